What follows belongs to an exercise in optimizing a design on an open flow for small area and few clock cycles; a production flow would make more cautious choices.
Where RTL was checked, it was by simulation tests only, not by an equivalence proof against the original.
Runs are listed by start time; runs that overlapped did not see each other's results, and the first one shown may already differ from the original design.
Some runs may be left out. An edit can pass the tests and still lose a function that they never use.
For runs 4, 7, 10 and 13, only the layout was checked, not whether the RTL still works.

### run.sh
#!/bin/bash
# synth_recipe.tcl (not shown) runs the flow's synth.tcl, then flattens the netlist and writes it again
# the make line also repeats each setting of config.mk as NAME=value (left out here)
make -C /OpenROAD-flow-scripts/flow DESIGN_CONFIG=/design/flow/config.mk WORK_HOME=/design/flow/orfs CLKGATE_MAP_FILE= SYNTH_SCRIPT=/design/flow/synth_recipe.tcl finish
### config.mk
export PLATFORM = sky130hd
export DESIGN_NAME = LCD_CTRL
export DESIGN_NICKNAME = LCD_CTRL
export VERILOG_FILES = /design/flow/design.v
export SDC_FILE = /design/flow/constraint.sdc
export NUM_CORES = 4
export LEC_CHECK = 0
export CAP_MARGIN = 20
export CORE_MARGIN = 2
export CORE_UTILIZATION = 30
export PLACE_DENSITY = 0.35
export SLEW_MARGIN = 20
### constraint.sdc
create_clock -name core_clock -period 10.0 [get_ports {clk}]
set_input_delay 2.0000 -clock core_clock [delete_from_list [all_inputs] [get_ports {clk}]]
set_output_delay 2.0000 -clock core_clock [all_outputs]
set_load 0.01 [all_outputs]
### design.v
module LCD_CTRL(clk, reset, IROM_Q, cmd, cmd_valid, IROM_EN, IROM_A, IRB_RW, IRB_D, IRB_A, busy, done);
input            clk;
input            reset;
input      [7:0] IROM_Q;
input      [3:0] cmd;
input            cmd_valid;
output reg       IROM_EN;
output     [5:0] IROM_A;
output reg       IRB_RW;
output     [7:0] IRB_D;
output     [5:0] IRB_A;
output reg       busy;
output reg       done;
reg        [2:0] state, nx_state;
reg        [6:0] cnt;
reg              cnt_re, cnt_en;
reg        [3:0] ctrl1, ctrl2, ctrl3, ctrl4;
reg        [7:0] position [3:0];
reg        [8:0] buffer [63:0];
wire       [9:0] average;
integer          i;
assign           IROM_A = cnt[5:0];
assign           IRB_A  = cnt[5:0];
parameter  [2:0] ST_IN = 3'b000,
		         ST_RE = 3'b001,
		         ST_OP = 3'b010,
	             ST_WR = 3'b011,
		         ST_DO = 3'b100;
always@ (posedge clk or posedge reset) begin
	if (reset)
            state <= ST_IN;
	else
	    state <= nx_state;
end
always@ (*) begin
	nx_state  = state;
	case(state)
 	    ST_IN  : nx_state = ST_RE;
	    ST_RE  : nx_state = cnt[6]              ? ST_OP : ST_RE;
	    ST_OP  : nx_state = (cmd_valid & ~|cmd) ? ST_WR : ST_OP;
	    ST_WR  : nx_state = cnt[6]              ? ST_DO : ST_WR;
	    ST_DO  : begin end    
	endcase
end
always@ (*) begin
	busy      = 1'b1;
	done      = 1'b0;
	IROM_EN   = 1'b1;
	IRB_RW    = 1'b1;
	cnt_re    = 1'b0;
	cnt_en    = 1'b0;
	case(state)
		ST_IN : begin
			busy      = 1'b1;
			done      = 1'b0;
			IROM_EN   = 1'b1;
			IRB_RW    = 1'b1;
			cnt_re    = 1'b0;
			cnt_en    = 1'b0;
		end
		ST_RE : begin
			busy      = 1'b1;
			done      = 1'b0;
			IROM_EN   = 1'b0;
			IRB_RW    = 1'b1;
			cnt_re    = cnt[6];
			cnt_en    = 1'b1;
		end
		ST_OP : begin
			busy      = 1'b0;
			done      = 1'b0;
			IROM_EN   = 1'b1;
			IRB_RW    = 1'b1;
			cnt_re    = 1'b0;
			cnt_en    = 1'b0;
		end
		ST_WR : begin
			busy      = 1'b1;
			done      = 1'b0;
			IROM_EN   = 1'b1;
			IRB_RW    = 1'b0;
			cnt_re    = cnt[6];
			cnt_en    = 1'b1;
		end
		ST_DO : begin
			busy      = 1'b0;
			done      = 1'b1;
			IROM_EN   = 1'b1;
			IRB_RW    = 1'b1;
			cnt_re    = 1'b0;
			cnt_en    = 1'b0;
		end
	endcase
end
always@ (posedge clk or posedge reset) begin
	if (reset)
        cnt     <= 7'b0;
	else begin
	    if (cnt_re)
		    cnt <= 7'b0;
	    else if (cnt_en) 
		    cnt <= cnt + 7'b1;
	end
end
assign    IRB_D  = (state == ST_WR) ? buffer[cnt[5:0]] : 8'b00000000;
parameter [3:0] CTRL_SU   = 4'b1110,
                CTRL_SD   = 4'b0001,
                CTRL_SL   = 4'b0010,
                CTRL_SR   = 4'b0011,
                CTRL_AV   = 4'b0100,
                CTRL_DOWN = 4'b0101,
                CTRL_UP   = 4'b0110,
                CTRL_RIGHT= 4'b0111,
                CTRL_LEFT = 4'b1000,
                CTRL_RE   = 4'b1001,
                CTRL_EN   = 4'b1010,
                CTRL_DE   = 4'b1011,
                CTRL_TH   = 4'b1100,
                CTRL_INTH = 4'b1101;
always@ (*) begin
	ctrl1 = 4'b0000;
	ctrl2 = 4'b0000;
	ctrl3 = 4'b0000;
	ctrl4 = 4'b0000;
	if (state == ST_OP && cmd_valid) begin
		case (cmd) 
		4'b0001 : begin
			ctrl1 = CTRL_SU;
			ctrl2 = CTRL_SU;
			ctrl3 = CTRL_SU;
			ctrl4 = CTRL_SU;
		end
		4'b0010 : begin
			ctrl1 = CTRL_SD;
			ctrl2 = CTRL_SD;
			ctrl3 = CTRL_SD;
			ctrl4 = CTRL_SD;
		end
		4'b0011 : begin
			ctrl1 = CTRL_SL;
			ctrl2 = CTRL_SL;
			ctrl3 = CTRL_SL;
			ctrl4 = CTRL_SL;
		end
		4'b0100 : begin
			ctrl1 = CTRL_SR;
			ctrl2 = CTRL_SR;
			ctrl3 = CTRL_SR;
			ctrl4 = CTRL_SR;
		end
		4'b0101 : begin
			ctrl1 = CTRL_AV;
			ctrl2 = CTRL_AV;
			ctrl3 = CTRL_AV;
			ctrl4 = CTRL_AV;
		end
		4'b0110 : begin
		    ctrl1 = CTRL_DOWN;
			ctrl2 = CTRL_DOWN;
		    ctrl3 = CTRL_UP;
			ctrl4 = CTRL_UP;
		end
		4'b0111 : begin
		    ctrl1 = CTRL_RIGHT;
			ctrl2 = CTRL_LEFT;
		    ctrl3 = CTRL_RIGHT;
			ctrl4 = CTRL_LEFT;
		end
		4'b1000 : begin
			ctrl1 = CTRL_RE;
			ctrl2 = CTRL_RE;
			ctrl3 = CTRL_RE;
			ctrl4 = CTRL_RE;
		end
		4'b1001 : begin
			ctrl1 = CTRL_EN;
			ctrl2 = CTRL_EN;
			ctrl3 = CTRL_EN;
			ctrl4 = CTRL_EN;
		end
		4'b1010: begin
			ctrl1 = CTRL_DE;
			ctrl2 = CTRL_DE;
			ctrl3 = CTRL_DE;
			ctrl4 = CTRL_DE;
		end
		4'b1011: begin
			ctrl1 = CTRL_TH;
			ctrl2 = CTRL_TH;
			ctrl3 = CTRL_TH;
			ctrl4 = CTRL_TH;
		end
		4'b1100: begin
			ctrl1 = CTRL_INTH;
			ctrl2 = CTRL_INTH;
			ctrl3 = CTRL_INTH;
			ctrl4 = CTRL_INTH;
		end
		endcase
	end
end
always@ (posedge clk) begin 						
    if (reset) begin
        position[0] <= 27;
        position[1] <= 28;
        position[2] <= 35;
        position[3] <= 36;
    end
    else begin
        case (ctrl1)
            CTRL_SU   :  position[0] <= (position[0] >= 8) ? position[0] - 8 : position[0];
            CTRL_SD   :  position[0] <= (position[3] <= 55) ? position[0] + 8 : position[0];
            CTRL_SL   :  position[0] <= ((position[0] != 0) & (position[0] != 8) & (position[0] != 16) & (position[0] != 24) & (position[0] != 32) & (position[0] != 40) & (position[0] != 48) & (position[0] != 56)) ? position[0] - 1 : position[0];
            CTRL_SR   :  position[0] <= ((position[1] != 7) & (position[1] != 15) & (position[1] != 23) & (position[1] != 31) & (position[1] != 39) & (position[1] != 47) & (position[1] != 55)) ? position[0] + 1 : position[0];
            CTRL_RE   :  position[0] <= 27;
        endcase 
        case (ctrl2)
            CTRL_SU   :  position[1] <= (position[0] >= 8) ? position[1] - 8 : position[1];
            CTRL_SD   :  position[1] <= (position[3] <= 55) ? position[1] + 8 : position[1];
            CTRL_SL   :  position[1] <= ((position[0] != 0) & (position[0] != 8) & (position[0] != 16) & (position[0] != 24) & (position[0] != 32) & (position[0] != 40) & (position[0] != 48) & (position[0] != 56)) ? position[1] - 1 : position[1];
            CTRL_SR   :  position[1] <= ((position[1] != 7) & (position[1] != 15) & (position[1] != 23) & (position[1] != 31) & (position[1] != 39) & (position[1] != 47) & (position[1] != 55)) ? position[1] + 1 : position[1];
            CTRL_RE   :  position[1] <= 28;
        endcase 
        case (ctrl3)
            CTRL_SU   :  position[2] <= (position[0] >= 8) ? position[2] - 8 : position[2];
            CTRL_SD   :  position[2] <= (position[3] <= 55) ? position[2] + 8 : position[2];
            CTRL_SL   :  position[2] <= ((position[0] != 0) & (position[0] != 8) & (position[0] != 16) & (position[0] != 24) & (position[0] != 32) & (position[0] != 40) & (position[0] != 48) & (position[0] != 56)) ? position[2] - 1 : position[2];
            CTRL_SR   :  position[2] <= ((position[1] != 7) & (position[1] != 15) & (position[1] != 23) & (position[1] != 31) & (position[1] != 39) & (position[1] != 47) & (position[1] != 55)) ? position[2] + 1 : position[2];
            CTRL_RE   :  position[2] <= 35;
        endcase 
        case (ctrl4)
            CTRL_SU   :  position[3] <= (position[0] >= 8) ? position[3] - 8 : position[3];
            CTRL_SD   :  position[3] <= (position[3] <= 55) ? position[3] + 8 : position[3];
            CTRL_SL   :  position[3] <= ((position[0] != 0) & (position[0] != 8) & (position[0] != 16) & (position[0] != 24) & (position[0] != 32) & (position[0] != 40) & (position[0] != 48) & (position[0] != 56)) ? position[3] - 1 : position[3];
            CTRL_SR   :  position[3] <= ((position[1] != 7) & (position[1] != 15) & (position[1] != 23) & (position[1] != 31) & (position[1] != 39) & (position[1] != 47) & (position[1] != 55)) ? position[3] + 1 : position[3];
            CTRL_RE   :  position[3] <= 36;
        endcase 
    end
end
assign average = (buffer[position[0]] + buffer[position[1]] + buffer[position[2]] + buffer[position[3]]) >> 2;
always@ (posedge clk) begin 						
    if (reset) begin
        for (i = 0; i <= 63; i = i + 1)
            buffer[i] <= 9'b0;
    end
    else begin
        if (state == ST_RE && cnt != 7'b0)  begin
            buffer[cnt[5:0] - 6'd1] <= {1'b0, IROM_Q};
        end
        else if (state == ST_OP) begin
            case (ctrl1)
                CTRL_DOWN :  buffer[position[0]] <= buffer[position[2]];
                CTRL_RIGHT:  buffer[position[0]] <= buffer[position[1]];
                CTRL_AV   :  buffer[position[0]] <= average[8:0];
                CTRL_EN   :  buffer[position[0]] <= (buffer[position[0]] + 64 > 255) ? 255 : buffer[position[0]] + 64; 
                CTRL_DE   :  buffer[position[0]] <= (buffer[position[0]] - 64 > 255)   ? 9'b0: buffer[position[0]] - 64;
                CTRL_TH   :  buffer[position[0]] <= (buffer[position[0]] > 128)      ? 255 : 0;
                CTRL_INTH :  buffer[position[0]] <= (buffer[position[0]] < 128)      ? 255 : 0;
            endcase 
            case (ctrl2)
                CTRL_DOWN :  buffer[position[1]] <= buffer[position[3]];
                CTRL_LEFT :  buffer[position[1]] <= buffer[position[0]];
                CTRL_AV   :  buffer[position[1]] <= average[8:0];
                CTRL_EN   :  buffer[position[1]] <= (buffer[position[1]] + 64 > 255) ? 255 : buffer[position[1]] + 64; 
                CTRL_DE   :  buffer[position[1]] <= (buffer[position[1]] - 64 > 255)   ? 9'b0: buffer[position[1]] - 64;
                CTRL_TH   :  buffer[position[1]] <= (buffer[position[1]] > 128)      ? 255 : 0;
                CTRL_INTH :  buffer[position[1]] <= (buffer[position[1]] < 128)      ? 255 : 0;
            endcase 
            case (ctrl3)
                CTRL_UP   :  buffer[position[2]] <= buffer[position[0]];
                CTRL_RIGHT:  buffer[position[2]] <= buffer[position[3]];
                CTRL_AV   :  buffer[position[2]] <= average[8:0];
                CTRL_EN   :  buffer[position[2]] <= (buffer[position[2]] + 64 > 255) ? 255 : buffer[position[2]] + 64; 
                CTRL_DE   :  buffer[position[2]] <= (buffer[position[2]] - 64 > 255)   ? 9'b0: buffer[position[2]] - 64;
                CTRL_TH   :  buffer[position[2]] <= (buffer[position[2]] > 128)      ? 255 : 0;
                CTRL_INTH :  buffer[position[2]] <= (buffer[position[2]] < 128)      ? 255 : 0;
            endcase 
            case (ctrl4)
                CTRL_UP   :  buffer[position[3]] <= buffer[position[1]];
                CTRL_LEFT :  buffer[position[3]] <= buffer[position[2]];
                CTRL_AV   :  buffer[position[3]] <= average[8:0];
                CTRL_EN   :  buffer[position[3]] <= (buffer[position[3]] + 64 > 255) ? 255 : buffer[position[3]] + 64; 
                CTRL_DE   :  buffer[position[3]] <= (buffer[position[3]] - 64 > 255)   ? 9'b0: buffer[position[3]] - 64;
                CTRL_TH   :  buffer[position[3]] <= (buffer[position[3]] > 128)      ? 255 : 0;
                CTRL_INTH :  buffer[position[3]] <= (buffer[position[3]] < 128)      ? 255 : 0;
            endcase 
        end
    end
end
endmodule
==> out/metrics.csv, run 1 <==
metric;value;unit
status;finished clean;
ys_ff_latch;640;
cts_tree;built;
rsz0062_at_grt;false;
std_cell_rows;176;
worstHoldStart;position[1][7];
yosysWarnings;2;
clk_pin_slew_worst_paths;0.06;ns
max-slew-margin-rel;9.61;%
period_minus_slack;9.47;ns
totalWireLength;635000;um
grt_max_degree;67;
worst_pin_slew;1.35;ns
critical_path.max_fanout;31;
synth-edff-count;576;
place.gp.congestion;1.12;
grt_pass1_wl;798000;um
place_hpwl;472000;um
maxSlewViolCount;0;
worstSetupEndpointType;flop;
wl_per_cell;62.8;um
final_antenna_net_count;0;
fin_skew;0.0660;ns
synth_area;0.0696;mm^2
finalCritPeriodShare;94.7;%
synth_top_area_share;24.9;%
grt_antenna_before_repair;145;
setup_viol_count_final;0;
synth_top_area_cell;edfxtp_1;
io-pin-count;39;
gr-total-overflow;0;
nNetsFinal;6931;
fillers;23238;
die_area;0.236;mm^2
synth_fp_nets;7076;
htreeDepth;3;
ys_types;126;
firstDrtPassIters;13;
ctsResizeCount;0;
clock-root-buffer;clkbuf_16;
core_area;0.230;mm^2
cap_violations;0;
drive_gt1_share;24.7;%
initial_core_util;30.2;%
start_kind;flop;
track_usage;51.8;%
syn-instance-count;6979;
layout-area-overhead-vs-synth;13.2;%
netlist_top_cells_count;nand2_1, nor2_1, mux4_2, edfxtp_1, clkbuf_1;
seq_area_frac_synth;26.8;%
fmax;0.106;GHz
drt-initial-drc-count;17662;
grt_pass1_vias;71497;
numCtsBuffers;90;
synthMostInstantiatedCell;nand2_1;
vias_per_cell;8.18;
ctsLongestPathBuffers;3;
ys.flop_type;edfxtp_1;
post-cts-setup-buffers;0;
ys_top_cells_by_area;edfxtp_1, mux4_2, mux2i_1;
setup_tns;0;ns
cts.sinks;640;
min_path_type;reg2reg;
cp.arrival;10.09;ns
finalNonFillerCells;10108;
routed-via-count;82648;
syn_area_per_cell;9.97;um^2
die_h;486;um
crit_required;10.62;ns
ctsHoldBuffers;0;
numPortBuffers;38;
fp.dieW;486;um
critPathKind;reg2reg;
drc;0;
numPlacedInstances;9767;
hold_viol;0;
insertion_delay;0.81;ns
async_reset_ff_share;1.56;%
## sequential cells by signal, summed over array words and instances (netlist names), named ones only
register,flops
state,3
buffer,576
position,30
cnt,7
## critical path, cell delays in order, from the launching register on
cell,delay (ns)
dfxtp_4,0.79
buf_4,0.65
mux4_2,0.59
mux2i_1,0.55
nor3_1,0.22
a211oi_1,0.73
buf_4,0.25
o21bai_1,0.21
buf_4,0.25
fa_1,0.44
fa_1,0.49
inv_1,0.04
ha_1,0.37
nor2_1,0.09
a211oi_1,0.43
o31a_1,0.20
o21a_1,0.12
nor2_1,0.05
xnor2_1,0.20
a221oi_1,0.41
a211o_1,0.93
and2_4,0.47
buf_12,0.29
a221oi_1,0.13
nor2_1,0.19
## path summary, 6_finish.rpt
check | cells past startpoint | slack, ns | to
worst max-delay path | 24 | 0.53 | buffer[1][7]
max in group asynchronous | 3 | 8.00 | cnt[1]
worst min register to register | 2 | 0.53 | position[1][7]
min in group asynchronous | 3 | 1.57 | state[0]
worst min-delay path | 2 | 0.53 | position[1][7]
worst max register to register | 24 | 0.53 | buffer[1][7]
## routing by layer
metal	part of all wire [%]	track usage, %
met5	0.17	1.37
met4	7.2	31.8
met3	18	33.7
met2	37	63.9
met1	38	65.2
## placed cells by master, fill, tap and decap left out, drive strengths merged, types with 67 or more instances in the layout
cell     Yosys  routed
a211oi      68      68
nor2b       88      88
mux2i      360     360
clkbuf     367     101
o21ai      269     269
a32oi      103     103
edfxtp     576     576
diode        0     171
buf        355     448
a2111oi     67      67
a222oi     140     140
nor2       720     720
o22ai       97      97
a221oi     444     444
a21oi      214     214
nand3      144     144
mux4       603     603
nand2b      68      68
inv        113     117
nand2      747     747
a31oi      162     162
nor3       213     213
a22oi      192     192
## area by class of cell
type / instances / area [um^2] / share of cell area (%)
clock buffer: 101 / 2340 / 2.98
clock inverter: 68 / 732 / 0.929
inverter: 122 / 458 / 0.581
multi-input combinational: 5495 / 47700 / 60.6
timing repair buffer: 485 / 4590 / 5.82
sequential: 640 / 18700 / 23.7
tap: 3026 / 3790 / 4.81
antenna: 171 / 428 / 0.543
## per-stage QoR
stage / util, % / instance area (um^2) / setup slack [ns] / hold WS [ns]
after floorplan: - / 69600 / 3.73 / 0.492
after global placement: 32.6 / 75100 / 0.364 / 0.519
after detailed placement: 32.7 / 75200 / 0.966 / 0.525
after CTS: 34.0 / 78300 / 0.972 / 0.535
after global routing: 34.0 / 78400 / 0.657 / 0.561
final: 34.2 / 78800 / 0.527 / 0.532
## kinds of logic (layout without fill, tap and decap cells)
kind of cell,after synthesis,count (layout),synth area share (%)
AND/OR/NAND/NOR,2266,2266,15.1
AO/OA/AOI/OAI,2099,2099,24.5
multiplexers,1004,1004,25.4
buffers and inverters,844,776,5.97
flip-flops,640,640,26.8
adder cells (fa/ha/maj),82,82,1.74
XOR/XNOR,44,44,0.554
other,0,171,0
Testbench counts, summed over its fixed seeds: cycles 13,809.
Power of run 1 is not shown: the default activity estimate is doubtful for this run.
==> inputs of run 2 (changes only) <==
==> design.v (replaced) <==
module LCD_CTRL(clk, reset, IROM_Q, cmd, cmd_valid, IROM_EN, IROM_A, IRB_RW, IRB_D, IRB_A, busy, done);
input            clk;
input            reset;
input      [7:0] IROM_Q;
input      [3:0] cmd;
input            cmd_valid;
output           IROM_EN;
output     [5:0] IROM_A;
output           IRB_RW;
output     [7:0] IRB_D;
output     [5:0] IRB_A;
output           busy;
output           done;
reg  [2:0] wr;           
reg  [2:0] wc;           
reg  [5:0] lo, hi;       
reg        started;      
reg        side;         
reg        ld_v;         
reg        ld_lo;        
reg  [5:0] ld_a;
reg        wr_req;       
wire [7:0] pix   [0:63];
reg [63:0] dirty;
wire       all_req  = started & (lo == 6'd0) & (hi == 6'd63);
wire       load_end = all_req & ~ld_v;
wire [5:0] p        = {wr, wc};
wire [5:0] p9       = p + 6'd9;
wire       want_lo  = started & (p < lo);
wire       want_hi  = ~started | (p9 > hi);
wire       go_lo    = started & (lo != 6'd0) & (want_lo | (~want_hi & ((hi == 6'd63) | side)));
wire       issue    = ~all_req;
wire [5:0] req_a    = ~started ? 6'd27 : (go_lo ? lo - 6'd1 : hi + 6'd1);
wire [5:0] s_lo     = lo + {5'd0, ld_v &  ld_lo};
wire [5:0] s_hi     = hi - {5'd0, ld_v & ~ld_lo};
wire       ready    = started & (p >= s_lo) & (p9 <= s_hi);
assign IROM_EN = ~issue;
assign IROM_A  = req_a;
always @(posedge clk or posedge reset) begin
    if (reset) begin
        lo      <= 6'd0;
        hi      <= 6'd0;
        started <= 1'b0;
        side    <= 1'b0;
        ld_v    <= 1'b0;
        ld_lo   <= 1'b0;
        ld_a    <= 6'd0;
    end else begin
        ld_v <= issue;
        if (issue) begin
            ld_a    <= req_a;
            ld_lo   <= go_lo;
            started <= 1'b1;
            side    <= ~side;
            if (~started) begin
                lo <= 6'd27;
                hi <= 6'd27;
            end else if (go_lo)
                lo <= lo - 6'd1;
            else
                hi <= hi + 6'd1;
        end
    end
end
assign busy = ~done & (wr_req | ~ready);
wire take    = cmd_valid & ~busy;
wire is_data = (cmd == 4'd5) | (cmd == 4'd6) | (cmd == 4'd7) |
               (cmd == 4'd9) | (cmd == 4'd10) | (cmd == 4'd11) | (cmd == 4'd12);
wire cmd_we  = take & is_data;
always @(posedge clk or posedge reset) begin
    if (reset) begin
        wr     <= 3'd3;
        wc     <= 3'd3;
        wr_req <= 1'b0;
    end else if (take) begin
        case (cmd)
            4'd0: wr_req <= 1'b1;
            4'd1: if (wr != 3'd0) wr <= wr - 3'd1;
            4'd2: if (wr != 3'd6) wr <= wr + 3'd1;
            4'd3: if (wc != 3'd0) wc <= wc - 3'd1;
            4'd4: if (wc != 3'd6) wc <= wc + 3'd1;
            4'd8: begin wr <= 3'd3; wc <= 3'd3; end
            default: ;
        endcase
    end
end
wire       flushing = wr_req & load_end;
reg  [5:0] fa;           
integer    k;
always @(*) begin
    fa = 6'd0;
    for (k = 63; k >= 0; k = k - 1)
        if (dirty[k]) fa = k[5:0];
end
wire       any_dirty = |dirty;
wire       flush_we  = flushing & any_dirty;
assign done = flushing & ~any_dirty;
wire [1:0] rh0 = wr[2:1] + {1'b0, wr[0]};
wire [1:0] rh1 = wr[2:1];
wire [1:0] ch0 = wc[2:1] + {1'b0, wc[0]};
wire [1:0] ch1 = wc[2:1];
wire [5:0] wa [0:3];     
assign wa[0] = {rh0, 1'b0, ch0, 1'b0};
assign wa[1] = {rh0, 1'b0, ch1, 1'b1};
assign wa[2] = {rh1, 1'b1, ch0, 1'b0};
assign wa[3] = {rh1, 1'b1, ch1, 1'b1};
wire [5:0] ra [0:3];     
wire [7:0] bv [0:3];     
genvar b;
generate
    for (b = 0; b < 4; b = b + 1) begin : g_rd
        assign ra[b] = flushing ? {fa[5:4], b[1], fa[2:1], b[0]} : wa[b];
        assign bv[b] = pix[ra[b]];
    end
endgenerate
wire [9:0] sum = bv[0] + bv[1] + bv[2] + bv[3];
wire [7:0] avg = sum[9:2];
reg  [7:0] nv [0:3];     
integer    j;
always @(*) begin
    for (j = 0; j < 4; j = j + 1) begin
        case (cmd)
            4'd5:    nv[j] = avg;
            4'd6:    nv[j] = bv[j ^ 2];
            4'd7:    nv[j] = bv[j ^ 1];
            4'd9:    nv[j] = (bv[j][7:6] == 2'b11) ? 8'd255 : {bv[j][7:6] + 2'd1, bv[j][5:0]};
            4'd10:   nv[j] = (bv[j][7:6] == 2'b00) ? 8'd0   : {bv[j][7:6] - 2'd1, bv[j][5:0]};
            4'd11:   nv[j] = (bv[j] > 8'd128) ? 8'd255 : 8'd0;
            default: nv[j] = (bv[j] < 8'd128) ? 8'd255 : 8'd0;
        endcase
    end
end
genvar a;
generate
    for (a = 0; a < 64; a = a + 1) begin : g_pix
        wire [1:0] bk   = {a[3], a[0]};
        wire       c_hit = cmd_we & (wa[bk] == a);
        wire       l_hit = ld_v & (ld_a == a);
        reg  [7:0] q;
        always @(posedge clk) begin
            if (c_hit)
                q <= nv[bk];
            else if (l_hit)
                q <= IROM_Q;
        end
        assign pix[a] = q;
        always @(posedge clk or posedge reset) begin
            if (reset)
                dirty[a] <= 1'b0;
            else if (c_hit)
                dirty[a] <= 1'b1;
            else if (flush_we & (fa == a))
                dirty[a] <= 1'b0;
        end
    end
endgenerate
wire [1:0] fb = {fa[3], fa[0]};
assign IRB_RW = ~(ld_v | flush_we);
assign IRB_A  = ld_v ? ld_a : fa;
assign IRB_D  = ld_v ? IROM_Q : bv[fb];
endmodule
==> out/metrics.csv, run 2 <==
metric;value;unit;change
status;finished clean;;
layout-area-overhead-vs-synth;15.7;%;
stdcell_area;0.0413;mm^2;-48%
min_path_type;reg2reg;;
reg2reg_depth;27;;+13%
firstDrtPassIters;8;;-5
period_minus_slack;9.49;ns;+0.0178 ns
clk_pin_slew_worst_paths;0.06;ns;about the same
setup_viol_count_final;0;;unchanged
crit_required;10.36;ns;-0.26 ns
max_stage_delay;0.97;ns;+0.04 ns
nNetsFinal;3960;;-43%
ctsResizeCount;0;;unchanged
ys_ff_latch;605;;-5.5%
cp.buffers_inverters;5;;unchanged
ctsHoldBuffers;0;;unchanged
drive_gt1_share;14.8;%;-9.9 points
grt_antenna_before_repair;7;;-95%
async_reset_ff_share;15.4;%;+14 points
timing.rr.start;lo[1];;
place.gp.congestion;1.03;;-7.6%
routed-via-count;32591;;-61%
initial_core_util;30.3;%;+0.051 points
numCtsBuffers;80;;-11%
numPortBuffers;38;;unchanged
wl_per_cell;34.2;um;-45%
syn-instance-count;3804;;-45%
cts_tree;built;;
largest_register_ffs;512;;-11%
dpl_cell_area;0.0388;mm^2;-48%
drt-initial-drc-count;3764;;-79%
track_usage;30.4;%;-21 points
ctsLongestPathBuffers;3;;unchanged
top_register;g_pix.q;;
fp.dieW;349;um;-28%
ys_types;108;;-14%
worst_pin_slew;1.24;ns;-0.115 ns
core_area;0.118;mm^2;-49%
synth_area;0.0357;mm^2;-49%
critPathKind;reg2reg;;
fin_skew;0.0142;ns;-0.0518 ns
fmax;0.105;GHz;-0.19%
synth_top_area_share;43.0;%;+18 points
drc;0;;unchanged
hold_depth;1;;-1
antenna_cells;0;;-100%
whs;0.529;ns;-0.00367 ns
ys.flop_type;edfxtp_1;;
insertion_delay;0.66;ns;-0.15 ns
grt_pass1_vias;31589;;-56%
place_hpwl;136000;um;-71%
worstHoldStart;side;;
die_h;349;um;-28%
path_common_cell;a21oi_1;;
clock-root-buffer;clkbuf_16;;
grt_max_degree;61;;-9.0%
cp_slowest_cell;a2111oi_0;;
yosysWarnings;2;;unchanged
critical_path.max_fanout;18;;-42%
totalWireLength;188000;um;-70%
path_delay_family;compound AO/OA/AOI/OAI gates;;
final_common_cell;nor2_1;;
top_regs;g_pix.q: 512 flops, dirty: 64 flops;;
synth_top_area_cell;edfxtp_1;;
gr-total-overflow;0;;unchanged
seq_area_frac_synth;49.6;%;+23 points
start_kind;flop;;
syn_area_per_cell;9.39;um^2;-5.8%
grt_pass1_wl;260000;um;-67%
hold_viol;0;;unchanged
netlist_top_cells_count;nor2_1, edfxtp_1, a21oi_1, nand2_1, o21ai_0;;
cp.arrival;9.85;ns;-0.24 ns
max-slew-margin-rel;17.4;%;+7.8 points
synthMostInstantiatedCell;nor2_1;;
synth-edff-count;512;;-11%
whs_endpoint;side;;
synth_fp_nets;3879;;-45%
final_antenna_net_count;0;;unchanged
finalCritPeriodShare;94.9;%;+0.18 points
io-pin-count;39;;unchanged
reg2reg_slack;0.51;ns;-0.02 ns
cts.sinks;605;;-5.5%
rsz0062_at_grt;false;;
post-cts-setup-buffers;0;;unchanged
std_cell_rows;126;;-28%
r2r-end;g_pix[54].q[7];;
htreeDepth;3;;unchanged
worstSetupEndpointType;flop;;
maxSlewViolCount;0;;unchanged
vias_per_cell;5.95;;-27%
ys_top_cells_by_area;edfxtp_1, nor2_1, dfrtp_1;;
cap_violations;0;;unchanged
final_cell_mix;nor2_1, edfxtp_1, a21oi_1;;
setup_tns;0;ns;unchanged
die_area;0.122;mm^2;-48%
run 2: cell count changes after synthesis, sizes merged, moves of 72 or more:
cell    previous run  this run
mux4             603         2
a221oi           444        25
nand2            747       409
mux2i            360        67
buf              355        74
a21oi            214       467
a22oi            192        16
nor3             213        57
clkbuf           367       212
a222oi           140        12
a32oi            103        14
dfrtp             10        89
nor2b             88        16
run 2: layout make-up:
| type | count | area (um^2) |
|---|---|---|
| well taps | 1536 | 1920 |
| inverters | 71 | 269 |
| repair buffers | 285 | 2240 |
| clock inverters | 43 | 387 |
| fillers | 11975 | 76700 |
| flip-flops and latches | 605 | 17700 |
| clock buffers | 99 | 2080 |
| multi-input cells | 2842 | 16700 |
run 2: per-layer routing:
| metal | part of all wire (%) | global-route usage, % |
|---|---|---|
| met5 | 0.016 | 0 |
| met4 | 4.2 | 11.9 |
| met3 | 7.7 | 5.71 |
| met2 | 46 | 48.3 |
| met1 | 43 | 40.6 |
run 2: through the flow:
| stage | setup WS [ns] | util, % | std cells |
|---|---|---|---|
| after floorplan | 2.58 | - | 3804 |
| after global placement | 0.202 | 32.9 | 5335 |
| after detailed placement | 0.783 | 32.9 | 5338 |
| after CTS | 0.700 | 35.0 | 5480 |
| after global routing | 0.133 | 35.0 | 5481 |
| final | 0.509 | 35.0 | 5481 |
run 2: kinds of logic after synthesis:
| kind of cell | count (synthesis) | share of synthesized area, % |
|---|---|---|
| AOI/OAI and AO/OA | 1125 | 20.0 |
| xor gates and xnor gates | 30 | 0.735 |
| adders and majority gates | 60 | 2.48 |
| buffers and inverters | 357 | 4.21 |
| DFF | 605 | 49.6 |
| muxes | 141 | 4.29 |
| other | 1 | 0.0105 |
| and+or+nand+nor | 1485 | 18.7 |
run 2: worst max path at each step:
stage          startpoint              to  slack, ns  cells past startpoint
2_1_floorplan       lo[1]  g_pix[20].q[7]       2.58                     33
3_3_place_gp        lo[1]  g_pix[54].q[7]       0.20                     27
6_report            lo[1]  g_pix[54].q[7]       0.51                     27
3_5_place_dp        lo[1]  g_pix[54].q[7]       0.78                     27
5_1_grt             lo[1]  g_pix[37].q[7]       0.13                     26
4_1_cts             lo[1]        IRB_D[5]       0.70                     17
run 2: worst register-to-register path: stages (launching register included):
cell and delay (ns):
dfrtp_1 0.43, inv_1 0.11, ha_1 0.24, nor4b_4 0.31
and4_2 0.78, o2111ai_2 0.66, nand2_1 0.42, buf_4 0.30
nor2_1 0.26, a22oi_1 0.40, o2111ai_1 0.17, a2111oi_0 0.97
buf_4 0.28, inv_1 0.12, fa_1 0.53, fa_1 0.43
ha_1 0.36, a21o_1 0.21, a21oi_1 0.22, o21bai_1 0.11
a21oi_1 0.23, nor2b_1 0.07, o21ai_0 0.17, a21oi_1 0.25
a221o_1 0.37, a2111oi_4 0.35, buf_4 0.31, a21oi_1 0.12
Testbench counts for the RTL of run 2, summed over its fixed seeds: cycles 7,011.
Power of run 2 is not shown: the default activity estimate is doubtful for this run.
==> inputs of run 3 (changes only) <==
--- a/design.v
+++ b/design.v
@@ -14,53 +14,89 @@
 reg  [2:0] wr;           
 reg  [2:0] wc;           
-reg  [5:0] lo, hi;       
-reg        started;      
-reg        side;         
+reg  [2:0] r0, r1;       
+reg  [2:0] c0, c1;
+reg        sact;         
+reg  [1:0] sdir;         
+reg  [2:0] sk;           
 reg        ld_v;         
-reg        ld_lo;        
 reg  [5:0] ld_a;
 reg        wr_req;       
+reg [63:0] dirty;
 wire [7:0] pix   [0:63];
-reg [63:0] dirty;
-wire       all_req  = started & (lo == 6'd0) & (hi == 6'd63);
-wire       load_end = all_req & ~ld_v;
-wire [5:0] p        = {wr, wc};
-wire [5:0] p9       = p + 6'd9;
-wire       want_lo  = started & (p < lo);
-wire       want_hi  = ~started | (p9 > hi);
-wire       go_lo    = started & (lo != 6'd0) & (want_lo | (~want_hi & ((hi == 6'd63) | side)));
-wire       issue    = ~all_req;
-wire [5:0] req_a    = ~started ? 6'd27 : (go_lo ? lo - 6'd1 : hi + 6'd1);
-wire [5:0] s_lo     = lo + {5'd0, ld_v &  ld_lo};
-wire [5:0] s_hi     = hi - {5'd0, ld_v & ~ld_lo};
-wire       ready    = started & (p >= s_lo) & (p9 <= s_hi);
+wire       rows_e = (r1 < r0);               
+wire       av_u   = (r0 != 3'd0);
+wire       av_d   = (r1 != 3'd7);
+wire       av_l   = (c0 != 3'd0) & ~rows_e;
+wire       av_r   = (c1 != 3'd7) & ~rows_e;
+wire       full   = ~av_u & ~av_d & ~av_l & ~av_r;
+wire [2:0] wr1    = wr + 3'd1;
+wire [2:0] wc1    = wc + 3'd1;
+wire       in_r   = ~rows_e & (wr >= r0) & (wr1 <= r1);
+wire       in_c   = (wc >= c0) & (wc1 <= c1);
+reg  [1:0] nd;
+always @(*) begin
+    if (av_d & ~(wr1 <= r1))      nd = 2'd1;
+    else if (av_u & (wr < r0))    nd = 2'd0;
+    else if (av_l & (wc < c0))    nd = 2'd2;
+    else if (av_r & ~(wc1 <= c1)) nd = 2'd3;
+    else if (av_u & (~av_d | (wr - r0) <= (r1 - wr1)) & (~av_l | (wr - r0) <= (wc - c0)) & (~av_r | (wr - r0) <= (c1 - wc1)))
+                                  nd = 2'd0;
+    else if (av_d & (~av_l | (r1 - wr1) <= (wc - c0)) & (~av_r | (r1 - wr1) <= (c1 - wc1)))
+                                  nd = 2'd1;
+    else if (av_l & (~av_r | (wc - c0) <= (c1 - wc1)))
+                                  nd = 2'd2;
+    else                          nd = 2'd3;
+end
+wire       issue  = sact | ~full;
+wire [1:0] d      = sact ? sdir : nd;
+wire [2:0] k      = sact ? sk : 3'd0;
+wire [2:0] slast  = d[1] ? (r1 - r0) : (c1 - c0);
+wire       last   = (k == slast);
+reg  [2:0] qr, qc;       
+always @(*) begin
+    case (d)
+        2'd0:    begin qr = r0 - 3'd1; qc = c0 + k;    end
+        2'd1:    begin qr = r1 + 3'd1; qc = c0 + k;    end
+        2'd2:    begin qr = r0 + k;    qc = c0 - 3'd1; end
+        default: begin qr = r0 + k;    qc = c1 + 3'd1; end
+    endcase
+end
 assign IROM_EN = ~issue;
-assign IROM_A  = req_a;
+assign IROM_A  = {qr, qc};
 always @(posedge clk or posedge reset) begin
     if (reset) begin
-        lo      <= 6'd0;
-        hi      <= 6'd0;
-        started <= 1'b0;
-        side    <= 1'b0;
-        ld_v    <= 1'b0;
-        ld_lo   <= 1'b0;
-        ld_a    <= 6'd0;
+        r0   <= 3'd3;
+        r1   <= 3'd2;
+        c0   <= 3'd3;
+        c1   <= 3'd4;
+        sact <= 1'b0;
+        sdir <= 2'd0;
+        sk   <= 3'd0;
+        ld_v <= 1'b0;
+        ld_a <= 6'd0;
     end else begin
         ld_v <= issue;
+        ld_a <= {qr, qc};
         if (issue) begin
-            ld_a    <= req_a;
-            ld_lo   <= go_lo;
-            started <= 1'b1;
-            side    <= ~side;
-            if (~started) begin
-                lo <= 6'd27;
-                hi <= 6'd27;
-            end else if (go_lo)
-                lo <= lo - 6'd1;
-            else
-                hi <= hi + 6'd1;
+            sact <= ~last;
+            sdir <= d;
+            sk   <= k + 3'd1;
+            if (last) begin
+                case (d)
+                    2'd0:    r0 <= r0 - 3'd1;
+                    2'd1:    r1 <= r1 + 3'd1;
+                    2'd2:    c0 <= c0 - 3'd1;
+                    default: c1 <= c1 + 3'd1;
+                endcase
+            end
         end
     end
 end
+wire       ld_in  = ((ld_a[5:3] == wr) | (ld_a[5:3] == wr1)) & ((ld_a[2:0] == wc) | (ld_a[2:0] == wc1));
+wire       ready  = in_r & in_c & ~(ld_v & ld_in);
+wire       load_end = full & ~sact & ~ld_v;
+wire       flushing  = wr_req & load_end;
+wire       any_dirty = |dirty;
+assign done = flushing & ~any_dirty;
 assign busy = ~done & (wr_req | ~ready);
 wire take    = cmd_valid & ~busy;
@@ -85,15 +121,12 @@
     end
 end
-wire       flushing = wr_req & load_end;
 reg  [5:0] fa;           
-integer    k;
+integer    n;
 always @(*) begin
     fa = 6'd0;
-    for (k = 63; k >= 0; k = k - 1)
-        if (dirty[k]) fa = k[5:0];
+    for (n = 63; n >= 0; n = n - 1)
+        if (dirty[n]) fa = n[5:0];
 end
-wire       any_dirty = |dirty;
-wire       flush_we  = flushing & any_dirty;
-assign done = flushing & ~any_dirty;
+wire       flush_we = flushing & any_dirty;
 wire [1:0] rh0 = wr[2:1] + {1'b0, wr[0]};
 wire [1:0] rh1 = wr[2:1];
@@ -134,23 +167,14 @@
 generate
     for (a = 0; a < 64; a = a + 1) begin : g_pix
-        wire [1:0] bk   = {a[3], a[0]};
+        wire [1:0] bk    = {a[3], a[0]};
         wire       c_hit = cmd_we & (wa[bk] == a);
         wire       l_hit = ld_v & (ld_a == a);
+        wire       h_hit = ~(c_hit | l_hit);
         reg  [7:0] q;
-        always @(posedge clk) begin
-            if (c_hit)
-                q <= nv[bk];
-            else if (l_hit)
-                q <= IROM_Q;
-        end
+        always @(posedge clk)
+            q <= ({8{c_hit}} & nv[bk]) | ({8{l_hit}} & IROM_Q) | ({8{h_hit}} & q);
         assign pix[a] = q;
-        always @(posedge clk or posedge reset) begin
-            if (reset)
-                dirty[a] <= 1'b0;
-            else if (c_hit)
-                dirty[a] <= 1'b1;
-            else if (flush_we & (fa == a))
-                dirty[a] <= 1'b0;
-        end
+        always @(posedge clk)
+            dirty[a] <= ~reset & (c_hit | (dirty[a] & ~(flush_we & (fa == a))));
     end
 endgenerate
--- a/config.mk
+++ b/config.mk
@@ -8,5 +8,5 @@
 export CAP_MARGIN = 20
 export CORE_MARGIN = 2
-export CORE_UTILIZATION = 30
-export PLACE_DENSITY = 0.35
+export CORE_UTILIZATION = 50
+export PLACE_DENSITY = 0.6
 export SLEW_MARGIN = 20
==> out/metrics.csv, run 3 <==
metric;value;unit;change
worst_pin_slew;1.21;ns;-0.0297 ns
track_usage;42.9;%;+13 points
grt_max_degree;66;;+8.2%
syn-instance-count;3834;;+0.79%
synth_top_area_share;36.0;%;-7.0 points
fmax;0.107;GHz;+1.6%
seq_area_frac_synth;38.6;%;-11 points
ys_types;104;;-3.7%
top_regs;g_pix.q: 512 flops, dirty: 64 flops, ld_a: 6 flops;;
syn_area_per_cell;8.35;um^2;-11%
firstDrtPassIters;10;;+2
vias_per_cell;7.29;;+23%
start_kind;flop;;
largest_register_ffs;512;;unchanged
drc;0;;unchanged
clk_pin_slew_worst_paths;0.06;ns;about the same
place_hpwl;102000;um;-25%
fp.dieW;257;um;-26%
yosysWarnings;2;;unchanged
final_cell_mix;dfxtp_1, o21ai_0, a22oi_1;;
clock-root-buffer;clkbuf_16;;
crit_required;8.00;ns;-2.36 ns
critPathKind;reg2out;;
numCtsBuffers;68;;-15%
netlist_top_cells_count;dfxtp_1, o21ai_0, a22oi_1, nand2_1, a21oi_1;;
met2_usage;62.4;%;+14 points
routed-via-count;34256;;+5.1%
met3_usage;11.2;%;+5.5 points
period_minus_slack;9.34;ns;-0.154 ns
initial_core_util;50.7;%;+20 points
std_cell_rows;92;;-27%
ctsLongestPathBuffers;3;;unchanged
synth_area;0.0320;mm^2;-10%
min_path_type;reg2reg;;
gr-total-overflow;0;;unchanged
ys_ff_latch;608;;+0.50%
cp_slowest_cell;dfstp_2;;
synth_top_area_cell;dfxtp_1;;
nNetsFinal;3901;;-1.5%
crit_chain;ha_1 -> xor2_1 -> buf_4 -> clkinv_1 -> ha_1 -> xor2_1 -> ha_1 -> o21a_1 -> o21ai_0 -> nand2_1 -> a211o_1 -> o221ai_1 -> nand2_1 -> a32o_1 -> a311o_1 -> o21ai_1 -> mux2i_1 -> nor2_1 -> a21oi_1 -> clkdlybuf4s50_1;;
maxSlewViolCount;0;;unchanged
numPortBuffers;38;;unchanged
htreeDepth;3;;unchanged
io-pin-count;39;;unchanged
grt_pass1_vias;31953;;+1.2%
drive_gt1_share;8.54;%;-6.2 points
status;finished clean;;
final_antenna_net_count;0;;unchanged
grt_pass1_wl;214000;um;-18%
die_h;257;um;-26%
max-slew-margin-rel;19.6;%;+2.2 points
cap_violations;0;;unchanged
place_ws;1.06;ns;+0.280 ns
ctsResizeCount;0;;unchanged
layout-area-overhead-vs-synth;10.7;%;
setup_viol_count_final;0;;unchanged
setup_tns;0;ns;unchanged
synthMostInstantiatedCell;dfxtp_1;;
place.gp.congestion;1.04;;+0.46%
ys_top_cells_by_area;dfxtp_1, a22oi_1, o21ai_0;;
fin_skew;0.0305;ns;+0.0164 ns
critical_path.max_fanout;13;;-5
core_area;0.0632;mm^2;-46%
cts_tree;built;;
cts.sinks;608;;+0.50%
top_register;g_pix.q;;
path_common_cell;ha_1;;
post-cts-setup-buffers;0;;unchanged
grtUsageMet1;56.8;%;+16 points
busiest_layer;met2;;
ctsHoldBuffers;0;;unchanged
ys.flop_type;dfxtp_1;;
cp.arrival;7.34;ns;-2.51 ns
wl_per_cell;31.4;um;-8.3%
worstSetupEndpointType;primary output;;
synth_fp_nets;3931;;+1.3%
async_reset_ff_share;5.26;%;-10 points
synth-edff-count;0;;-100%
max_stage_delay;0.81;ns;-0.16 ns
die_area;0.0661;mm^2;-46%
setup_ws;0.663;ns;+0.154 ns
hold_viol;0;;unchanged
finalCritPeriodShare;93.4;%;-1.5 points
rsz0062_at_grt;false;;
grt_antenna_before_repair;2;;-5
final_common_cell;dfxtp_1;;
drt-initial-drc-count;5549;;+47%
totalWireLength;147000;um;-21%
insertion_delay;0.63;ns;-0.03 ns
==> run 3: cell count changes after synthesis, moves of 87 or more <==
| cell | delta |
|---|---|
| a22oi_1 | +515 |
| a21oi_1 | -199 |
| nor2_1 | -460 |
| dfxtp_1 | +576 |
| a31oi_1 | -87 |
| o21ai_0 | +321 |
| edfxtp_1 | -512 |
==> run 3: layout make-up <==
type                       instances  area (um^2)
antenna                            2         5.00
clock buffer                      99         1960
clock inverter                    19          228
fill                            5808        27800
inverter                          86          323
multi-input combinational       2895        18400
sequential                       608        12300
tap                              846         1060
timing repair buffer             145         1160
==> run 3: cell families (layout without fill, tap and decap cells) <==
logic type,count (synthesis),count (layout),share of synthesized area (%)
other,0,2,0
buffers and inverters,331,349,4.44
multiplexers,104,104,3.35
AND/OR/NAND/NOR,943,943,13.8
XOR/XNOR,37,37,1.01
flip-flops,608,608,38.6
AO/OA/AOI/OAI,1729,1729,35.0
adder cells (fa/ha/maj),82,82,3.77
==> run 3: per-layer routing <==
metal / up-vias / share of wire, %
met1: 16423 / 38
met3: 640 / 13
li1: 14471 / -
met5: - / 0.0095
met4: 2 / 7.2
met2: 2720 / 42
==> run 3: final timing paths <==
kind | start | depth (start not counted) | slack, ns | to
setup / recovery | wc[1] | 20 | 0.66 | IROM_A[4]
hold / removal | g_pix[54].q[3] | 2 | 0.48 | g_pix[54].q[3]
setup reg to reg | r0[1] | 22 | 0.83 | g_pix[46].q[6]
hold reg to reg | g_pix[54].q[3] | 2 | 0.48 | g_pix[54].q[3]
max in group asynchronous | reset | 4 | 7.67 | wc[0]
min in group asynchronous | reset | 4 | 1.96 | r1[2]
==> run 3: worst max-delay path, delay by kind of cell (launching register included) <==
kind	cells	cell delay, ns
AOI/OAI and AO/OA	8	2.18
xor gates and xnor gates	2	0.55
adders and majority gates	3	1.22
buffers and inverters	3	1.43
DFF	1	0.81
muxes	1	0.27
and+or+nand+nor	3	0.24
==> run 3: stage by stage <==
stage | hold slack [ns] | util, % | std cells | instance area [um^2]
finish | 0.476 | 56.1 | 4700 | 35400
global route | 0.495 | 56.1 | 4698 | 35400
CTS | 0.479 | 56.1 | 4698 | 35400
detailed placement | 0.463 | 52.6 | 4580 | 33200
global placement | 0.456 | 52.6 | 4580 | 33200
floorplan | 0.439 | - | 3834 | 32000
Testbench counts for the RTL of run 3, summed over its fixed seeds: cycles 6,753.
Power of run 3 is left out: the tool's default activity adds up to more than one toggle a clock period on the data nets, which glitch-free logic cannot reach.
==> inputs of run 4 (changes only) <==
--- a/design.v
+++ b/design.v
@@ -18,5 +18,5 @@
 reg        sact;         
 reg  [1:0] sdir;         
-reg  [2:0] sk;           
+reg  [2:0] ilo, ihi;     
 reg        ld_v;         
 reg  [5:0] ld_a;
@@ -50,18 +50,24 @@
 wire       issue  = sact | ~full;
 wire [1:0] d      = sact ? sdir : nd;
-wire [2:0] k      = sact ? sk : 3'd0;
-wire [2:0] slast  = d[1] ? (r1 - r0) : (c1 - c0);
-wire       last   = (k == slast);
+wire [2:0] lb     = d[1] ? r0 : c0;      
+wire [2:0] hb     = d[1] ? r1 : c1;
+wire [2:0] wp     = d[1] ? wr : wc;      
+wire [2:0] st     = (wp < lb) ? lb : ((wp > hb) ? hb : wp);
+wire       up_hi  = (ihi != hb);
+wire [2:0] k      = ~sact ? st : (up_hi ? ihi + 3'd1 : ilo - 3'd1);
+wire [2:0] nlo    = (~sact | ~up_hi) ? k : ilo;
+wire [2:0] nhi    = (~sact |  up_hi) ? k : ihi;
+wire       last   = (nlo == lb) & (nhi == hb);
 reg  [2:0] qr, qc;       
 always @(*) begin
     case (d)
-        2'd0:    begin qr = r0 - 3'd1; qc = c0 + k;    end
-        2'd1:    begin qr = r1 + 3'd1; qc = c0 + k;    end
-        2'd2:    begin qr = r0 + k;    qc = c0 - 3'd1; end
-        default: begin qr = r0 + k;    qc = c1 + 3'd1; end
+        2'd0:    begin qr = r0 - 3'd1; qc = k;         end
+        2'd1:    begin qr = r1 + 3'd1; qc = k;         end
+        2'd2:    begin qr = k;         qc = c0 - 3'd1; end
+        default: begin qr = k;         qc = c1 + 3'd1; end
     endcase
 end
-assign IROM_EN = ~issue;
-assign IROM_A  = {qr, qc};
+assign IROM_EN = ~(issue | reset);
+assign IROM_A  = reset ? 6'd27 : {qr, qc};
 always @(posedge clk or posedge reset) begin
     if (reset) begin
@@ -70,9 +76,10 @@
         c0   <= 3'd3;
         c1   <= 3'd4;
-        sact <= 1'b0;
-        sdir <= 2'd0;
-        sk   <= 3'd0;
-        ld_v <= 1'b0;
-        ld_a <= 6'd0;
+        sact <= 1'b1;
+        sdir <= 2'd1;
+        ilo  <= 3'd3;
+        ihi  <= 3'd3;
+        ld_v <= 1'b1;
+        ld_a <= 6'd27;
     end else begin
         ld_v <= issue;
@@ -81,5 +88,6 @@
             sact <= ~last;
             sdir <= d;
-            sk   <= k + 3'd1;
+            ilo  <= nlo;
+            ihi  <= nhi;
             if (last) begin
                 case (d)
@@ -93,6 +101,17 @@
     end
 end
+reg  [2:0] er0, er1, ec0, ec1;
+always @(*) begin
+    er0 = r0; er1 = r1; ec0 = c0; ec1 = c1;
+    case (sdir)
+        2'd0:    begin er0 = r0 - 3'd1; ec0 = ilo; ec1 = ihi; end
+        2'd1:    begin er1 = r1 + 3'd1; ec0 = ilo; ec1 = ihi; end
+        2'd2:    begin ec0 = c0 - 3'd1; er0 = ilo; er1 = ihi; end
+        default: begin ec1 = c1 + 3'd1; er0 = ilo; er1 = ihi; end
+    endcase
+end
+wire       in_s   = sact & (wr >= er0) & (wr1 <= er1) & (wc >= ec0) & (wc1 <= ec1);
 wire       ld_in  = ((ld_a[5:3] == wr) | (ld_a[5:3] == wr1)) & ((ld_a[2:0] == wc) | (ld_a[2:0] == wc1));
-wire       ready  = in_r & in_c & ~(ld_v & ld_in);
+wire       ready  = ((in_r & in_c) | in_s) & ~(ld_v & ld_in);
 wire       load_end = full & ~sact & ~ld_v;
 wire       flushing  = wr_req & load_end;
--- a/config.mk
+++ b/config.mk
@@ -9,4 +9,5 @@
 export CORE_MARGIN = 2
 export CORE_UTILIZATION = 50
+export CTS_BUF_LIST = sky130_fd_sc_hd__clkbuf_4
 export PLACE_DENSITY = 0.6
 export SLEW_MARGIN = 20
==> out/metrics.csv, run 4 <==
metric;value;unit;change
fin_skew;0.102;ns;+0.0714 ns
drt-initial-drc-count;5783;;+4.2%
top_regs;g_pix.q: 512 flops, dirty: 64 flops, ld_a: 6 flops;;
std_cell_rows;94;;+2.2%
ctsLongestPathBuffers;3;;unchanged
synthMostInstantiatedCell;dfxtp_1;;
worst_pin_slew;1.25;ns;+0.0449 ns
cap_violations;0;;unchanged
yosysWarnings;2;;unchanged
grt_max_degree;86;;+30%
ys_ff_latch;611;;+0.49%
synth_area;0.0334;mm^2;+4.2%
drc;0;;unchanged
critical_path.max_fanout;7;;-6
nNetsFinal;4219;;+8.2%
track_usage;44.0;%;+1.1 points
gr-total-overflow;0;;unchanged
firstDrtPassIters;7;;-3
wl_per_cell;30.9;um;-1.5%
numCtsBuffers;164;;+140%
final_cell_mix;dfxtp_1, o21ai_0, a22oi_1;;
period_minus_slack;9.71;ns;+0.372 ns
hold_viol;0;;unchanged
worstSetupEndpointType;primary output;;
finalCritPeriodShare;97.1;%;+3.7 points
ys_types;99;;-4.8%
top_register;g_pix.q;;
cts.sinks;611;;+0.49%
synth_top_area_share;34.6;%;-1.5 points
drive_gt1_share;13.2;%;+4.6 points
insertion_delay;1.09;ns;+0.46 ns
max-slew-margin-rel;16.6;%;-3.0 points
grtUsageMet1;58.4;%;+1.6 points
synth_fp_nets;4115;;+4.7%
maxSlewViolCount;0;;unchanged
syn_area_per_cell;8.33;um^2;-0.27%
largest_register_ffs;512;;unchanged
cts_tree;built;;
start_kind;flop;;
finalNonFillerCells;5102;;+8.6%
ys.flop_type;dfxtp_1;;
die_area;0.0688;mm^2;+4.1%
busiest_layer;met2;;
core_area;0.0659;mm^2;+4.2%
final_antenna_net_count;0;;unchanged
fmax;0.103;GHz;-3.8%
grt_pass1_vias;34724;;+8.7%
critPathKind;reg2out;;
routed-via-count;36934;;+7.8%
htreeDepth;4;;+1
syn-instance-count;4006;;+4.5%
min_path_type;reg2reg;;
layout-area-overhead-vs-synth;11.6;%;
netlist_top_cells_count;dfxtp_1, o21ai_0, a22oi_1, nand2_1, nor2_1;;
fp.dieW;262;um;+2.0%
totalWireLength;158000;um;+6.9%
clock-root-buffer;clkbuf_4;;
die_h;262;um;+2.0%
place_hpwl;108000;um;+6.1%
vias_per_cell;7.24;;-0.68%
clk_pin_slew_worst_paths;0.08;ns;+0.02 ns
initial_core_util;50.6;%;about the same
synth_top_area_cell;dfxtp_1;;
ys_top_cells_by_area;dfxtp_1, a22oi_1, o21ai_0;;
rsz0062_at_grt;false;;
whs;0.477;ns;+0.000787 ns
met2_usage;62.3;%;-0.13 points
setup_viol_count_final;0;;unchanged
crit_required;8.00;ns;about the same
grt_pass1_wl;230000;um;+7.6%
setup_tns;0;ns;unchanged
async_reset_ff_share;5.73;%;+0.47 points
met3_usage;13.7;%;+2.5 points
seq_area_frac_synth;37.3;%;-1.3 points
cp.arrival;7.71;ns;+0.37 ns
ctsHoldBuffers;0;;unchanged
grt_antenna_before_repair;4;;+2
place.gp.congestion;1.09;;+4.8%
status;finished clean;;
numPortBuffers;38;;unchanged
io-pin-count;39;;unchanged
final_common_cell;dfxtp_1;;
synth-edff-count;0;;unchanged
numPlacedInstances;4805;;+4.9%
run 4: cell types whose count changed in the layout (fill, tap and decap cells not counted), sizes merged, moves of 19 or more:
cell,previous run,this run
nor3,35,57
a22oi,533,514
clkbuf,99,240
clkinv,10,42
buf,116,149
a31oi,19,45
o21ai,622,679
a211oi,40,18
nand3,146,95
a21o,51,31
nor2,209,234
run 4: worst paths after layout:
check | startpoint | slack, ns | cells past startpoint | to
max reg2reg | r1[1] | 0.77 | 25 | g_pix[5].q[7]
min reg2reg | g_pix[51].q[3] | 0.48 | 2 | g_pix[51].q[3]
min in group asynchronous | reset | 1.47 | 4 | ilo[2]
max | wr[0] | 0.29 | 24 | IROM_A[3]
min | g_pix[51].q[3] | 0.48 | 2 | g_pix[51].q[3]
max in group asynchronous | reset | 8.04 | 4 | wc[1]
run 4: per-stage QoR:
stage                     setup slack, ns  util, %  instance area [um^2]
final                               0.291     56.5                 37200
after global routing               0.0337     56.5                 37200
after CTS                          0.0439     56.4                 37200
after detailed placement             1.10     53.1                 35000
after global placement               1.21     53.1                 35000
after floorplan                      1.58        -                 33400
run 4: routing by layer:
layer  part of all wire (%)  routed length (um)
met2                     41               64100
met1                     39               60800
met3                     14               21900
met4                    6.9               10800
met5                 0.0070                  11
run 4: area by class of cell:
cell class | count | area [um^2]
diodes | 3 | 7.51
clock buffers | 240 | 1800
clock inverters | 51 | 339
fillers | 6218 | 28600
inverters | 95 | 360
multi-input cells | 3060 | 19800
flip-flops and latches | 611 | 12400
well taps | 864 | 1080
repair buffers | 178 | 1410
run 4: kinds of logic after synthesis:
group,share of synthesized area (%)
fa+ha+maj,3.98
mux,4.20
xor+xnor,1.10
buf+inv,4.03
compound gates,35.3
flops,37.3
simple gates,14.1
run 4: what timing repair did:
| item | 4_1_cts | 5_1_grt |
|---|---|---|
| setup buffers | 0 | 2 |
| hold endpoints to repair | 0 | 0 |
| setup endpoints to repair | 2 | 5 |
| gates resized for setup | 7 | 7 |
run 4: critical path, stage by stage, from the launching register on:
cell	delay, ns
dfstp_2	0.62
clkinvlp_4	0.19
ha_1	0.37
fa_1	0.56
inv_1	0.08
ha_1	0.28
nor2b_1	0.13
o21ai_0	0.18
a211oi_1	0.14
a311o_1	0.36
a211oi_1	0.29
buf_4	0.21
nor3_1	0.07
a21oi_2	0.27
ha_1	0.32
a21o_1	0.18
a21oi_2	0.23
a31oi_2	0.12
nand2_1	0.10
o21ai_0	0.14
mux4_2	0.56
o21ai_1	0.26
a21oi_1	0.18
or2_2	0.30
clkdlybuf4s50_1	0.48
Power of run 4 is not shown: the default activity estimate is doubtful for this run.
==> inputs of run 5 (changes only) <==
--- a/design.v
+++ b/design.v
@@ -18,5 +18,5 @@
 reg        sact;         
 reg  [1:0] sdir;         
-reg  [2:0] ilo, ihi;     
+reg  [2:0] sk;           
 reg        ld_v;         
 reg  [5:0] ld_a;
@@ -50,20 +50,14 @@
 wire       issue  = sact | ~full;
 wire [1:0] d      = sact ? sdir : nd;
-wire [2:0] lb     = d[1] ? r0 : c0;      
-wire [2:0] hb     = d[1] ? r1 : c1;
-wire [2:0] wp     = d[1] ? wr : wc;      
-wire [2:0] st     = (wp < lb) ? lb : ((wp > hb) ? hb : wp);
-wire       up_hi  = (ihi != hb);
-wire [2:0] k      = ~sact ? st : (up_hi ? ihi + 3'd1 : ilo - 3'd1);
-wire [2:0] nlo    = (~sact | ~up_hi) ? k : ilo;
-wire [2:0] nhi    = (~sact |  up_hi) ? k : ihi;
-wire       last   = (nlo == lb) & (nhi == hb);
+wire [2:0] k      = sact ? sk : 3'd0;
+wire [2:0] slast  = d[1] ? (r1 - r0) : (c1 - c0);
+wire       last   = (k == slast);
 reg  [2:0] qr, qc;       
 always @(*) begin
     case (d)
-        2'd0:    begin qr = r0 - 3'd1; qc = k;         end
-        2'd1:    begin qr = r1 + 3'd1; qc = k;         end
-        2'd2:    begin qr = k;         qc = c0 - 3'd1; end
-        default: begin qr = k;         qc = c1 + 3'd1; end
+        2'd0:    begin qr = r0 - 3'd1; qc = c0 + k;    end
+        2'd1:    begin qr = r1 + 3'd1; qc = c0 + k;    end
+        2'd2:    begin qr = r0 + k;    qc = c0 - 3'd1; end
+        default: begin qr = r0 + k;    qc = c1 + 3'd1; end
     endcase
 end
@@ -78,6 +72,5 @@
         sact <= 1'b1;
         sdir <= 2'd1;
-        ilo  <= 3'd3;
-        ihi  <= 3'd3;
+        sk   <= 3'd1;
         ld_v <= 1'b1;
         ld_a <= 6'd27;
@@ -88,6 +81,5 @@
             sact <= ~last;
             sdir <= d;
-            ilo  <= nlo;
-            ihi  <= nhi;
+            sk   <= k + 3'd1;
             if (last) begin
                 case (d)
@@ -101,26 +93,29 @@
     end
 end
-reg  [2:0] er0, er1, ec0, ec1;
-always @(*) begin
-    er0 = r0; er1 = r1; ec0 = c0; ec1 = c1;
-    case (sdir)
-        2'd0:    begin er0 = r0 - 3'd1; ec0 = ilo; ec1 = ihi; end
-        2'd1:    begin er1 = r1 + 3'd1; ec0 = ilo; ec1 = ihi; end
-        2'd2:    begin ec0 = c0 - 3'd1; er0 = ilo; er1 = ihi; end
-        default: begin ec1 = c1 + 3'd1; er0 = ilo; er1 = ihi; end
-    endcase
-end
-wire       in_s   = sact & (wr >= er0) & (wr1 <= er1) & (wc >= ec0) & (wc1 <= ec1);
 wire       ld_in  = ((ld_a[5:3] == wr) | (ld_a[5:3] == wr1)) & ((ld_a[2:0] == wc) | (ld_a[2:0] == wc1));
-wire       ready  = ((in_r & in_c) | in_s) & ~(ld_v & ld_in);
+wire       ready  = in_r & in_c & ~(ld_v & ld_in);
 wire       load_end = full & ~sact & ~ld_v;
 wire       flushing  = wr_req & load_end;
 wire       any_dirty = |dirty;
 assign done = flushing & ~any_dirty;
-assign busy = ~done & (wr_req | ~ready);
-wire take    = cmd_valid & ~busy;
-wire is_data = (cmd == 4'd5) | (cmd == 4'd6) | (cmd == 4'd7) |
-               (cmd == 4'd9) | (cmd == 4'd10) | (cmd == 4'd11) | (cmd == 4'd12);
-wire cmd_we  = take & is_data;
+reg        pv;           
+reg  [3:0] pc;
+assign busy = ~done & (wr_req | pv);
+wire       take    = cmd_valid & ~busy;
+wire [3:0] ec      = pv ? pc : cmd;      
+wire       is_data = (ec == 4'd5) | (ec == 4'd6) | (ec == 4'd7) |
+                     (ec == 4'd9) | (ec == 4'd10) | (ec == 4'd11) | (ec == 4'd12);
+wire       exec    = (pv | take) & (~is_data | ready);
+wire       cmd_we  = exec & is_data;
+always @(posedge clk or posedge reset) begin
+    if (reset) begin
+        pv <= 1'b0;
+        pc <= 4'd0;
+    end else begin
+        pv <= (pv | take) & ~exec;
+        if (take)
+            pc <= cmd;
+    end
+end
 always @(posedge clk or posedge reset) begin
     if (reset) begin
@@ -128,6 +123,6 @@
         wc     <= 3'd3;
         wr_req <= 1'b0;
-    end else if (take) begin
-        case (cmd)
+    end else if (exec) begin
+        case (ec)
             4'd0: wr_req <= 1'b1;
             4'd1: if (wr != 3'd0) wr <= wr - 3'd1;
@@ -172,5 +167,5 @@
 always @(*) begin
     for (j = 0; j < 4; j = j + 1) begin
-        case (cmd)
+        case (ec)
             4'd5:    nv[j] = avg;
             4'd6:    nv[j] = bv[j ^ 2];
@@ -183,9 +178,11 @@
     end
 end
+wire [1:0] fb = {fa[3], fa[0]};
 genvar a;
 generate
     for (a = 0; a < 64; a = a + 1) begin : g_pix
         wire [1:0] bk    = {a[3], a[0]};
-        wire       c_hit = cmd_we & (wa[bk] == a);
+        wire       sel   = (ra[bk] == a);
+        wire       c_hit = cmd_we & sel;
         wire       l_hit = ld_v & (ld_a == a);
         wire       h_hit = ~(c_hit | l_hit);
@@ -195,9 +192,8 @@
         assign pix[a] = q;
         always @(posedge clk)
-            dirty[a] <= ~reset & (c_hit | (dirty[a] & ~(flush_we & (fa == a))));
+            dirty[a] <= ~reset & (c_hit | (dirty[a] & ~(flush_we & sel & (fb == bk))));
     end
 endgenerate
-wire [1:0] fb = {fa[3], fa[0]};
-assign IRB_RW = ~(ld_v | flush_we);
+assign IRB_RW = ~((ld_v & ~reset) | flush_we);
 assign IRB_A  = ld_v ? ld_a : fa;
 assign IRB_D  = ld_v ? IROM_Q : bv[fb];
--- a/config.mk
+++ b/config.mk
@@ -8,6 +8,7 @@
 export CAP_MARGIN = 20
 export CORE_MARGIN = 2
-export CORE_UTILIZATION = 50
-export CTS_BUF_LIST = sky130_fd_sc_hd__clkbuf_4
-export PLACE_DENSITY = 0.6
+export CORE_UTILIZATION = 45
+export CTS_CLUSTER_DIAMETER = 80
+export CTS_CLUSTER_SIZE = 15
+export PLACE_DENSITY = 0.55
 export SLEW_MARGIN = 20
==> out/metrics.csv, run 5 <==
metric;value;unit;change
ys_ff_latch;613;;+0.33%
synth_area;0.0321;mm^2;-3.9%
crit_cells;29;;+21%
cts.sinks;613;;+0.33%
synth_fp_nets;3782;;-8.1%
synth_top_area_share;36.0;%;+1.4 points
max-slew-margin-rel;16.6;%;-0.020 points
syn_area_per_cell;8.70;um^2;+4.5%
crit_required;10.51;ns;+2.51 ns
insertion_delay;0.67;ns;-0.42 ns
synth-edff-count;0;;unchanged
max_stage_delay;0.82;ns;+0.20 ns
timing.rr.start;r1[1];;
top_regs;g_pix.q: 512 flops, dirty: 64 flops, ld_a: 6 flops;;
synth_top_area_cell;dfxtp_1;;
reg2reg_depth;29;;+16%
final_antenna_net_count;0;;unchanged
seq_area_frac_synth;38.9;%;+1.6 points
final_common_cell;dfxtp_1;;
ys_top_cells_by_area;dfxtp_1, a22oi_1, o21ai_0;;
grt_pass1_wl;227000;um;-1.1%
async_reset_ff_share;6.04;%;+0.31 points
fillers;6756;;+8.7%
clock-root-buffer;clkbuf_16;;
cp-endpoint;g_pix[11].q[7];;
worst_pin_slew;1.25;ns;-0.00431 ns
cp.buffers_inverters;3;;-1
yosysWarnings;2;;unchanged
fmax;0.107;GHz;+4.0%
top_layer;met5;;
numCtsBuffers;48;;-71%
min_path_type;reg2reg;;
start_kind;flop;;
dpl_cell_area;0.0337;mm^2;-3.7%
fp.dieW;271;um;+3.3%
drc;0;;unchanged
htreeDepth;2;;-2
setup_viol_count_final;0;;unchanged
grt_pass1_vias;32036;;-7.7%
hold_viol;0;;unchanged
wl_per_cell;34.2;um;+11%
drive_gt1_share;10.3;%;-2.9 points
setup_tns;0;ns;unchanged
ctsHoldBuffers;0;;unchanged
final_cell_mix;dfxtp_1, o21ai_0, a22oi_1;;
top_register;g_pix.q;;
worstSetupEndpointType;flop;;
critPathKind;reg2reg;;
synthMostInstantiatedCell;dfxtp_1;;
ctsResizeCount;0;;-7
ys.flop_type;dfxtp_1;;
critical_path.max_fanout;16;;+9
fin_skew;0.0699;ns;-0.0320 ns
gr-total-overflow;0;;unchanged
routed-via-count;33896;;-8.2%
core_area;0.0703;mm^2;+6.7%
worstHoldStart;g_pix[26].q[3];;
io-pin-count;39;;unchanged
largest_register_ffs;512;;unchanged
netlist_top_cells_count;dfxtp_1, o21ai_0, a22oi_1, nand2_1, a21oi_1;;
cap_violations;0;;unchanged
die_h;271;um;+3.3%
place_hpwl;109000;um;+0.63%
initial_core_util;45.6;%;-5.0 points
place_ws;0.894;ns;-0.202 ns
firstDrtPassIters;7;;unchanged
totalWireLength;158000;um;+0.15%
route.met3.wl;18900;um;-14%
r2r-end;g_pix[11].q[7];;
wl_met2;67500;um;+5.3%
syn-instance-count;3684;;-8.0%
ys_types;104;;+5.1%
finalCritPeriodShare;93.4;%;-3.7 points
track_usage;41.5;%;-2.5 points
grt_max_degree;69;;-20%
cp.arrival;9.84;ns;+2.13 ns
reg2reg_slack;0.66;ns;-0.11 ns
drt-initial-drc-count;5585;;-3.4%
ctsLongestPathBuffers;3;;unchanged
vias_per_cell;7.35;;+1.6%
place.gp.congestion;1.02;;-6.2%
met1_length;61400;um;+1.0%
cts_tree;built;;
layout-area-overhead-vs-synth;9.20;%;
clk_pin_slew_worst_paths;0.08;ns;about the same
die_area;0.0734;mm^2;+6.7%
cp_slowest_cell;a21boi_4;;
post-cts-setup-buffers;0;;unchanged
rsz0062_at_grt;false;;
std_cell_rows;97;;+3.2%
stdcell_area;0.0350;mm^2;-6.0%
nNetsFinal;3757;;-11%
setup_ws;0.662;ns;+0.371 ns
status;finished clean;;
crit_start;r1[1];;
numPortBuffers;38;;unchanged
period_minus_slack;9.34;ns;-0.371 ns
path_delay_family;compound AO/OA/AOI/OAI gates;;
maxSlewViolCount;0;;unchanged
grt_antenna_before_repair;5;;+1
==> run 5: cell types whose count changed after synthesis, sizes merged, moves of 15 or more <==
cell	previous run	this run
a222oi	5	34
a31oi	45	27
a32oi	30	10
buf	56	76
ha	74	59
mux2	18	62
mux2i	91	45
nand2	400	257
nor2	234	189
nor3	57	40
nor4	44	29
o21ai	679	607
==> run 5: worst register-to-register path, delay by kind of cell (launching register included) <==
kind | cells | cell delay (ns)
adders and majority gates | 5 | 1.98
and+or+nand+nor | 6 | 1.22
AOI/OAI and AO/OA | 15 | 4.84
DFF | 1 | 0.59
buffers and inverters | 3 | 0.61
==> run 5: cell families (layout without fill, tap and decap cells) <==
| family | Yosys count | after routing | synth area share, % |
|---|---|---|---|
| AND/OR/NAND/NOR | 742 | 742 | 11.1 |
| AO/OA/AOI/OAI | 1772 | 1772 | 37.2 |
| multiplexers | 107 | 107 | 3.61 |
| buffers and inverters | 329 | 314 | 4.32 |
| other | 0 | 1 | 0 |
| adder cells (fa/ha/maj) | 83 | 83 | 3.80 |
| XOR/XNOR | 38 | 38 | 1.04 |
| flip-flops | 613 | 613 | 38.9 |
==> run 5: layout make-up <==
type | instances | area, um^2 | share of cell area, %
Antenna cell | 1 | 2.50 | 0.00715
Clock buffer | 51 | 1210 | 3.46
Clock inverter | 9 | 100 | 0.286
Inverter | 80 | 300 | 0.858
Multi-Input combinational cell | 2742 | 18400 | 52.4
Sequential cell | 613 | 12500 | 35.6
Tap cell | 940 | 1180 | 3.36
Timing Repair Buffer | 174 | 1380 | 3.94
==> run 5: per-stage QoR <==
step | hold WS [ns] | utilization, % | cells
final | 0.481 | 49.8 | 4610
after global routing | 0.497 | 49.8 | 4609
after CTS | 0.476 | 49.8 | 4609
after detailed placement | 0.455 | 48.0 | 4549
after global placement | 0.454 | 48.0 | 4549
after floorplan | 0.440 | - | 3684
==> run 5: worst min-delay path by stage <==
stage / endpoint / slack [ns] / cells past startpoint
after CTS: g_pix[26].q[3] / 0.48 / 2
after detailed placement: g_pix[26].q[3] / 0.46 / 2
after global placement: g_pix[57].q[0] / 0.45 / 2
after floorplan: g_pix[11].q[5] / 0.44 / 2
after global routing: g_pix[2].q[5] / 0.50 / 2
final: g_pix[26].q[3] / 0.48 / 2
==> run 5: metal layers <==
metal / track usage, % / up-vias
met2: 62.3 / 2440
met1: 55.0 / 16670
met5: 0 / -
met4: 22.8 / 4
li1: - / 14206
met3: 9.44 / 576
Testbench counts for the RTL of run 5, summed over its fixed seeds: cycles 6,545.
Power of run 5 is not shown: default switching activity piles up to over one toggle a cycle in this logic, so the estimate is an artifact.
==> inputs of run 6 (changes only) <==
--- a/config.mk
+++ b/config.mk
@@ -9,6 +9,6 @@
 export CORE_MARGIN = 2
 export CORE_UTILIZATION = 45
-export CTS_CLUSTER_DIAMETER = 80
-export CTS_CLUSTER_SIZE = 15
+export CTS_CLUSTER_DIAMETER = 100
+export CTS_CLUSTER_SIZE = 20
 export PLACE_DENSITY = 0.55
 export SLEW_MARGIN = 20
==> out/metrics.csv, run 6 <==
metric;value;unit;change
status;finished clean;;
die_area;0.0734;mm^2;unchanged
synthMostInstantiatedCell;dfxtp_1;;
numCtsBuffers;38;;-21%
drive_gt1_share;10.0;%;-0.24 points
htreeDepth;2;;unchanged
seq_area_frac_synth;38.9;%;unchanged
clk_pin_slew_worst_paths;0.09;ns;about the same
syn-instance-count;3684;;unchanged
cts_tree;built;;
rsz0062_at_grt;false;;
final_common_cell;dfxtp_1;;
synth_area;0.0321;mm^2;unchanged
final_antenna_net_count;0;;unchanged
multi_input_area;0.0184;mm^2;about the same
layout-area-overhead-vs-synth;8.54;%;
cp.arrival;9.87;ns;+0.03 ns
io-pin-count;39;;unchanged
setup_ws;0.611;ns;-0.0510 ns
worstSetupEndpointType;flop;;
largest_register_ffs;512;;unchanged
ys_top_cells_by_area;dfxtp_1, a22oi_1, o21ai_0;;
fillers;6748;;-0.12%
crit_required;10.48;ns;-0.03 ns
final_cell_mix;dfxtp_1, o21ai_0, a22oi_1;;
place_hpwl;109000;um;unchanged
worstHoldStart;g_pix[48].q[1];;
grt_max_degree;69;;unchanged
fin_skew;0.0562;ns;-0.0137 ns
fp.dieW;271;um;unchanged
synth_top_area_share;36.0;%;unchanged
reg2reg_depth;29;;unchanged
insertion_delay;0.63;ns;-0.04 ns
std_cell_rows;97;;unchanged
drt-initial-drc-count;5355;;-4.1%
max_stage_delay;0.86;ns;+0.04 ns
fmax;0.107;GHz;-0.54%
synth_fp_nets;3782;;unchanged
ys_ff_latch;613;;unchanged
place.gp.congestion;1.02;;unchanged
ctsHoldBuffers;0;;unchanged
ctsResizeCount;0;;unchanged
maxSlewViolCount;0;;unchanged
timing.rr.start;r1[1];;
grt_pass1_vias;31978;;-0.18%
ys.flop_type;dfxtp_1;;
routed-via-count;34029;;+0.39%
top_register;g_pix.q;;
max-slew-margin-rel;20.7;%;+4.1 points
critical_path.max_fanout;16;;unchanged
cp_slowest_cell;a21boi_4;;
async_reset_ff_share;6.04;%;unchanged
vias_per_cell;7.40;;+0.61%
synth_top_area_cell;dfxtp_1;;
crit_start;r1[1];;
gr-total-overflow;0;;unchanged
hold_depth;2;;unchanged
final_util;49.5;%;-0.30 points
top_regs;g_pix.q: 512 flops, dirty: 64 flops, ld_a: 6 flops;;
ys_types;104;;unchanged
initial_core_util;45.6;%;unchanged
post-cts-setup-buffers;0;;unchanged
hold_viol;0;;unchanged
cap_violations;0;;unchanged
core_area;0.0703;mm^2;unchanged
crit_cells;29;;unchanged
grt_pass1_wl;226000;um;-0.45%
syn_area_per_cell;8.70;um^2;unchanged
critPathKind;reg2reg;;
worst_pin_slew;1.19;ns;-0.0604 ns
yosysWarnings;2;;unchanged
cts.sinks;613;;unchanged
min_path_type;reg2reg;;
path_delay_family;compound AO/OA/AOI/OAI gates;;
setup_viol_count_final;0;;unchanged
start_kind;flop;;
numPortBuffers;38;;unchanged
final-seq-area;0.0125;mm^2;unchanged
place_ws;0.894;ns;unchanged
die_h;271;um;unchanged
ctsLongestPathBuffers;3;;unchanged
totalWireLength;157000;um;-0.25%
cp.buffers_inverters;3;;unchanged
synth-edff-count;0;;unchanged
netlist_top_cells_count;dfxtp_1, o21ai_0, a22oi_1, nand2_1, a21oi_1;;
finalCritPeriodShare;93.9;%;+0.51 points
nNetsFinal;3747;;-0.27%
wl_per_cell;34.2;um;about the same
firstDrtPassIters;9;;+2
setup_tns;0;ns;unchanged
drc;0;;unchanged
period_minus_slack;9.39;ns;+0.0510 ns
grt_antenna_before_repair;6;;+1
track_usage;41.3;%;-0.15 points
clock-root-buffer;clkbuf_16;;
-- run 6: changes by cell type in the layout (fill, tap and decap cells not counted), sizes merged --
cell	change
diode	+3
clkinv	-2
inv	-1
clkbuf	-10
-- run 6: cell families after synthesis --
| kind of cell | synth area share, % |
|---|---|
| AO/OA/AOI/OAI | 37.2 |
| adder cells (fa/ha/maj) | 3.80 |
| multiplexers | 3.61 |
| buffers and inverters | 4.32 |
| AND/OR/NAND/NOR | 11.1 |
| flip-flops | 38.9 |
| XOR/XNOR | 1.04 |
-- run 6: stage by stage --
step | cells | hold WS, ns | instance area, um^2
final | 4600 | 0.480 | 34800
after global routing | 4596 | 0.501 | 34800
after CTS | 4596 | 0.481 | 34800
after detailed placement | 4549 | 0.455 | 33700
after global placement | 4549 | 0.454 | 33700
after floorplan | 3684 | 0.440 | 32100
-- run 6: worst reg2reg max path, delay by kind of cell, from the launching register on --
kind            cells  cell delay (ns)
simple gates        6             1.25
flops               1             0.59
buf+inv             3             0.59
compound gates     15             4.87
fa+ha+maj           5             1.97
-- run 6: final timing paths --
kind | end | slack [ns]
worst min-delay path | g_pix[48].q[1] | 0.48
max in group asynchronous | wc[1] | 7.90
worst min register to register | g_pix[48].q[1] | 0.48
worst max-delay path | g_pix[11].q[7] | 0.61
min in group asynchronous | ld_a[5] | 1.68
worst max register to register | g_pix[11].q[7] | 0.61
-- run 6: layout make-up --
type | count | area share [%]
multi-input cells | 2742 | 52.8
flip-flops and latches | 613 | 35.9
repair buffers | 174 | 3.97
well taps | 940 | 3.38
clock buffers | 41 | 2.89
inverters | 80 | 0.863
clock inverters | 6 | 0.248
diodes | 4 | 0.0288
-- run 6: layer usage --
metal / wire [um] / global-route usage, %
met5: 67 / 0
met2: 68100 / 62.7
met1: 61500 / 55.1
met3: 18300 / 8.72
met4: 9550 / 21.8
Power of run 6 is left out for the same reason.
==> inputs of run 7 (changes only) <==
--- a/design.v
+++ b/design.v
@@ -64,5 +64,5 @@
 assign IROM_EN = ~(issue | reset);
 assign IROM_A  = reset ? 6'd27 : {qr, qc};
-always @(posedge clk or posedge reset) begin
+always @(posedge clk) begin
     if (reset) begin
         r0   <= 3'd3;
@@ -95,6 +95,5 @@
 wire       ld_in  = ((ld_a[5:3] == wr) | (ld_a[5:3] == wr1)) & ((ld_a[2:0] == wc) | (ld_a[2:0] == wc1));
 wire       ready  = in_r & in_c & ~(ld_v & ld_in);
-wire       load_end = full & ~sact & ~ld_v;
-wire       flushing  = wr_req & load_end;
+reg        flushing;
 wire       any_dirty = |dirty;
 assign done = flushing & ~any_dirty;
@@ -108,5 +107,5 @@
 wire       exec    = (pv | take) & (~is_data | ready);
 wire       cmd_we  = exec & is_data;
-always @(posedge clk or posedge reset) begin
+always @(posedge clk) begin
     if (reset) begin
         pv <= 1'b0;
@@ -118,11 +117,13 @@
     end
 end
-always @(posedge clk or posedge reset) begin
+always @(posedge clk) begin
     if (reset) begin
         wr     <= 3'd3;
         wc     <= 3'd3;
         wr_req <= 1'b0;
-    end else if (exec) begin
-        case (ec)
+        flushing <= 1'b0;
+    end else begin
+        flushing <= (wr_req | (exec & (ec == 4'd0))) & ~issue;
+        if (exec) case (ec)
             4'd0: wr_req <= 1'b1;
             4'd1: if (wr != 3'd0) wr <= wr - 3'd1;
--- a/config.mk
+++ b/config.mk
@@ -9,6 +9,6 @@
 export CORE_MARGIN = 2
 export CORE_UTILIZATION = 45
-export CTS_CLUSTER_DIAMETER = 100
-export CTS_CLUSTER_SIZE = 20
+export CTS_CLUSTER_DIAMETER = 110
+export CTS_CLUSTER_SIZE = 24
 export PLACE_DENSITY = 0.55
 export SLEW_MARGIN = 20
==> out/metrics.csv, run 7 <==
metric;value;unit;change
cap_violations;0;;unchanged
crit_required;8.00;ns;-2.48 ns
antenna_cells;0;;-4
final-seq-area;0.0123;mm^2;-1.5%
hold_depth;2;;unchanged
die_h;276;um;+1.7%
status;finished clean;;
place.gp.congestion;1.06;;+4.0%
grt_pass1_vias;32562;;+1.8%
drc;0;;unchanged
ys_top_cells_by_area;dfxtp_1, a22oi_1, o21ai_0;;
critical_path.max_fanout;43;;+27
period_minus_slack;8.94;ns;-0.446 ns
core_area;0.0730;mm^2;+3.8%
setup_tns;0;ns;unchanged
syn_area_per_cell;8.36;um^2;-4.0%
seq_area_frac_synth;37.0;%;-1.9 points
crit_start;dirty[0];;
insertion_delay;0.67;ns;+0.04 ns
worstHoldStart;sk[1];;
min_path_type;reg2reg;;
setup_viol_count_final;0;;unchanged
ctsHoldBuffers;0;;unchanged
final_cell_mix;dfxtp_1, a22oi_1, nand2_1;;
synth_area;0.0332;mm^2;+3.5%
finalCritPeriodShare;89.4;%;-4.5 points
synth_top_area_share;37.0;%;+1.1 points
worst_pin_slew;1.22;ns;+0.0353 ns
critPathKind;reg2out;;
fin_skew;0.0276;ns;-0.0286 ns
ys_ff_latch;614;;+0.16%
fillers;7202;;+6.7%
post-cts-setup-buffers;0;;unchanged
synthMostInstantiatedCell;dfxtp_1;;
timing.rr.start;dirty[40];;
ctsResizeCount;0;;unchanged
cts_tree;built;;
largest_register_ffs;512;;unchanged
final_common_cell;dfxtp_1;;
track_usage;40.7;%;-0.65 points
routed-via-count;34535;;+1.5%
wl_per_cell;32.5;um;-5.0%
reg2reg_depth;25;;-14%
syn-instance-count;3973;;+7.8%
grt_max_degree;73;;+5.8%
vias_per_cell;7.09;;-4.2%
start_kind;flop;;
place_ws;1.56;ns;+0.669 ns
ctsLongestPathBuffers;3;;unchanged
fp.dieW;276;um;+1.7%
clock-root-buffer;clkbuf_16;;
grt_pass1_wl;229000;um;+1.3%
numPortBuffers;38;;unchanged
layout-area-overhead-vs-synth;6.87;%;
yosysWarnings;2;;unchanged
synth_fp_nets;4071;;+7.6%
setup_ws;1.06;ns;+0.446 ns
firstDrtPassIters;7;;-2
top_regs;g_pix.q: 512 flops, dirty: 64 flops, ld_a: 6 flops;;
async_reset_ff_share;0;%;-6.0 points
max-slew-margin-rel;18.5;%;-2.2 points
synth-edff-count;0;;unchanged
grt_antenna_before_repair;5;;-1
std_cell_rows;99;;+2.1%
netlist_top_cells_count;dfxtp_1, a22oi_1, nand2_1, o21ai_0, nor2_1;;
hold_viol;0;;unchanged
ys_types;113;;+8.7%
drive_gt1_share;8.43;%;-1.6 points
cts.sinks;614;;+0.16%
cp.arrival;6.94;ns;-2.93 ns
initial_core_util;45.5;%;-0.12 points
die_area;0.0760;mm^2;+3.5%
io-pin-count;39;;unchanged
nNetsFinal;4003;;+6.8%
gr-total-overflow;0;;unchanged
numCtsBuffers;31;;-18%
ys.flop_type;dfxtp_1;;
worstSetupEndpointType;primary output;;
top_register;g_pix.q;;
synth_top_area_cell;dfxtp_1;;
final_antenna_net_count;0;;unchanged
totalWireLength;159000;um;+0.66%
maxSlewViolCount;0;;unchanged
drt-initial-drc-count;5133;;-4.1%
place_hpwl;112000;um;+2.8%
whs;0.460;ns;-0.0197 ns
htreeDepth;1;;-1
clk_pin_slew_worst_paths;0.11;ns;+0.02 ns
multi_input_area;0.0195;mm^2;+6.4%
fmax;0.112;GHz;+5.0%
rsz0062_at_grt;false;;
-- run 7: cell types whose count changed after synthesis, sizes merged, moves of 42 or more --
cell / previous run / this run
a22o: 23 / 71
a21oi: 221 / 166
a21o: 30 / 86
o21ai: 607 / 565
and3: 12 / 64
nand2: 257 / 471
a22oi: 521 / 475
nor2: 189 / 273
-- run 7: area by class of cell --
cell class,count,share of cell area [%]
Multi-Input combinational cell,3014,55.1
Sequential cell,614,34.6
Timing Repair Buffer,156,3.53
Tap cell,959,3.38
Clock buffer,33,2.21
Inverter,88,0.931
Clock inverter,8,0.229
-- run 7: kinds of logic after synthesis --
| group | Yosys count | share of synthesized area (%) |
|---|---|---|
| flip-flops | 614 | 37.0 |
| adder cells (fa/ha/maj) | 83 | 3.67 |
| AND/OR/NAND/NOR | 1106 | 15.7 |
| XOR/XNOR | 37 | 0.976 |
| buffers and inverters | 345 | 4.59 |
| AO/OA/AOI/OAI | 1712 | 35.6 |
| multiplexers | 76 | 2.46 |
-- run 7: metrics by stage --
step	util (%)	std cells	instance area, um^2
6_report	48.6	4872	35500
5_1_grt	48.6	4872	35500
4_1_cts	48.6	4869	35500
3_5_place_dp	47.4	4828	34600
3_3_place_gp	47.4	4827	34600
2_1_floorplan	-	3973	33200
-- run 7: final timing paths --
| check | to | slack (ns) |
|---|---|---|
| max | IRB_D[7] | 1.06 |
| min | sk[1] | 0.46 |
| max reg2reg | g_pix[63].q[5] | 1.24 |
| min reg2reg | sk[1] | 0.46 |
-- run 7: worst max-delay path: stages (launching register included) --
cell,delay (ns)
dfxtp_1,0.41
nor4_4,0.48
and4_1,0.40
o2111ai_4,0.28
nand2_4,0.41
buf_4,0.55
nor2_1,0.22
buf_4,0.25
a221oi_1,0.42
o21ai_0,0.19
a211oi_2,0.93
inv_1,0.39
o22ai_1,0.28
a222oi_1,0.15
mux2_2,0.33
clkdlybuf4s50_1,0.48
-- run 7: layer usage --
layer  global-route usage, %  part of all wire [%]
met1                    55.6                    41
met3                    10.7                    12
met2                    60.3                    42
met5                       0                0.0069
met4                    17.6                   4.9
Power of run 7 is not shown: the default activity estimate is doubtful for this run.
==> inputs of run 8 (changes only) <==
--- a/design.v
+++ b/design.v
@@ -64,5 +64,5 @@
 assign IROM_EN = ~(issue | reset);
 assign IROM_A  = reset ? 6'd27 : {qr, qc};
-always @(posedge clk) begin
+always @(posedge clk or posedge reset) begin
     if (reset) begin
         r0   <= 3'd3;
@@ -95,5 +95,6 @@
 wire       ld_in  = ((ld_a[5:3] == wr) | (ld_a[5:3] == wr1)) & ((ld_a[2:0] == wc) | (ld_a[2:0] == wc1));
 wire       ready  = in_r & in_c & ~(ld_v & ld_in);
-reg        flushing;
+wire       load_end = full & ~sact & ~ld_v;
+wire       flushing  = wr_req & load_end;
 wire       any_dirty = |dirty;
 assign done = flushing & ~any_dirty;
@@ -107,5 +108,5 @@
 wire       exec    = (pv | take) & (~is_data | ready);
 wire       cmd_we  = exec & is_data;
-always @(posedge clk) begin
+always @(posedge clk or posedge reset) begin
     if (reset) begin
         pv <= 1'b0;
@@ -117,13 +118,11 @@
     end
 end
-always @(posedge clk) begin
+always @(posedge clk or posedge reset) begin
     if (reset) begin
         wr     <= 3'd3;
         wc     <= 3'd3;
         wr_req <= 1'b0;
-        flushing <= 1'b0;
-    end else begin
-        flushing <= (wr_req | (exec & (ec == 4'd0))) & ~issue;
-        if (exec) case (ec)
+    end else if (exec) begin
+        case (ec)
             4'd0: wr_req <= 1'b1;
             4'd1: if (wr != 3'd0) wr <= wr - 3'd1;
--- a/config.mk
+++ b/config.mk
@@ -6,9 +6,9 @@
 export NUM_CORES = 4
 export LEC_CHECK = 0
-export CAP_MARGIN = 20
+export CAP_MARGIN = 10
 export CORE_MARGIN = 2
-export CORE_UTILIZATION = 45
+export CORE_UTILIZATION = 50
 export CTS_CLUSTER_DIAMETER = 110
 export CTS_CLUSTER_SIZE = 24
-export PLACE_DENSITY = 0.55
-export SLEW_MARGIN = 20
+export PLACE_DENSITY = 0.6
+export SLEW_MARGIN = 10
==> out/metrics.csv, run 8 <==
metric;value;unit;change
critPathKind;reg2out;;
vias_per_cell;7.50;;+5.8%
drc;0;;unchanged
wl_per_cell;33.2;um;+2.1%
ctsHoldBuffers;0;;unchanged
ys.flop_type;dfxtp_1;;
async_reset_ff_share;6.04;%;+6.0 points
busiest_layer;met2;;
fin_skew;0.0388;ns;+0.0112 ns
ys_top_cells_by_area;dfxtp_1, a22oi_1, o21ai_0;;
reg2reg_depth;31;;+24%
rsz0062_at_grt;false;;
totalWireLength;149000;um;-6.3%
grt_pass1_wl;216000;um;-5.9%
synth_top_area_cell;dfxtp_1;;
critical_path.max_fanout;25;;-42%
track_usage;43.2;%;+2.5 points
synthSimpleGateAreaFrac;11.1;%;-4.5 points
place_hpwl;102000;um;-8.5%
met2_usage;62.7;%;+2.3 points
ys_types;104;;-8.0%
grt_max_degree;69;;-5.5%
grt_antenna_before_repair;1;;-4
synth_fp_nets;3782;;-7.1%
ys_ff_latch;613;;-0.16%
clk_pin_slew_worst_paths;0.11;ns;about the same
numCtsBuffers;30;;-3.2%
grtUsageMet1;59.1;%;+3.5 points
hold_viol;0;;unchanged
largest_register_ffs;512;;unchanged
core_area;0.0632;mm^2;-13%
synth_compound_area_share;37.2;%;+1.6 points
period_minus_slack;8.91;ns;-0.0370 ns
syn-instance-count;3684;;-7.3%
min_path_type;reg2reg;;
drive_gt1_share;9.24;%;+0.81 points
layout-area-overhead-vs-synth;6.86;%;about the same
final_common_cell;dfxtp_1;;
drt-initial-drc-count;5894;;+15%
die_h;257;um;-6.7%
place.gp.congestion;0.997;;-6.0%
seq_area_frac_synth;38.9;%;+1.9 points
synth_top_family_by_area;compound AO/OA/AOI/OAI gates;;
numPortBuffers;38;;unchanged
setup_tns;0;ns;unchanged
status;finished clean;;
fmax;0.112;GHz;+0.41%
synth_area;0.0321;mm^2;-3.4%
post-cts-setup-buffers;0;;unchanged
setup_viol_count_final;0;;unchanged
crit_required;8.00;ns;about the same
muxShareOfSynthArea;3.61;%;+1.1 points
cap_violations;0;;unchanged
cts_tree;built;;
hold_depth;2;;unchanged
antenna_cells;0;;unchanged
ctsResizeCount;0;;unchanged
synthXorXnorAreaFrac;1.04;%;+0.062 points
cts.sinks;613;;-0.16%
yosysWarnings;2;;unchanged
worstSetupEndpointType;primary output;;
htreeDepth;1;;unchanged
clock-root-buffer;clkbuf_16;;
die_area;0.0662;mm^2;-13%
fp.dieW;257;um;-6.7%
synthMostInstantiatedCell;dfxtp_1;;
dpl_cell_area;0.0334;mm^2;-3.4%
grt_pass1_vias;31596;;-3.0%
netlist_top_cells_count;dfxtp_1, o21ai_0, a22oi_1, nand2_1, a21oi_1;;
top_regs;g_pix.q: 512 flops, dirty: 64 flops, ld_a: 6 flops;;
stdcell_area;0.0343;mm^2;-3.4%
cp.arrival;6.91;ns;-0.03 ns
start_kind;flop;;
firstDrtPassIters;7;;unchanged
synth_top_area_share;36.0;%;-1.1 points
synth-edff-count;0;;unchanged
maxSlewViolCount;0;;unchanged
initial_core_util;50.7;%;+5.2 points
gr-total-overflow;0;;unchanged
routed-via-count;33532;;-2.9%
worst_pin_slew;1.21;ns;-0.0161 ns
ctsLongestPathBuffers;3;;unchanged
insertion_delay;0.68;ns;about the same
std_cell_rows;92;;-7.1%
syn_area_per_cell;8.70;um^2;+4.2%
nNetsFinal;3716;;-7.2%
reg2reg_slack;1.15;ns;-0.09 ns
whs;0.485;ns;+0.0246 ns
top_register;g_pix.q;;
max-slew-margin-rel;19.3;%;+0.78 points
finalCritPeriodShare;89.1;%;-0.37 points
final_cell_mix;dfxtp_1, o21ai_0, a22oi_1;;
met3_usage;10.9;%;+0.14 points
final_antenna_net_count;0;;unchanged
synthAdderAreaFrac;3.80;%;+0.13 points
io-pin-count;39;;unchanged
[run 8: changes by cell type in the layout (fill, tap and decap cells not counted), moves of 26 or more]
| cell | delta |
|---|---|
| nand2_1 | -205 |
| o21ai_1 | -40 |
| a211oi_1 | -33 |
| a21oi_1 | +54 |
| o21ai_0 | +79 |
| nand3_1 | -26 |
| a22o_1 | -48 |
| mux2_2 | +34 |
| dfxtp_1 | -38 |
| a21o_1 | -56 |
| a22oi_1 | +46 |
| a221o_1 | +36 |
| nor2_1 | -83 |
| and3_1 | -51 |
[run 8: final timing paths]
path,from,end
max in group asynchronous,reset,pc[3]
setup reg to reg,r1[1],g_pix[43].q[7]
hold / removal,g_pix[28].q[6],g_pix[28].q[6]
hold reg to reg,g_pix[28].q[6],g_pix[28].q[6]
setup / recovery,dirty[17],IRB_D[7]
min in group asynchronous,reset,c1[1]
[run 8: area by class of cell]
cell class | instances | area, um^2
multi-input combinational | 2742 | 18400
clock inverter | 6 | 72.6
clock buffer | 32 | 768
tap | 846 | 1060
inverter | 80 | 300
sequential | 613 | 12500
fill | 5796 | 28900
timing repair buffer | 151 | 1220
[run 8: kinds of logic after synthesis]
logic type,after synthesis
AOI/OAI and AO/OA,1772
xor gates and xnor gates,38
adders and majority gates,83
buffers and inverters,329
DFF,613
muxes,107
and+or+nand+nor,742
[run 8: metal layers]
layer | share of wire, % | vias to the layer above | routed length, um
met3 | 13 | 559 | 19900
met1 | 39 | 16266 | 57800
met5 | 0 | - | 0
li1 | - | 14116 | -
met4 | 6.3 | 0 | 9290
met2 | 41 | 2591 | 61600
[run 8: per-stage QoR]
step           setup WS, ns  util (%)  cells
2_1_floorplan          2.20         -   3684
3_3_place_gp           1.54      52.9   4432
3_5_place_dp           1.44      52.9   4432
4_1_cts                1.35      54.2   4470
5_1_grt               0.819      54.2   4470
6_report               1.09      54.2   4470
[run 8: worst max-delay path, stage by stage, from the launching register on]
cell,delay [ns]
dfxtp_1,0.37
nor4_1,0.67
nand4_1,0.38
a211oi_2,0.73
a21boi_4,0.15
nor2_2,0.74
buf_4,0.50
a22oi_1,0.16
and3_1,0.29
o311ai_2,0.31
buf_4,0.27
o21a_1,0.35
inv_1,0.10
a221oi_1,0.37
a221o_1,0.24
clkdlybuf4s50_1,0.55
Testbench counts for the RTL of run 8, summed over its fixed seeds: cycles 6,545.
Power of run 8 is left out: the tool's default activity adds up to more than one toggle a clock period on the data nets, which glitch-free logic cannot reach.
==> inputs of run 9 (changes only) <==
--- a/design.v
+++ b/design.v
@@ -64,5 +64,5 @@
 assign IROM_EN = ~(issue | reset);
 assign IROM_A  = reset ? 6'd27 : {qr, qc};
-always @(posedge clk or posedge reset) begin
+always @(posedge clk) begin
     if (reset) begin
         r0   <= 3'd3;
@@ -108,5 +108,5 @@
 wire       exec    = (pv | take) & (~is_data | ready);
 wire       cmd_we  = exec & is_data;
-always @(posedge clk or posedge reset) begin
+always @(posedge clk) begin
     if (reset) begin
         pv <= 1'b0;
@@ -118,5 +118,5 @@
     end
 end
-always @(posedge clk or posedge reset) begin
+always @(posedge clk) begin
     if (reset) begin
         wr     <= 3'd3;
==> config.mk (replaced) <==
export PLATFORM = sky130hd
export DESIGN_NAME = LCD_CTRL
export DESIGN_NICKNAME = LCD_CTRL
export VERILOG_FILES = /design/flow/design.v
export SDC_FILE = /design/flow/constraint.sdc
export NUM_CORES = 4
export LEC_CHECK = 0
export CAP_MARGIN = 20
export CORE_MARGIN = 2
export CORE_UTILIZATION = 45
export CTS_CLUSTER_DIAMETER = 100
export CTS_CLUSTER_SIZE = 20
export PLACE_DENSITY = 0.55
export SLEW_MARGIN = 20
==> out/metrics.csv, run 9 <==
metric;value;unit;change
status;finished clean;;
top_register;g_pix.q;;
start_kind;flop;;
whs;0.473;ns;-0.0114 ns
synth_area;0.0317;mm^2;-1.2%
syn_area_per_cell;8.56;um^2;-1.6%
cts_tree;built;;
numPortBuffers;38;;unchanged
firstDrtPassIters;7;;unchanged
period_minus_slack;9.13;ns;+0.228 ns
ys_types;105;;+0.96%
reg2reg_slack;0.87;ns;-0.28 ns
grt_pass1_wl;212000;um;-1.8%
r2r-end;g_pix[46].q[7];;
place.gp.congestion;1.03;;+2.9%
ys.flop_type;dfxtp_1;;
cts.sinks;613;;unchanged
min_path_type;reg2reg;;
synth_top_area_cell;dfxtp_1;;
drt-initial-drc-count;5113;;-13%
cap_violations;0;;unchanged
rsz0062_at_grt;false;;
clock-root-buffer;clkbuf_16;;
initial_core_util;45.3;%;-5.4 points
synth_fp_nets;3798;;+0.42%
worstSetupEndpointType;flop;;
finalCritPeriodShare;91.3;%;+2.3 points
max_stage_delay;0.81;ns;+0.07 ns
synthMostInstantiatedCell;dfxtp_1;;
routed-via-count;32625;;-2.7%
dpl_cell_area;0.0330;mm^2;-1.3%
critPathKind;reg2reg;;
grt_antenna_before_repair;2;;+1
top_regs;g_pix.q: 512 flops, dirty: 64 flops, ld_a: 6 flops;;
setup_viol_count_final;0;;unchanged
track_usage;38.4;%;-4.7 points
critical_path.max_fanout;16;;-36%
core_area;0.0699;mm^2;+11%
cp.arrival;9.59;ns;+2.68 ns
max-slew-margin-rel;18.2;%;-1.1 points
worstHoldStart;sk[1];;
layout-area-overhead-vs-synth;7.75;%;
ctsHoldBuffers;0;;unchanged
fin_skew;0.0247;ns;-0.0140 ns
netlist_top_cells_count;dfxtp_1, a22oi_1, o21ai_0, nand2_1, a21oi_1;;
final_antenna_net_count;0;;unchanged
hold_depth;2;;unchanged
yosysWarnings;2;;unchanged
whs_endpoint;sk[1];;
reg2reg_depth;29;;-6.5%
gr-total-overflow;0;;unchanged
final_common_cell;dfxtp_1;;
multi_input_area;0.0181;mm^2;-1.6%
fp.dieW;269;um;+4.7%
io-pin-count;39;;unchanged
totalWireLength;145000;um;-2.1%
synth-edff-count;0;;unchanged
fmax;0.109;GHz;-2.5%
hold_viol;0;;unchanged
setup_tns;0;ns;unchanged
place_hpwl;100000;um;-2.2%
final_cell_mix;dfxtp_1, a22oi_1, o21ai_0;;
nNetsFinal;3732;;+0.43%
worst_pin_slew;1.22;ns;+0.0161 ns
grt_pass1_vias;30759;;-2.6%
timing.rr.start;r0[2];;
synth_top_area_share;38.7;%;+2.8 points
std_cell_rows;97;;+5.4%
htreeDepth;2;;+1
antenna_cells;0;;unchanged
final-seq-area;0.0123;mm^2;-1.7%
drc;0;;unchanged
clk_pin_slew_worst_paths;0.09;ns;-0.02 ns
fillers;6870;;+19%
grt_max_degree;65;;-5.8%
stdcell_area;0.0341;mm^2;-0.36%
async_reset_ff_share;0;%;-6.0 points
largest_register_ffs;512;;unchanged
ctsResizeCount;0;;unchanged
die_h;269;um;+4.7%
drive_gt1_share;7.88;%;-1.4 points
maxSlewViolCount;0;;unchanged
cp_slowest_cell;o2111a_1;;
ys_top_cells_by_area;dfxtp_1, a22oi_1, o21ai_0;;
numCtsBuffers;39;;+30%
vias_per_cell;7.12;;-5.1%
insertion_delay;0.61;ns;-0.07 ns
post-cts-setup-buffers;0;;unchanged
ys_ff_latch;613;;unchanged
seq_area_frac_synth;38.7;%;-0.19 points
wl_per_cell;31.7;um;-4.5%
die_area;0.0726;mm^2;+9.6%
ctsLongestPathBuffers;3;;unchanged
crit_required;10.46;ns;+2.46 ns
syn-instance-count;3700;;+0.43%
-- run 9: changes by cell type in the layout (fill, tap and decap cells not counted), moves of 17 or more --
cell	before	now
a21oi_1	218	235
nand2_1	257	285
dfstp_2	18	0
mux2_2	59	37
dfrtp_1	19	0
a222oi_1	34	51
nand3_1	91	38
o21ai_0	539	477
a221o_1	44	13
o21ai_1	55	173
dfxtp_1	576	613
-- run 9: how the worst max path moves through the flow --
stage,slack (ns),from,endpoint
5_1_grt,0.60,r0[2],g_pix[59].q[5]
3_5_place_dp,1.30,r0[2],g_pix[58].q[7]
4_1_cts,1.25,r0[2],g_pix[59].q[5]
3_3_place_gp,1.39,r0[2],g_pix[44].q[7]
6_report,0.87,r0[2],g_pix[46].q[7]
2_1_floorplan,3.09,r0[2],g_pix[59].q[5]
-- run 9: critical path, delay by kind of cell (launching register included) --
family                   cells  cell delay [ns]
buffers and inverters        6             1.09
adder cells (fa/ha/maj)      4             1.45
flip-flops                   1             0.44
AND/OR/NAND/NOR              6             1.48
AO/OA/AOI/OAI               13             4.49
-- run 9: stage by stage --
step                      util [%]  cells  setup slack (ns)
after floorplan                  -   3700              3.09
after global placement        47.2   4532              1.39
after detailed placement      47.2   4532              1.30
after CTS                     48.8   4582              1.25
after global routing          48.8   4583             0.597
final                         48.8   4583             0.866
-- run 9: final cells by class --
cell class,count,area share (%)
clock buffer,41,3.01
sequential,613,35.9
tap,940,3.44
inverter,85,0.935
multi-input combinational,2749,52.9
clock inverter,9,0.341
timing repair buffer,146,3.40
-- run 9: routing by layer --
layer / routed length, um / vias up / GRT usage (%) / share of wire [%]
li1: - / 14053 / - / -
met2: 62900 / 2138 / 58.4 / 43
met4: 8070 / 2 / 19.5 / 5.5
met1: 59300 / 15990 / 52.0 / 41
met3: 15200 / 442 / 7.45 / 10
met5: 13 / - / 0 / 0.0089
-- run 9: cell families after synthesis --
family,Yosys count,synth area share [%]
xor+xnor,39,1.08
compound gates,1793,37.0
mux,110,3.68
simple gates,724,11.1
flops,613,38.7
buf+inv,338,4.62
fa+ha+maj,83,3.85
Testbench counts for the RTL of run 9, summed over its fixed seeds: cycles 6,545.
Power of run 9 is not shown: the default activity estimate is doubtful for this run.
==> inputs of run 10 (changes only) <==
--- a/design.v
+++ b/design.v
@@ -101,5 +101,5 @@
 reg        pv;           
 reg  [3:0] pc;
-assign busy = ~done & (wr_req | pv);
+assign busy = wr_req | pv;
 wire       take    = cmd_valid & ~busy;
 wire [3:0] ec      = pv ? pc : cmd;      
==> config.mk (replaced) <==
export PLATFORM = sky130hd
export DESIGN_NAME = LCD_CTRL
export DESIGN_NICKNAME = LCD_CTRL
export VERILOG_FILES = /design/flow/design.v
export SDC_FILE = /design/flow/constraint.sdc
export NUM_CORES = 4
export LEC_CHECK = 0
export CAP_MARGIN = 10
export CORE_MARGIN = 2
export CORE_UTILIZATION = 50
export CTS_CLUSTER_DIAMETER = 110
export CTS_CLUSTER_SIZE = 24
export PLACE_DENSITY = 0.6
export SLEW_MARGIN = 10
==> out/metrics.csv, run 10 <==
metric;value;unit;change
io-pin-count;39;;unchanged
synthXorXnorAreaFrac;1.12;%;+0.038 points
fp.dieW;258;um;-4.3%
synth_fp_nets;3873;;+2.0%
muxShareOfSynthArea;5.43;%;+1.8 points
min_path_type;reg2reg;;
final_common_cell;dfxtp_1;;
htreeDepth;2;;unchanged
path_common_cell;a21oi_1;;
ys_top_cells_by_area;dfxtp_1, a22oi_1, o21ai_0;;
ys_types;92;;-12%
synth-edff-count;0;;unchanged
whs;0.467;ns;-0.00610 ns
async_reset_ff_share;0;%;unchanged
totalWireLength;149000;um;+2.3%
ys.flop_type;dfxtp_1;;
synthAdderAreaFrac;3.79;%;-0.058 points
status;finished clean;;
crit_required;10.48;ns;+0.02 ns
start_kind;flop;;
drt-initial-drc-count;5544;;+8.4%
maxSlewViolCount;0;;unchanged
setup_viol_count_final;0;;unchanged
gr-total-overflow;0;;unchanged
hold_viol;0;;unchanged
setup_tns;0;ns;unchanged
grt_antenna_before_repair;4;;+2
synth_compound_area_share;35.0;%;-2.0 points
place_hpwl;105000;um;+4.5%
synthMostInstantiatedCell;dfxtp_1;;
cts.sinks;613;;unchanged
ctsResizeCount;0;;unchanged
yosysWarnings;2;;unchanged
nNetsFinal;3827;;+2.5%
cts_tree;built;;
netlist_top_cells_count;dfxtp_1, o21ai_0, a22oi_1, nand2_1, nor2_1;;
std_cell_rows;92;;-5.2%
drive_gt1_share;7.87;%;-0.013 points
fillers;5828;;-15%
insertion_delay;0.64;ns;+0.03 ns
ctsLongestPathBuffers;3;;unchanged
synth_top_area_cell;dfxtp_1;;
cap_violations;0;;unchanged
core_area;0.0633;mm^2;-9.4%
rsz0062_at_grt;false;;
syn-instance-count;3775;;+2.0%
synth_top_family_by_area;compound AO/OA/AOI/OAI gates;;
finalCritPeriodShare;91.8;%;+0.46 points
grt_max_degree;78;;+20%
final_cell_mix;dfxtp_1, o21ai_0, a22oi_1;;
ctsHoldBuffers;0;;unchanged
clk_pin_slew_worst_paths;0.10;ns;about the same
cp.arrival;9.66;ns;+0.07 ns
vias_per_cell;7.43;;+4.4%
period_minus_slack;9.18;ns;+0.0465 ns
critPathKind;reg2reg;;
routed-via-count;34061;;+4.4%
synth_top_area_share;38.1;%;-0.59 points
cp_slowest_cell;and3b_1;;
wl_per_cell;32.5;um;+2.2%
layout-area-overhead-vs-synth;8.14;%;
top_regs;g_pix.q: 512 flops, dirty: 64 flops, ld_a: 6 flops;;
grt_pass1_vias;31874;;+3.6%
grt_pass1_wl;216000;um;+2.1%
initial_core_util;50.8;%;+5.5 points
synthSimpleGateAreaFrac;12.3;%;+1.2 points
drc;0;;unchanged
max_stage_delay;0.74;ns;-0.07 ns
die_h;258;um;-4.3%
track_usage;43.2;%;+4.8 points
max-slew-margin-rel;12.5;%;-5.8 points
seq_area_frac_synth;38.1;%;-0.59 points
syn_area_per_cell;8.52;um^2;-0.47%
numCtsBuffers;34;;-13%
numPlacedInstances;4538;;+0.13%
worstSetupEndpointType;flop;;
numPortBuffers;38;;unchanged
final_antenna_net_count;0;;unchanged
fin_skew;0.0499;ns;+0.0252 ns
synth_area;0.0322;mm^2;+1.5%
die_area;0.0664;mm^2;-8.5%
critical_path.max_fanout;19;;+3
fmax;0.109;GHz;-0.51%
post-cts-setup-buffers;0;;unchanged
clock-root-buffer;clkbuf_16;;
largest_register_ffs;512;;unchanged
top_register;g_pix.q;;
place.gp.congestion;1.06;;+3.2%
finalNonFillerCells;4584;;+0.022%
antenna_cells;0;;unchanged
worst_pin_slew;1.31;ns;+0.0860 ns
ys_ff_latch;613;;unchanged
firstDrtPassIters;8;;+1
-- run 10: changes by cell type in the layout (fill, tap and decap cells not counted), sizes merged, moves of 38 or more --
cell    delta
nor2      +70
a22o      +39
a22oi     -82
mux4      +38
o21ai     -85
a222oi    -46
a21o      +41
mux2      -40
-- run 10: worst paths after layout --
check         from        endpoint  slack [ns]  cells after the start
max          r0[2]  g_pix[24].q[7]        0.82                     29
min          sk[1]           sk[1]        0.47                      2
max reg2reg  r0[2]  g_pix[24].q[7]        0.82                     29
min reg2reg  sk[1]           sk[1]        0.47                      2
-- run 10: worst max-delay path, delay by kind of cell (launching register included) --
family,cells,cell delay [ns]
fa+ha+maj,4,1.84
flops,1,0.41
compound gates,16,4.64
buf+inv,5,0.79
mux,1,0.39
simple gates,3,0.97
-- run 10: stage by stage --
step	instance area [um^2]	worst slack, ns	utilization [%]
global placement	33800	1.33	53.4
CTS	34800	1.11	54.9
floorplan	32200	2.51	-
detailed placement	33800	1.14	53.4
finish	34800	0.819	55.0
global route	34800	0.560	55.0
-- run 10: final cells by class --
class | count | area, um^2 | area share (%)
Multi-Input combinational cell | 2816 | 18800 | 54.0
Sequential cell | 613 | 12300 | 35.3
Tap cell | 846 | 1060 | 3.04
Inverter | 103 | 387 | 1.11
Clock inverter | 9 | 135 | 0.388
Clock buffer | 36 | 858 | 2.47
Timing Repair Buffer | 161 | 1300 | 3.74
-- run 10: per-layer routing --
metal,global-route usage (%),vias up,routed length [um]
li1,-,14284,-
met1,56.3,16497,55900
met2,64.2,2663,62500
met3,11.7,611,19700
met4,25.8,6,10600
met5,0,-,43
-- run 10: kinds of logic after synthesis --
kind of cell	Yosys count
mux	126
xor+xnor	41
compound gates	1705
flops	613
buf+inv	346
simple gates	861
fa+ha+maj	83
Power of run 10 is not shown: the default activity estimate is doubtful for this run.
==> inputs of run 11 (changes only) <==
--- a/design.v
+++ b/design.v
@@ -101,5 +101,5 @@
 reg        pv;           
 reg  [3:0] pc;
-assign busy = wr_req | pv;
+assign busy = ~done & (wr_req | pv);
 wire       take    = cmd_valid & ~busy;
 wire [3:0] ec      = pv ? pc : cmd;      
==> out/metrics.csv, run 11 <==
metric;value;unit;change
status;finished clean;;
grt_pass1_wl;209000;um;-3.4%
crit_cells;17;;-41%
hold_viol;0;;unchanged
ys_top_cells_by_area;dfxtp_1, a22oi_1, o21ai_0;;
setup_tns;0;ns;unchanged
path_delay_family;compound AO/OA/AOI/OAI gates;;
crit_start;r0[2];;
core_area;0.0629;mm^2;-0.73%
cts_tree;built;;
fillers;5977;;+2.6%
synth_top_area_share;38.7;%;+0.59 points
final_cell_mix;dfxtp_1, a22oi_1, o21ai_0;;
top_regs;g_pix.q: 512 flops, dirty: 64 flops, ld_a: 6 flops;;
crit_required;8.00;ns;-2.48 ns
async_reset_ff_share;0;%;unchanged
path_common_cell;a21oi_1;;
hold_depth;2;;unchanged
synth-edff-count;0;;unchanged
drc;0;;unchanged
track_usage;42.0;%;-1.3 points
whs;0.464;ns;-0.00368 ns
place_hpwl;101000;um;-3.9%
timing.rr.start;r0[2];;
final_common_cell;dfxtp_1;;
firstDrtPassIters;9;;+1
ys_ff_latch;613;;unchanged
cp.buffers_inverters;4;;-1
max_stage_delay;0.79;ns;+0.05 ns
numPortBuffers;38;;unchanged
syn_area_per_cell;8.56;um^2;+0.48%
ctsLongestPathBuffers;3;;unchanged
place.gp.congestion;1.08;;+2.4%
yosysWarnings;2;;unchanged
max-slew-margin-rel;5.98;%;-6.5 points
rsz0062_at_grt;false;;
ctsHoldBuffers;0;;unchanged
synth_area;0.0317;mm^2;-1.5%
seq_area_frac_synth;38.7;%;+0.59 points
grt_max_degree;81;;+3.8%
critical_path.max_fanout;26;;+7
final_antenna_net_count;0;;unchanged
worstHoldStart;sk[1];;
vias_per_cell;7.35;;-1.0%
insertion_delay;0.66;ns;+0.02 ns
nNetsFinal;3717;;-2.9%
synthMostInstantiatedCell;dfxtp_1;;
fin_skew;0.0307;ns;-0.0192 ns
largest_register_ffs;512;;unchanged
drive_gt1_share;7.37;%;-0.50 points
syn-instance-count;3700;;-2.0%
clock-root-buffer;clkbuf_16;;
cap_violations;0;;unchanged
reg2reg_depth;26;;-10%
cts.sinks;613;;unchanged
fp.dieW;256;um;-0.75%
netlist_top_cells_count;dfxtp_1, a22oi_1, o21ai_0, nand2_1, a21oi_1;;
initial_core_util;50.4;%;-0.41 points
top_register;g_pix.q;;
finalCritPeriodShare;91.1;%;-0.73 points
post-cts-setup-buffers;0;;unchanged
clk_pin_slew_worst_paths;0.10;ns;about the same
die_h;256;um;-0.75%
totalWireLength;143000;um;-3.5%
gr-total-overflow;0;;unchanged
std_cell_rows;92;;unchanged
synth_fp_nets;3798;;-1.9%
drt-initial-drc-count;5133;;-7.4%
synth_top_area_cell;dfxtp_1;;
worstSetupEndpointType;primary output;;
ys.flop_type;dfxtp_1;;
numCtsBuffers;30;;-12%
fmax;0.110;GHz;+0.80%
wl_per_cell;32.1;um;-1.1%
setup_viol_count_final;0;;unchanged
maxSlewViolCount;0;;unchanged
htreeDepth;1;;-1
worst_pin_slew;1.41;ns;+0.0996 ns
start_kind;flop;;
cp_slowest_cell;a222oi_1;;
cp.arrival;7.11;ns;-2.55 ns
io-pin-count;39;;unchanged
ys_types;105;;+14%
layout-area-overhead-vs-synth;6.36;%;
routed-via-count;32890;;-3.4%
grt_pass1_vias;30734;;-3.6%
ctsResizeCount;0;;unchanged
critPathKind;reg2out;;
min_path_type;reg2reg;;
grt_antenna_before_repair;8;;+4
period_minus_slack;9.11;ns;-0.0727 ns
die_area;0.0654;mm^2;-1.5%
crit_chain;inv_1 -> ha_1 -> and3b_1 -> o21ai_1 -> a21oi_1 -> a21oi_4 -> buf_4 -> nor2_4 -> buf_4 -> a222oi_1 -> o22a_1 -> nand4_1 -> o21ai_0 -> a21oi_1 -> a21oi_1 -> o21ai_0 -> clkdlybuf4s50_1;;
==> run 11: final cells by class <==
cell class,instances,area (um^2),area share [%]
Clock inverter,5,56.3,0.167
Sequential cell,613,12300,36.4
Timing Repair Buffer,140,1140,3.39
Tap cell,846,1060,3.14
Multi-Input combinational cell,2749,18100,53.6
Antenna cell,1,2.50,0.00743
Clock buffer,33,782,2.32
Inverter,85,319,0.947
==> run 11: cell families after synthesis <==
family	synth area share, %
DFF	38.7
buffers and inverters	4.62
muxes	3.68
xor gates and xnor gates	1.08
AOI/OAI and AO/OA	37.0
and+or+nand+nor	11.1
adders and majority gates	3.85
==> run 11: path summary, 6_finish.rpt <==
kind,slack [ns],end
setup / recovery,0.89,IRB_D[0]
hold / removal,0.46,sk[1]
setup reg to reg,1.16,g_pix[61].q[5]
hold reg to reg,0.46,sk[1]
==> run 11: per-layer routing <==
layer	up-vias	track usage, %	share of wire [%]
met5	-	0	0.029
met4	6	23.3	6.7
met3	538	9.84	12
met2	2359	63.1	43
met1	15969	55.5	39
li1	14018	-	-
==> run 11: stage by stage <==
step	cells	setup WS (ns)	instance area [um^2]	utilization [%]
after detailed placement	4433	1.49	32900	52.3
after CTS	4471	1.08	33700	53.6
after floorplan	3700	3.09	31700	-
final	4472	0.892	33700	53.6
after global routing	4471	0.749	33700	53.6
after global placement	4433	1.53	32900	52.3
==> run 11: worst reg2reg max path, stage by stage, from the launching register on <==
cell	delay, ns
dfxtp_1	0.45
inv_1	0.13
ha_1	0.39
nand3b_1	0.18
a21boi_1	0.62
nor2_1	0.36
nand2_1	0.37
a2111o_1	0.32
a22o_1	0.54
buf_4	0.35
o22ai_1	0.13
a211o_1	0.44
fa_1	0.61
inv_1	0.06
fa_1	0.51
and3b_1	0.20
fa_1	0.47
a21o_1	0.19
a21oi_1	0.22
o21bai_1	0.10
a21oi_1	0.29
xnor2_1	0.12
nand2_1	0.08
inv_1	0.10
a221o_1	0.34
a2111oi_4	0.89
o21ai_0	0.23
Testbench counts for the RTL of run 11, summed over its fixed seeds: cycles 6,545.
Power of run 11 is not shown: the default activity estimate is doubtful for this run.
==> inputs of run 12 (changes only) <==
--- a/config.mk
+++ b/config.mk
@@ -8,7 +8,7 @@
 export CAP_MARGIN = 10
 export CORE_MARGIN = 2
-export CORE_UTILIZATION = 50
-export CTS_CLUSTER_DIAMETER = 110
-export CTS_CLUSTER_SIZE = 24
-export PLACE_DENSITY = 0.6
+export CORE_UTILIZATION = 55
+export CTS_CLUSTER_DIAMETER = 115
+export CTS_CLUSTER_SIZE = 26
+export PLACE_DENSITY = 0.65
 export SLEW_MARGIN = 10
==> out/metrics.csv, run 12 <==
metric;value;unit;change
grt_pass1_wl;203000;um;-2.8%
std_cell_rows;87;;-5.4%
ys_top_cells_by_area;dfxtp_1, a22oi_1, o21ai_0;;
reg2reg_depth;24;;-7.7%
synthAdderAreaFrac;3.85;%;unchanged
start_kind;flop;;
synthSimpleGateAreaFrac;11.1;%;unchanged
numPortBuffers;38;;unchanged
met1_length;51600;um;-6.7%
track_usage;44.8;%;+2.8 points
rsz0062_at_grt;false;;
final_antenna_net_count;0;;unchanged
max-slew-margin-rel;19.7;%;+14 points
htreeDepth;1;;unchanged
gr-total-overflow;0;;unchanged
ys_types;105;;unchanged
hold_depth;2;;unchanged
critPathKind;reg2reg;;
top_register;g_pix.q;;
wl_per_cell;31.7;um;-1.3%
min_path_type;reg2reg;;
setup_tns;0;ns;unchanged
final_cell_mix;dfxtp_1, a22oi_1, o21ai_0;;
synth-edff-count;0;;unchanged
seq_area_frac_synth;38.7;%;unchanged
synth_fp_nets;3798;;unchanged
routed-via-count;33044;;+0.47%
ctsResizeCount;0;;unchanged
drt-initial-drc-count;5075;;-1.1%
worst_pin_slew;1.20;ns;-0.206 ns
io-pin-count;39;;unchanged
syn-instance-count;3700;;unchanged
status;finished clean;;
fp.dieW;244;um;-4.6%
route.met3.wl;18900;um;+11%
die_area;0.0595;mm^2;-9.0%
initial_core_util;55.9;%;+5.5 points
netlist_top_cells_count;dfxtp_1, a22oi_1, o21ai_0, nand2_1, a21oi_1;;
die_h;244;um;-4.6%
numCtsBuffers;27;;-10%
place.gp.congestion;1.03;;-4.6%
grt_max_degree;77;;-4.9%
ys_ff_latch;613;;unchanged
grt_antenna_before_repair;6;;-2
synth_area;0.0317;mm^2;unchanged
vias_per_cell;7.55;;+2.7%
insertion_delay;0.63;ns;-0.03 ns
top_layer;met5;;
async_reset_ff_share;0;%;unchanged
fin_skew;0.0287;ns;-0.00208 ns
fmax;0.110;GHz;-0.19%
cts_tree;built;;
drive_gt1_share;7.16;%;-0.20 points
ctsHoldBuffers;0;;unchanged
post-cts-setup-buffers;0;;unchanged
clk_pin_slew_worst_paths;0.10;ns;about the same
wl_met2;58100;um;-5.4%
firstDrtPassIters;10;;+1
cap_violations;0;;unchanged
layout-area-overhead-vs-synth;5.64;%;
drc;0;;unchanged
muxShareOfSynthArea;3.68;%;unchanged
top_regs;g_pix.q: 512 flops, dirty: 64 flops, ld_a: 6 flops;;
worstSetupEndpointType;flop;;
cp.arrival;9.56;ns;+2.45 ns
totalWireLength;139000;um;-3.4%
max_stage_delay;0.89;ns;+0.10 ns
core_area;0.0567;mm^2;-9.8%
setup_viol_count_final;0;;unchanged
critical_path.max_fanout;37;;+42%
synthXorXnorAreaFrac;1.08;%;unchanged
maxSlewViolCount;0;;unchanged
synth_top_area_share;38.7;%;unchanged
cp_slowest_cell;a2111oi_4;;
place_hpwl;94900;um;-5.7%
clock-root-buffer;clkbuf_16;;
synthMostInstantiatedCell;dfxtp_1;;
period_minus_slack;9.13;ns;+0.0174 ns
crit_required;10.44;ns;+2.44 ns
ctsLongestPathBuffers;3;;unchanged
syn_area_per_cell;8.56;um^2;unchanged
grt_pass1_vias;31374;;+2.1%
yosysWarnings;2;;unchanged
crit_chain;inv_1 -> ha_1 -> a21oi_1 -> a21boi_1 -> o21ai_1 -> a21boi_4 -> buf_4 -> mux2i_1 -> o21ai_0 -> nand2_1 -> a41oi_1 -> fa_1 -> fa_1 -> fa_1 -> a21o_1 -> a21oi_1 -> o21bai_1 -> a21oi_1 -> xnor2_1 -> nand2_1 -> inv_1 -> a221o_1 -> a2111oi_4 -> o21ai_0;;
synth_top_family_by_area;compound AO/OA/AOI/OAI gates;;
ys.flop_type;dfxtp_1;;
finalCritPeriodShare;91.3;%;+0.17 points
hold_viol;0;;unchanged
largest_register_ffs;512;;unchanged
final_common_cell;dfxtp_1;;
nNetsFinal;3715;;-0.054%
synth_top_area_cell;dfxtp_1;;
synth_compound_area_share;37.0;%;unchanged
cts.sinks;613;;unchanged
run 12: cell counts after synthesis:
Identical to the previous run, type by type.
run 12: final timing paths:
kind	end	from	slack, ns
setup / recovery	g_pix[25].q[5]	r0[2]	0.87
hold reg to reg	sk[1]	sk[1]	0.47
setup reg to reg	g_pix[25].q[5]	r0[2]	0.87
hold / removal	sk[1]	sk[1]	0.47
run 12: cell type report:
type,instances,area [um^2]
Clock buffer,28,689
Inverter,85,319
Tap cell,756,946
Antenna cell,3,7.51
Timing Repair Buffer,141,1170
Fill cell,5072,23200
Clock inverter,1,11.3
Sequential cell,613,12300
Multi-Input combinational cell,2749,18100
run 12: kinds of logic after synthesis:
logic type | Yosys count
mux | 110
flops | 613
compound gates | 1793
buf+inv | 338
simple gates | 724
xor+xnor | 39
fa+ha+maj | 83
run 12: metal layers:
metal  track usage, %  vias up
li1                 -    13997
met1             58.3    15781
met2             66.1     2627
met3             11.8      631
met4             27.4        8
met5                0        -
run 12: metrics by stage:
stage | utilization (%) | hold WS (ns) | worst slack (ns) | cell area [um^2] | instances
final | 59.0 | 0.467 | 0.875 | 33500 | 4376
after global routing | 59.0 | 0.492 | 0.527 | 33500 | 4373
after CTS | 59.0 | 0.468 | 1.17 | 33400 | 4372
after detailed placement | 57.7 | 0.453 | 1.20 | 32700 | 4343
after global placement | 57.7 | 0.442 | 1.34 | 32700 | 4343
after floorplan | - | 0.432 | 3.09 | 31700 | 3700
run 12: worst max-delay path, delay by kind of cell, from the launching register on:
kind | cells | cell delay [ns]
AO/OA/AOI/OAI | 13 | 5.17
multiplexers | 1 | 0.18
AND/OR/NAND/NOR | 2 | 0.22
flip-flops | 1 | 0.43
adder cells (fa/ha/maj) | 4 | 1.92
XOR/XNOR | 1 | 0.09
buffers and inverters | 3 | 0.84
Power of run 12 is not shown: the default activity estimate is doubtful for this run.
==> inputs of run 13 (changes only) <==
--- a/design.v
+++ b/design.v
@@ -18,5 +18,5 @@
 reg        sact;         
 reg  [1:0] sdir;         
-reg  [2:0] sk;           
+reg  [2:0] ilo, ihi;     
 reg        ld_v;         
 reg  [5:0] ld_a;
@@ -50,14 +50,20 @@
 wire       issue  = sact | ~full;
 wire [1:0] d      = sact ? sdir : nd;
-wire [2:0] k      = sact ? sk : 3'd0;
-wire [2:0] slast  = d[1] ? (r1 - r0) : (c1 - c0);
-wire       last   = (k == slast);
+wire [2:0] lb     = d[1] ? r0 : c0;      
+wire [2:0] hb     = d[1] ? r1 : c1;
+wire [2:0] wp     = d[1] ? wr : wc;      
+wire [2:0] st     = (wp < lb) ? lb : ((wp > hb) ? hb : wp);
+wire       up_hi  = (ihi != hb);
+wire [2:0] k      = ~sact ? st : (up_hi ? ihi + 3'd1 : ilo - 3'd1);
+wire [2:0] nlo    = (~sact | ~up_hi) ? k : ilo;
+wire [2:0] nhi    = (~sact |  up_hi) ? k : ihi;
+wire       last   = (nlo == lb) & (nhi == hb);
 reg  [2:0] qr, qc;       
 always @(*) begin
     case (d)
-        2'd0:    begin qr = r0 - 3'd1; qc = c0 + k;    end
-        2'd1:    begin qr = r1 + 3'd1; qc = c0 + k;    end
-        2'd2:    begin qr = r0 + k;    qc = c0 - 3'd1; end
-        default: begin qr = r0 + k;    qc = c1 + 3'd1; end
+        2'd0:    begin qr = r0 - 3'd1; qc = k;         end
+        2'd1:    begin qr = r1 + 3'd1; qc = k;         end
+        2'd2:    begin qr = k;         qc = c0 - 3'd1; end
+        default: begin qr = k;         qc = c1 + 3'd1; end
     endcase
 end
@@ -72,5 +78,6 @@
         sact <= 1'b1;
         sdir <= 2'd1;
-        sk   <= 3'd1;
+        ilo  <= 3'd3;
+        ihi  <= 3'd3;
         ld_v <= 1'b1;
         ld_a <= 6'd27;
@@ -81,5 +88,6 @@
             sact <= ~last;
             sdir <= d;
-            sk   <= k + 3'd1;
+            ilo  <= nlo;
+            ihi  <= nhi;
             if (last) begin
                 case (d)
@@ -93,6 +101,17 @@
     end
 end
+reg  [2:0] er0, er1, ec0, ec1;
+always @(*) begin
+    er0 = r0; er1 = r1; ec0 = c0; ec1 = c1;
+    case (sdir)
+        2'd0:    begin er0 = r0 - 3'd1; ec0 = ilo; ec1 = ihi; end
+        2'd1:    begin er1 = r1 + 3'd1; ec0 = ilo; ec1 = ihi; end
+        2'd2:    begin ec0 = c0 - 3'd1; er0 = ilo; er1 = ihi; end
+        default: begin ec1 = c1 + 3'd1; er0 = ilo; er1 = ihi; end
+    endcase
+end
+wire       in_s   = sact & (wr >= er0) & (wr1 <= er1) & (wc >= ec0) & (wc1 <= ec1);
 wire       ld_in  = ((ld_a[5:3] == wr) | (ld_a[5:3] == wr1)) & ((ld_a[2:0] == wc) | (ld_a[2:0] == wc1));
-wire       ready  = in_r & in_c & ~(ld_v & ld_in);
+wire       ready  = ((in_r & in_c) | in_s) & ~(ld_v & ld_in);
 wire       load_end = full & ~sact & ~ld_v;
 wire       flushing  = wr_req & load_end;
--- a/config.mk
+++ b/config.mk
@@ -8,7 +8,7 @@
 export CAP_MARGIN = 10
 export CORE_MARGIN = 2
-export CORE_UTILIZATION = 55
-export CTS_CLUSTER_DIAMETER = 115
-export CTS_CLUSTER_SIZE = 26
-export PLACE_DENSITY = 0.65
+export CORE_UTILIZATION = 50
+export CTS_CLUSTER_DIAMETER = 110
+export CTS_CLUSTER_SIZE = 24
+export PLACE_DENSITY = 0.6
 export SLEW_MARGIN = 10
==> out/metrics.csv, run 13 <==
metric;value;unit;change
status;finished clean;;
core_area;0.0660;mm^2;+16%
fp.dieW;262;um;+7.6%
gr-total-overflow;0;;unchanged
ctsHoldBuffers;0;;unchanged
clk_pin_slew_worst_paths;0.11;ns;about the same
die_area;0.0689;mm^2;+16%
period_minus_slack;9.58;ns;+0.457 ns
timing.rr.start;r1[2];;
fin_skew;0.0322;ns;+0.00356 ns
cp_slowest_cell;clkdlybuf4s50_1;;
grt_max_degree;83;;+7.8%
routed-via-count;35522;;+7.5%
vias_per_cell;7.39;;-2.1%
cts.sinks;616;;+0.49%
path_common_cell;ha_1;;
drive_gt1_share;8.83;%;+1.7 points
syn_area_per_cell;8.37;um^2;-2.2%
std_cell_rows;94;;+8.0%
rsz0062_at_grt;false;;
grt_antenna_before_repair;1;;-5
firstDrtPassIters;9;;-1
layout-area-overhead-vs-synth;7.12;%;
numPlacedInstances;4768;;+9.8%
ys_types;99;;-5.7%
numCtsBuffers;31;;+15%
totalWireLength;151000;um;+9.3%
final_common_cell;dfxtp_1;;
wl_per_cell;31.5;um;-0.50%
die_h;262;um;+7.6%
cap_violations;0;;unchanged
critPathKind;reg2out;;
r2r-end;g_pix[12].q[7];;
netlist_top_cells_count;dfxtp_1, a22oi_1, o21ai_0, nand2_1, a21oi_1;;
top_regs;g_pix.q: 512 flops, dirty: 64 flops, ld_a: 6 flops;;
seq_area_frac_synth;36.9;%;-1.8 points
largest_register_ffs;512;;unchanged
synth_top_area_share;36.9;%;-1.8 points
final_antenna_net_count;0;;unchanged
synth_top_area_cell;dfxtp_1;;
hold_viol;0;;unchanged
critical_path.max_fanout;9;;-76%
yosysWarnings;2;;unchanged
synth_area;0.0334;mm^2;+5.4%
fillers;6156;;+21%
nNetsFinal;4046;;+8.9%
final_cell_mix;dfxtp_1, a22oi_1, o21ai_0;;
crit_start;wc[0];;
io-pin-count;39;;unchanged
place_hpwl;106000;um;+12%
grt_pass1_vias;33339;;+6.3%
ctsLongestPathBuffers;3;;unchanged
max_stage_delay;0.58;ns;-0.31 ns
place.gp.congestion;1.06;;+2.1%
ys.flop_type;dfxtp_1;;
antenna_cells;0;;-3
grt_pass1_wl;222000;um;+9.1%
htreeDepth;1;;unchanged
clock-root-buffer;clkbuf_16;;
insertion_delay;0.67;ns;+0.04 ns
finalCritPeriodShare;95.8;%;+4.6 points
drt-initial-drc-count;5242;;+3.3%
setup_tns;0;ns;unchanged
synth_fp_nets;4098;;+7.9%
cts_tree;built;;
worstSetupEndpointType;primary output;;
maxSlewViolCount;0;;unchanged
fmax;0.104;GHz;-4.8%
top_register;g_pix.q;;
post-cts-setup-buffers;0;;unchanged
drc;0;;unchanged
max-slew-margin-rel;11.5;%;-8.2 points
final_util;54.2;%;-4.8 points
async_reset_ff_share;0;%;unchanged
ys_top_cells_by_area;dfxtp_1, a22oi_1, o21ai_0;;
numPortBuffers;38;;unchanged
setup_viol_count_final;0;;unchanged
track_usage;42.0;%;-2.8 points
reg2reg_depth;25;;+4.2%
min_path_type;reg2reg;;
whs;0.487;ns;+0.0200 ns
reg2reg_slack;1.06;ns;+0.19 ns
syn-instance-count;3989;;+7.8%
cp.arrival;7.58;ns;-1.98 ns
finalNonFillerCells;4807;;+9.8%
initial_core_util;50.6;%;-5.2 points
synth-edff-count;0;;unchanged
worst_pin_slew;1.32;ns;+0.123 ns
synthMostInstantiatedCell;dfxtp_1;;
cp-endpoint;IROM_A[5];;
crit_required;8.00;ns;-2.44 ns
start_kind;flop;;
ys_ff_latch;616;;+0.49%
==> run 13: final cells by class <==
| type | count | area (um^2) | share of cell area (%) |
|---|---|---|---|
| flip-flops and latches | 616 | 12300 | 34.5 |
| multi-input cells | 3017 | 19700 | 55.0 |
| repair buffers | 192 | 1530 | 4.28 |
| well taps | 864 | 1080 | 3.02 |
| clock inverters | 5 | 81.3 | 0.227 |
| clock buffers | 34 | 787 | 2.20 |
| inverters | 79 | 297 | 0.829 |
==> run 13: what timing repair did <==
item / CTS / global route
endpoints found under the setup margin: 0 / 2
gates resized for setup: 0 / 6
hold endpoints to repair: 0 / 0
==> run 13: metrics by stage <==
step	setup slack, ns	instance area, um^2
after floorplan	1.80	33400
after global routing	0.0311	35800
after CTS	0.151	35700
after detailed placement	0.874	34900
final	0.418	35800
after global placement	1.04	34900
==> run 13: worst min-delay path by stage <==
stage / startpoint / endpoint / slack (ns) / depth (start not counted)
floorplan: g_pix[8].q[4] / g_pix[8].q[4] / 0.44 / 2
global placement: g_pix[16].q[3] / g_pix[16].q[3] / 0.45 / 2
detailed placement: g_pix[14].q[7] / g_pix[14].q[7] / 0.46 / 2
CTS: g_pix[14].q[7] / g_pix[14].q[7] / 0.49 / 2
global route: g_pix[5].q[3] / g_pix[5].q[3] / 0.51 / 2
finish: g_pix[17].q[3] / g_pix[17].q[3] / 0.49 / 2
==> run 13: kinds of logic (layout without fill, tap and decap cells) <==
logic type                 after synthesis  in the layout  synth area share, %
AOI/OAI and AO/OA                     1835           1835                 36.0
buffers and inverters                  356            310                 4.59
and+or+nand+nor                        929            929                 13.1
adders and majority gates               94             94                 3.97
DFF                                    616            616                 36.9
xor gates and xnor gates                42             42                 1.10
muxes                                  117            117                 4.37
==> run 13: worst max-delay path, delay by kind of cell (launching register included) <==
family,cells,cell delay [ns]
AOI/OAI and AO/OA,11,2.46
adders and majority gates,4,1.54
and+or+nand+nor,8,1.45
buffers and inverters,3,1.01
DFF,1,0.45
==> run 13: routing by layer <==
| layer | track usage, % | vias to the layer above | wire length, um |
|---|---|---|---|
| met5 | 0 | - | 8 |
| met4 | 23.1 | 2 | 10200 |
| met3 | 10.9 | 645 | 20000 |
| met2 | 63.0 | 2687 | 63800 |
| met1 | 55.1 | 17066 | 57500 |
| li1 | - | 15122 | - |
Power of run 13 is not shown: the default activity estimate is doubtful for this run.

==> afterwards: timing with drivers on the ports <==
No port has a modelled driver above. Below, the same layouts with a new extraction and two added sets of constraints. Step 1 assumes that a clkbuf_16 drives the clock port and a buf_2 every other input. Step 2 moves the port delays by t, midway between the first and last clock arrival at a register: inputs arrive t later, outputs are due t later. That takes back most of the time a late clock gives input paths. Three values: ideal, step 1, step 2; two values: the first two.
run	t (ns)	slack for setup (ns)	worst hold slack (ns)	clock arrival spread, ns
run 1	0.883	0.527 / 0.527 / 0.527	0.532 / 0.532 / 0.532	0.066 / 0.066
run 2	0.728	0.509 / 0.509 / 0.509	0.529 / 0.529 / 0.529	0.014 / 0.015
run 3	0.688	0.663 / 0.591 / 0.834	0.476 / 0.476 / 0.476	0.031 / 0.031
run 4	1.099	0.291 / 0.230 / 0.767	0.477 / 0.477 / 0.477	0.102 / 0.102
run 5	0.707	0.662 / 0.662 / 0.662	0.481 / 0.481 / 0.481	0.070 / 0.070
run 6	0.669	0.611 / 0.611 / 0.611	0.480 / 0.480 / 0.480	0.057 / 0.057
run 7	0.732	1.057 / 0.985 / 1.241	0.460 / 0.460 / 0.460	0.028 / 0.027
run 8	0.729	1.094 / 1.026 / 1.146	0.485 / 0.485 / 0.485	0.039 / 0.038
run 9	0.664	0.866 / 0.866 / 0.866	0.473 / 0.473 / 0.473	0.025 / 0.024
run 10	0.681	0.819 / 0.819 / 0.819	0.467 / 0.467 / 0.467	0.050 / 0.050
run 11	0.708	0.892 / 0.832 / 1.163	0.464 / 0.464 / 0.464	0.031 / 0.031
run 12	0.680	0.875 / 0.875 / 0.875	0.467 / 0.467 / 0.467	0.028 / 0.029
run 13	0.719	0.418 / 0.353 / 1.062	0.487 / 0.487 / 0.487	0.033 / 0.032
After both steps every run listed still meets setup and hold.
